Source: an optimization exercise on an open RTL-to-GDS flow (aim: small area and a short achievable clock period). Production flows keep margins and buffers that such runs may drop.
In this exercise RTL edits were held to simulation tests only and were not proved equivalent to the original.
Order is by start time. A run may have started before the one above it ended, and the first run may already hold edits.
The series may have gaps, and a smaller design here may also do less where the tests do not look.
Power figures rest on the tool's default switching activity, not on a simulated workload.

--- flow/run.sh ---
#!/bin/bash
# synth_recipe.tcl (not shown) runs the flow's synth.tcl, then flattens the netlist and writes it again
# the make line also repeats each setting of config.mk as NAME=value (left out here)
make -C /OpenROAD-flow-scripts/flow DESIGN_CONFIG=/design/flow/config.mk WORK_HOME=/design/flow/orfs CLKGATE_MAP_FILE= SYNTH_SCRIPT=/design/flow/synth_recipe.tcl finish
--- flow/constraint.sdc ---
create_clock -name core_clock -period 8.0 [get_ports {PCLK}]
set_input_delay 1.6000 -clock core_clock [delete_from_list [all_inputs] [get_ports {PCLK}]]
set_output_delay 1.6000 -clock core_clock [all_outputs]
set_load 0.01 [all_outputs]
--- flow/config.mk ---
export PLATFORM = sky130hd
export DESIGN_NAME = i3c_slave_regs
export DESIGN_NICKNAME = i3c_slave_regs
export VERILOG_FILES = /design/flow/design.v
export SDC_FILE = /design/flow/constraint.sdc
export NUM_CORES = 4
export LEC_CHECK = 0
export CAP_MARGIN = 20
export CORE_MARGIN = 2
export CORE_UTILIZATION = 40
export SLEW_MARGIN = 20
--- flow/design.v ---
module i3c_regs #(
    parameter ENA_ID48B       = 3'd1,  
    parameter  ID_48B         = 48'h0,   
    parameter ID_AS_REGS      = 12'd0,   
    parameter  ID_BCR         = 8'd0,    
    parameter  ID_DCR         = 8'd0,    
    parameter ENA_SADDR       = 2'd0,  
    parameter  SADDR_P        = 0,       
    parameter ENA_MAPPED      = 5'd0,    
    parameter  MAP_CNT        = 4'd1,    
    parameter  MAP_I2CID      = 24'd0, 
    parameter  MAP_DA_AUTO    = {5'd0,1'b0,1'b0,3'd0,1'b0,1'b0,1'b0},
    parameter  MAP_DA_DAA     = 0,       
    parameter ENA_IBI_MR_HJ   = 0,       
    parameter  CLK_SLOW_BITS  = 6,       
    parameter  CLK_SLOW_MATCH = 6'd47,   
    parameter  CLK_SLOW_HJMUL = 10'd1000, 
    parameter  ERROR_HANDLING = 3'd0,
    parameter ENA_CCC_HANDLING= 6'd0,    
    parameter RSTACT_CONFIG   = 26'd0,   
    parameter MAX_RDLEN       = 0,       
    parameter MAX_WRLEN       = 0,       
    parameter MAX_DS_WR       = 0,       
    parameter MAX_DS_RD       = 0,       
    parameter MAX_DS_RDTURN   = 0,       
    parameter SEL_BUS_IF      = 0,       
    parameter FIFO_TYPE       = 0,       
    parameter  EXT_FIFO       = 3'd0,    
    parameter  ENA_TOBUS_FIFO = 0,       
    parameter  ENA_FROMBUS_FIFO=0,       
    parameter ENA_HDR         = 0,       
    parameter ENA_TIMEC       = 6'b000010,     
    parameter TIMEC_FREQ_ACC  = {8'd24,8'd10}, 
    parameter BLOCK_ID        = 0,       
    parameter ENA_MASTER      = 0,       
    parameter [7:0] PID_CNT   = MAP_DA_AUTO[8+4:8]  
  )
  (
  input               PRESETn,           
  input               PCLK,              
  input               PSEL,              
  input               PENA,              
  input        [11:2] PADDR,             
  input               PWRITE,            
  output       [31:0] PRDATA,            
  input        [31:0] PWDATA,            
  output              PREADY,            
  output              wr_err,            
  input         [1:0] ign_mwrite,        
  output              cf_SlvEna,         
  output              cf_SlvNack,        
  output        [7:0] cf_SlvSA,          
  output        [3:0] cf_IdInst,         
  output              cf_IdRand,         
  output              cf_Offline,        
  output       [31:0] cf_Partno,         
  output        [7:0] cf_IdBcr,          
  output        [7:0] cf_IdDcr,          
  output       [14:0] cf_IdVid,          
  output              cf_DdrOK,          
  output              cf_TspOK,          
  output              cf_TslOK,          
  output       [11:0] cf_MaxRd,          
  output       [11:0] cf_MaxWr,          
  output       [23:0] cf_RstActTim,      
  output        [7:0] cf_BAMatch,        
  output       [15:0] cf_TCclk,          
  output              cf_s0ignore,       
  output              cf_matchss,        
  output              cf_IbiExtData,     
  output        [3:0] cf_IbiMapIdx,      
  output        [2:0] cf_i2c_dev_rev,    
  output        [1:0] cf_HdrCmd,         
  output        [8:0] cf_vgpio,          
  output        [6:0] cf_CccMask,        
  output  [MAP_CNT-1:0] map_daa_use,       
  output[(MAP_CNT*8)-1:0] map_daa_dcr,       
  output[(MAP_CNT*PID_CNT)-1:0] map_daa_pid,  
  output        [7:0] SetDA,             
  output [(MAP_CNT*10)-1:0] SetMappedDASA,  
  output        [2:0] SetSA10b,          
  input               is_slave,          
  input               master_comp,       
  input       [29:28] raw_ActState,      
  input       [27:24] raw_EvState,       
  input         [2:0] raw_TimeC,         
  input         [6:0] raw_Request,       
  input         [7:0] raw_DynAddr,       
  input         [2:0] raw_DynChgCause,   
  input        [12:0] raw_match_idx,     
  output       [19:8] reg_IntEna,        
  output        [5:0] reg_DmaCtrl,       
  input        [19:8] inp_IntStates,     
  output        [2:0] reg_EvPend,        
  output        [7:0] reg_EvIbiByte,     
  input               inp_EvNoCancel,    
  input       [22:20] inp_EvDet,         
  input         [5:0] inp_GenErr,        
  input        [11:8] inp_DataErr,       
  output        [5:0] msk_GenErr,        
  output       [11:8] msk_DataErr,       
  input               inp_err_loc,       
  output       [19:8] reg_clrIntStates,  
  output        [5:0] reg_clrGenErr,     
  output       [11:8] reg_clrDataErr,    
  output              reg_holdOErr,      
  input               inpflg_MaxRd,      
  input               inpflg_MaxWr,      
  input        [11:0] inp_MaxRW,         
  output              reg_TbEnd,         
  output              reg_TbFlush,       
  output              reg_FbFlush,       
  input               inp_dma_last_tb,   
  output        [5:4] reg_TxTrig,        
  output        [7:6] reg_RxTrig,        
  input       [20:16] inp_TxCnt,         
  input       [28:24] inp_RxCnt,         
  input               inp_TxFull,        
  input               inp_RxEmpty,       
  output        [1:0] regflg_wr_cnt,     
  output        [7:0] reg_wdata,         
  output        [1:0] regflg_rd_cnt,     
  input         [7:0] inp_fb_data,       
  output        [8:7] reg_ActMode,       
  output        [3:0] reg_PendInt,       
  output       [15:8] reg_StatusRes,     
  input               hdr_new_cmd,       
  input         [7:0] raw_hdr_cmd,       
  input               map_rstdaa,        
  input               map_setaasa,       
  input               map_daa_ena,       
  input         [3:0] map_sa_idx,        
  input         [7:1] map_daa_da,        
  output       [10:0] ibi_wr_fifo,       
  input               ibi_wr_ack,        
  output              exp_owrite_err,
  output              exp_oread_err
  );
  wire                is_read, is_pre_read, is_write;
  reg          [14:0] pre_reg;           
  wire                ma_config, ma_stat, ma_ctrl, ma_intset, ma_intclr;
  wire                ma_intmasked, ma_errwarn, ma_dmactrl, ma_datactrl;
  wire                ma_wdatab, ma_wdatabe, ma_rdatab, ma_capable, ma_capable2;
  wire                ma_dynaddr, ma_maxlimits, ma_idpartno, ma_idext, ma_idvid;
  wire                ma_wdatah, ma_wdatahe, ma_rdatah;  
  wire                ma_wibidata, ma_wdatab1, ma_tcclk, ma_msgmap, ma_rsttim, ma_id;
  wire                ma_vgpio, ma_hdrcmd, ma_cccmask, ma_errwarnmask;
  wire                ma_mapctrl0, ma_mapctrln;
  wire                ma_merrwarn;       
  wire         [31:0] dmac, maxl, idpart, idext;
  wire         [14:0] idvid;
  reg                 slv_ena;
  reg                 slv_nack;
  wire        [31:25] opt_slv_saddr;     
  reg                 s0ignore_r;
  reg                 matchss_r;
  wire                opt_idrand;
  reg                 slv_offline;
  wire                opt_ddrok, opt_tspok, opt_tslok;
  wire          [2:0] opt_ctrl_ev;
  wire         [15:8] opt_ctrl_ibidata;
  wire        [19:16] opt_pendint;
  wire        [21:20] opt_actmode;
  wire        [31:24] opt_statusres;
  wire          [7:0] opt_bamatch;
  wire         [15:0] opt_tcclk;
  wire          [5:4] opt_txtrig;
  wire          [7:6] opt_rxtrig;
  wire                opt_ibi_wr_empty;
  wire         [23:0] opt_rsttimes;
  wire          [1:0] opt_hdrcmd;
  wire          [1:0] hdr_cmd;
  wire         [15:8] opt_vgpio_match;
  wire                opt_vgpio_ccc;
  wire          [7:0] write_data;        
  wire          [7:0] read_buff;         
  wire          [7:0] read_buff2;
  wire         [19:8] int_ena;
  reg                 tb_end_r;          
  reg                 tb_flush_r;
  reg                 fb_flush_r;
  wire         [31:0] capable;           
  wire         [31:0] capable2;          
  reg                 oread_err;
  reg                 owrite_err;
  wire          [3:0] MapLastIdx;
  wire          [4:0] MapLastDet;        
  wire          [7:0] MapLastDA;
  wire         [31:0] mapctrl_reg;       
  assign is_read     = PSEL & PENA  & ~PWRITE;
  assign is_pre_read = PSEL & ~PENA & ~PWRITE;
  assign is_write    = PSEL & PENA  & PWRITE;
  assign PREADY  = 1;                    
  generate                               
    assign ma_config     = PADDR == (12'h004>>2);
    assign ma_stat       = PADDR == (12'h008>>2);
    assign ma_ctrl       = PADDR == (12'h00C>>2);
    if (SEL_BUS_IF[2]) begin : allow_irq
      assign ma_intset   = PADDR == (12'h010>>2);
      assign ma_intclr   = PADDR == (12'h014>>2);
      assign ma_intmasked= PADDR == (12'h018>>2);
    end else begin
      assign ma_intset   = 1'b0;
      assign ma_intclr   = 1'b0;
      assign ma_intmasked= 1'b0;
    end
    assign ma_errwarn    = PADDR == (12'h01C>>2);
    assign ma_merrwarn   = ENA_MASTER[0]&(PADDR == (12'h09C>>2));
    assign ma_dmactrl    = SEL_BUS_IF[3] &
                           ((PADDR == (12'h020>>2)) | (ENA_MASTER[0]&(PADDR == (12'hA0>>2))));
    assign ma_datactrl   = (PADDR == (12'h02C>>2)) | (ENA_MASTER[0]&(PADDR == (12'hAC>>2)));
    assign ma_wdatab     = (PADDR == (12'h030>>2)) | (ENA_MASTER[0]&(PADDR == (12'hB0>>2)));
    assign ma_wdatab1    = (PADDR == (12'h054>>2)) | (ENA_MASTER[0]&(PADDR == (12'hCC>>2)));
    assign ma_wdatabe    = (PADDR == (12'h034>>2)) | (ENA_MASTER[0]&(PADDR == (12'hB4>>2)));
    assign ma_rdatab     = (PADDR == (12'h040>>2)) | (ENA_MASTER[0]&(PADDR == (12'hC0>>2)));
    assign ma_wdatah     = (SEL_BUS_IF[4] & (PADDR == (12'h038>>2))) | 
                           (ENA_MASTER[0]&(PADDR == (12'hB8>>2))) |
                           (ENA_MASTER[0]&(PADDR == (12'hD0>>2))) |
                           (ENA_MASTER[0]&(PADDR == (12'hD8>>2)));
    assign ma_wdatahe    = (SEL_BUS_IF[4] & (PADDR == (12'h03C>>2)))|
                           (ENA_MASTER[0]&(PADDR == (12'hBC>>2)));
    assign ma_rdatah     = (SEL_BUS_IF[4] & (PADDR == (12'h048>>2))) | 
                           (ENA_MASTER[0]&(PADDR == (12'hC8>>2))) |
                           (ENA_MASTER[0]&(PADDR == (12'hD4>>2))) |
                           (ENA_MASTER[0]&(PADDR == (12'hDC>>2)));
    assign ma_wibidata   = (ENA_IBI_MR_HJ[5]&(PADDR == (12'h050>>2)));
    assign ma_capable    = PADDR == (12'h060>>2);
    assign ma_capable2   = PADDR == (12'h05C>>2);
    assign ma_dynaddr    = PADDR == (12'h064>>2);
    assign ma_maxlimits  = ENA_CCC_HANDLING[1] & (PADDR == (12'h068>>2));
    assign ma_idpartno   = ((ENA_ID48B == 3'd3) |
                            (ENA_ID48B == 3'd4)) &
                           (PADDR == (12'h06C>>2));
    assign ma_idext      = (ID_AS_REGS[3] | ID_AS_REGS[2] |
                            (ENA_ID48B == 3'd2) | (|MAP_I2CID)) &
                           (PADDR == (12'h070>>2));
    assign ma_rsttim     = RSTACT_CONFIG[1] & (PADDR == (12'h100>>2));
    assign ma_idvid      = ID_AS_REGS[4] & (PADDR == (12'h074>>2));
    assign ma_tcclk      = ENA_TIMEC[5] & (PADDR == (12'h078>>2));
    assign ma_msgmap     = ENA_MAPPED[0] & (PADDR == (12'h07C>>2));
    assign ma_vgpio      = ID_AS_REGS[8] & (PADDR == (12'h104>>2));
    assign ma_hdrcmd     = ID_AS_REGS[7] & (PADDR == (12'h108>>2));
    assign ma_cccmask    = ID_AS_REGS[9] & (PADDR == (12'h10C>>2));
    assign ma_errwarnmask= ID_AS_REGS[10] & (PADDR == (12'h110>>2));
    localparam MPMX = 12'h11C+(MAP_CNT*4);
    assign ma_mapctrln   = ENA_MAPPED[0] & 
                             ((PADDR >= (12'h120>>2)) & (PADDR <= (MPMX>>2)));
    assign ma_mapctrl0   = ENA_MAPPED[0] & (PADDR == (12'h11C>>2));
    assign ma_id         = PADDR == (12'hFFC>>2);
  endgenerate
  assign wr_err = is_write & 
                  (ma_intmasked | ma_rdatab | ma_rdatah | ma_capable | ma_capable2 |
                   ma_msgmap | ma_id);
  assign PRDATA = {32{is_read}} & (
    ({32{ma_config}}   & {cf_SlvSA[7:1],1'b0,cf_BAMatch,4'd0,hdr_cmd,cf_Offline,
                          cf_IdRand,1'b0,cf_TslOK,cf_TspOK,cf_DdrOK,cf_s0ignore,
                          cf_matchss,cf_SlvNack,cf_SlvEna}) |
    ({32{ma_stat}}     & {pre_reg[14:7],2'd0,inp_EvDet[21:20],inp_IntStates[19:8],
                          1'b0,pre_reg[6:0]}) |
    ({32{ma_ctrl}}     & {opt_statusres,2'b00,opt_actmode, opt_pendint,
                          opt_ctrl_ibidata[15:8],cf_IbiMapIdx,cf_IbiExtData,1'b0,
                          opt_ctrl_ev[1:0]}) |
    ({32{ma_intset}}   & {12'd0,int_ena,8'd0}) |
    ({32{ma_intclr}}   & {12'd0,int_ena,8'd0}) |
    ({32{ma_intmasked}}& {12'd0,int_ena[19:8]&inp_IntStates[19:8],8'd0}) |
    ({32{ma_errwarn}}  & {14'd0,owrite_err,oread_err,4'd0,inp_DataErr,2'd0,inp_GenErr}) |
    ({32{ma_datactrl}} & {inp_RxEmpty,inp_TxFull,1'b0,inp_RxCnt,3'd0,inp_TxCnt, 
                          8'd0,opt_rxtrig,opt_txtrig, 2'b00,2'b00}) |
    ({32{ma_rdatab}}   & {24'd0,read_buff}) |
    ({32{ma_rdatah}}   & {16'd0,read_buff,read_buff2}) |
    ({32{ma_wibidata}} & {31'd0, opt_ibi_wr_empty}) |
    ({32{ma_capable}}  & {capable}) |
    ({32{ma_capable2}} & {capable2}) |
    ({32{ma_dynaddr}}  & (|MapLastIdx ?
                          {15'd0,MapLastDet,MapLastIdx,MapLastDA} :
                          {15'd0,SetDA[0],5'd0, 
                           SetDA[0]?{3'd0,SetDA[7:0]} :
                                    {pre_reg[10:8],{8{pre_reg[0]}} & pre_reg[7:0]}})) |
    ({32{ma_dmactrl}}  & {dmac}) |
    ({32{ma_maxlimits}}& {maxl}) |
    ({32{ma_idpartno}} & {idpart}) |
    ({32{ma_idext}}    & {idext}) |
    ({32{ma_idvid}}    & {17'd0,idvid}) |
    ({32{ma_tcclk}}    & {16'd0,opt_tcclk}) |
    ({32{ma_msgmap}}   & {12'd0,pre_reg[11:8],4'd0,pre_reg[7:4],3'd0,pre_reg[12],pre_reg[3:0]}) |
    ({32{ma_rsttim}}   & {8'd0,opt_rsttimes[23:0]}) |
    ({32{ma_vgpio}}    & {16'd0,opt_vgpio_match[15:8],7'd0,opt_vgpio_ccc}) |
    ({32{ma_hdrcmd}}   & {opt_hdrcmd[1:0],22'd0,raw_hdr_cmd[7:0]}) |  
    ({32{ma_cccmask}}  & {25'd0,cf_CccMask[6:0]}) |
    ({32{ma_errwarnmask}}&{14'd0,6'd0,msk_DataErr,2'd0,msk_GenErr}) |
    ({32{ma_mapctrl0}} & {15'd0,SetDA[0],5'd0, 
                           SetDA[0]?{3'd0,SetDA[7:0]} :
                                    {pre_reg[10:8],{8{pre_reg[0]}} & pre_reg[7:0]}}) |
    ({32{ma_mapctrln}} & mapctrl_reg) |
    ({32{ma_id}}       & {BLOCK_ID})     
    );
  wire [1:0] timec = raw_TimeC[0] ? (|raw_TimeC[2:1] ? 2'd3 : 2'd1) : 
                     |raw_TimeC[2:1] ? 2'd2 : 2'd0;
  always @ (posedge PCLK or negedge PRESETn)
    if (!PRESETn) 
      pre_reg   <= 15'd0;                
    else if (is_pre_read)
      if (ma_stat)                       
        pre_reg[14:0] <= {timec,raw_ActState[29:28],
                          ~raw_EvState[27:24] & 4'b1011,  
                          raw_Request[6:0]};
      else if (ma_dynaddr | ma_mapctrl0)
        pre_reg[10:0]  <= {raw_DynChgCause,raw_DynAddr};
      else if (ma_msgmap)
        pre_reg[12:0] <= raw_match_idx;
  assign cf_SlvEna    = slv_ena;
  assign cf_SlvNack   = slv_nack;
  assign cf_SlvSA[7:1]= opt_slv_saddr;   
  assign cf_SlvSA[0]  = |opt_slv_saddr;  
  assign cf_IdInst    = idext[3:0];
  assign cf_i2c_dev_rev= idext[6:4];
  assign cf_IdRand    = opt_idrand;
  assign cf_Offline   = slv_offline;
  assign cf_Partno    = idpart;
  assign cf_IdBcr     = idext[23:16];
  assign cf_IdDcr     = idext[15:8];
  assign cf_IdVid     = idvid;
  assign cf_DdrOK     = opt_ddrok;
  assign cf_TspOK     = opt_tspok;
  assign cf_TslOK     = opt_tslok;
  assign cf_MaxRd     = maxl[11:0];
  assign cf_MaxWr     = maxl[27:16];
  assign cf_RstActTim = opt_rsttimes;
  assign cf_BAMatch   = opt_bamatch;
  assign cf_TCclk     = opt_tcclk;
  assign cf_s0ignore  = s0ignore_r;
  assign cf_matchss   = matchss_r;
  assign cf_vgpio     = {opt_vgpio_ccc,opt_vgpio_match[15:8]};
  assign reg_IntEna   = int_ena;
  assign reg_DmaCtrl  = dmac[5:0];
  assign reg_TbEnd    = tb_end_r;        
  assign reg_TbFlush  = tb_flush_r;      
  assign reg_FbFlush  = fb_flush_r;      
  assign reg_TxTrig   = opt_txtrig;
  assign reg_RxTrig   = opt_rxtrig;
  assign reg_wdata    = write_data;      
  assign reg_clrGenErr  = (is_write & ma_errwarn) ? PWDATA[5:0]  : 6'd0;
  assign reg_clrDataErr = (is_write & ma_errwarn) ? PWDATA[11:8] : 4'd0;
  assign reg_holdOErr = oread_err | owrite_err;
  assign reg_EvPend   = slv_ena ? opt_ctrl_ev : 3'd0;
  assign reg_EvIbiByte= opt_ctrl_ibidata;
  assign reg_PendInt  = opt_pendint;
  assign reg_ActMode  = opt_actmode;
  assign reg_StatusRes= opt_statusres;
  generate 
    if (ENA_SADDR == 2'd3) begin : saddr_reg
      reg       [7:1] saddr_r;
      assign opt_slv_saddr = saddr_r;
      always @ (posedge PCLK or negedge PRESETn)
        if (!PRESETn)                  saddr_r <= 7'd0;
        else if (0)             saddr_r <= 7'd0;
        else if (is_write & ma_config) saddr_r <= PWDATA[31:25];
    end else begin
      assign opt_slv_saddr = 7'd0;
    end
    if (ENA_IBI_MR_HJ[4]) begin : bamatch_reg
      reg [CLK_SLOW_BITS-1:0] bamatch_r;
      assign opt_bamatch = bamatch_r;  
      always @ (posedge PCLK or negedge PRESETn)
        if (!PRESETn)                  bamatch_r <= CLK_SLOW_MATCH[CLK_SLOW_BITS-1:0]; 
        else if (0)             bamatch_r <= CLK_SLOW_MATCH[CLK_SLOW_BITS-1:0]; 
        else if (is_write & ma_config) bamatch_r <= PWDATA[(16+CLK_SLOW_BITS-1):16];
    end else begin
      assign opt_bamatch = 0;
    end
    if (ENA_TIMEC[5]) begin : tcclk_reg
      reg [15:0] tcclk_r;
      assign opt_tcclk = tcclk_r;
      always @ (posedge PCLK or negedge PRESETn)
        if (!PRESETn)                 tcclk_r <= TIMEC_FREQ_ACC[15:0]; 
        else if (0)            tcclk_r <= TIMEC_FREQ_ACC[15:0]; 
        else if (is_write & ma_tcclk) tcclk_r <= PWDATA[15:0];
    end else begin
      assign opt_tcclk = 16'd0;
    end
    if (ID_AS_REGS[1]) begin : rand_reg
      reg             idrand_r;
      assign opt_idrand = idrand_r;
      always @ (posedge PCLK or negedge PRESETn)
        if (!PRESETn)                  idrand_r <= 1'b0; 
        else if (0)             idrand_r <= 1'b0; 
        else if (is_write & ma_config) idrand_r <= PWDATA[8];
    end else begin
      assign opt_idrand = 1'b0;
    end
    if (ENA_HDR[0]) begin : ddr_reg
      reg               ddr_ok_r;
      assign opt_ddrok = ddr_ok_r;
      always @ (posedge PCLK or negedge PRESETn)
        if (!PRESETn)                  ddr_ok_r <= 1'b0; 
        else if (0)             ddr_ok_r <= 1'b0; 
        else if (is_write & ma_config) ddr_ok_r <= PWDATA[4];
    end else begin
      assign opt_ddrok = 1'b0;
    end
    if (0  ) begin : tsp_reg
      reg               tsp_ok_r;
      assign opt_tspok = tsp_ok_r;
      always @ (posedge PCLK or negedge PRESETn)
        if (!PRESETn)                  tsp_ok_r <= 1'b0; 
        else if (0)             tsp_ok_r <= 1'b0; 
        else if (is_write & ma_config) tsp_ok_r <= PWDATA[5];
    end else begin
      assign opt_tspok = 1'b0;
    end
    if (0  ) begin : tsl_reg
      reg               tsl_ok_r;
      assign opt_tslok = tsl_ok_r;
      always @ (posedge PCLK or negedge PRESETn)
        if (!PRESETn)                  tsl_ok_r <= 1'b0; 
        else if (0)             tsl_ok_r <= 1'b0; 
        else if (is_write & ma_config) tsl_ok_r <= PWDATA[6];
    end else begin
      assign opt_tslok = 1'b0;
    end
    if (ENA_IBI_MR_HJ != 0) begin : ctrl_reg
      reg         [3:0] ctrl_ev_r;  
      reg               is_da;
      wire ev_chg_ok = ~|PWDATA[1:0] |
                       (~|ctrl_ev_r[1:0] &
                          (((PWDATA[1:0]==2'd1)&ENA_IBI_MR_HJ[0]) |
                           ((PWDATA[1:0]==2'd2)&ENA_IBI_MR_HJ[2])  |
                           ((PWDATA[1:0]==2'd3)&ENA_IBI_MR_HJ[3])));
      wire ev_allowed = ~|PWDATA[1:0] | (&PWDATA[1:0] & ~is_da) | (^PWDATA[1:0] & is_da);
      always @ (posedge PCLK or negedge PRESETn)
        if (!PRESETn)
          ctrl_ev_r        <= 4'd0;  
        else if (0)
          ctrl_ev_r        <= 4'd0;  
        else if (inp_EvDet[22:20] == 3'd3)  
          ctrl_ev_r        <= 4'd0;         
        else if (is_write & ma_ctrl) begin  
          if (ev_chg_ok & ~inp_EvNoCancel & ev_allowed)
            ctrl_ev_r[3:0] <= {2'b10,PWDATA[1:0]};  
        end else if (ctrl_ev_r[3])
          ctrl_ev_r[3:2]   <= 2'b01;     
      assign opt_ctrl_ev      = ctrl_ev_r[2:0];
      always @ (posedge PCLK or negedge PRESETn)
        if (!PRESETn)
          is_da <= 1'b0;  
        else if (0)
          is_da <= 1'b0;  
        else if (PSEL & ~PENA & PWRITE)
          is_da <= raw_DynAddr[0];
      if (ENA_MAPPED[0]) begin : ibi_map_idx
        reg       [7:0] midx_r;  
        wire [((MAP_CNT+1)*8)-1:0] addrs = {SetMappedDASA[(MAP_CNT*10)-1:(MAP_CNT*2)],raw_DynAddr};
        wire      [3:0] idx = (PWDATA[7:4]>MAP_CNT) ? 4'd0 : PWDATA[7:4];
        wire      [3:0] vidx = addrs[idx<<3] ? idx : 4'd0;
        always @ (posedge PCLK or negedge PRESETn)
          if (!PRESETn)
            midx_r <= 4'd0;  
          else if (0)
            midx_r <= 4'd0;  
          else if (is_write & ma_ctrl) 
            midx_r <= vidx;
        assign cf_IbiMapIdx = midx_r;
      end else begin
        assign cf_IbiMapIdx = 4'd0;
      end
    end else begin
      assign opt_ctrl_ev   = 3'd0;
      assign cf_IbiMapIdx  = 4'd0;
    end
    if (ENA_IBI_MR_HJ[1]) begin : ibidata_reg
      reg        [15:8] ctrl_ibidata_r;
      reg               ctrl_extd_r;
      assign opt_ctrl_ibidata = ctrl_ibidata_r;
      assign cf_IbiExtData    = ctrl_extd_r;
      always @ (posedge PCLK or negedge PRESETn)
        if (!PRESETn) begin
          ctrl_ibidata_r   <= 8'd0;
          ctrl_extd_r      <= 1'b0;
        end else if (0) begin
          ctrl_ibidata_r   <= 8'd0;
          ctrl_extd_r      <= 1'b0;
        end else if (is_write & ma_ctrl) begin
          if (~inp_EvNoCancel)
            ctrl_ibidata_r <= PWDATA[15:8];
          ctrl_extd_r      <= PWDATA[3];
        end
    end else begin
      assign opt_ctrl_ibidata = 8'd0;
      assign cf_IbiExtData    = 1'b0;
    end
    if (ENA_CCC_HANDLING[2]) begin : status_fields
      reg       [19:16] ctrl_pendint_r;
      reg       [21:20] ctrl_actmode_r;
      assign opt_pendint = ctrl_pendint_r;
      assign opt_actmode = ctrl_actmode_r;
      always @ (posedge PCLK or negedge PRESETn)
        if (!PRESETn) begin
          ctrl_pendint_r <= 4'd0;
          ctrl_actmode_r <= 2'd0;
        end else if (0) begin
          ctrl_pendint_r <= 4'd0;
          ctrl_actmode_r <= 2'd0;
        end else if (is_write & ma_ctrl) begin
          ctrl_pendint_r <= PWDATA[19:16];
          ctrl_actmode_r <= PWDATA[21:20];
        end
    end else begin
      assign opt_pendint = 4'd0;
      assign opt_actmode = 2'd0;
    end
    if (ENA_CCC_HANDLING[3]) begin : status_vend
      reg       [31:24] ctrl_statusres_r;
      assign opt_statusres = ctrl_statusres_r;
      always @ (posedge PCLK or negedge PRESETn)
        if (!PRESETn) 
          ctrl_statusres_r <= 8'd0;
        else if (0) 
          ctrl_statusres_r <= 8'd0;
        else if (is_write & ma_ctrl) 
          ctrl_statusres_r <= PWDATA[31:24];
    end else begin
      assign opt_statusres = 8'd0;
    end
    if (SEL_BUS_IF[3]) begin : dma_reg
      reg         [5:0] dma_r;
      wire              is_slv_done = is_slave & inp_IntStates[9] & 
                                      (inp_IntStates[10] | inp_IntStates[8]);
      wire              is_mst_done = ~is_slave & master_comp;
      assign dmac = {26'd0, dma_r};
      always @ (posedge PCLK or negedge PRESETn)
        if (!PRESETn)
          dma_r        <= 6'h10;
        else if (0)
          dma_r        <= 6'h10;
        else if (is_write & ma_dmactrl) begin
          dma_r[3:0]   <= PWDATA[3:0];   
          if (SEL_BUS_IF[4])
            dma_r[5:4] <= &PWDATA[5:4] ? 2'd0 : PWDATA[5:4];
        end else if (is_slv_done | is_mst_done | inp_err_loc) begin
          dma_r[3:2] <= (dma_r[3:2]==2'd1) ? 2'd0 : dma_r[3:2];
          dma_r[1:0] <= (dma_r[1:0]==2'd1) ? 2'd0 : dma_r[1:0];
        end
    end else begin
      assign dmac = 32'd0;                 
    end
    if (ENA_CCC_HANDLING[1]) begin : ccc_max
      reg        [11:0] maxrd_r, maxwr_r;
      assign maxl = {4'd0,maxwr_r,4'd0,maxrd_r};
      always @ (posedge PCLK or negedge PRESETn)
        if (!PRESETn) begin
          maxrd_r <= MAX_RDLEN;
          maxwr_r <= MAX_WRLEN;
        end else if (0) begin
          maxrd_r <= MAX_RDLEN;
          maxwr_r <= MAX_WRLEN;
        end else if (inpflg_MaxRd)       
          maxrd_r <= inp_MaxRW;
        else if (inpflg_MaxWr)           
          maxwr_r <= inp_MaxRW;
        else if (is_write & ma_maxlimits) begin
          maxrd_r <= PWDATA[11:0];
          maxwr_r <= PWDATA[27:16];
        end
    end else begin
      assign maxl = 32'd0;
    end
    wire [7:0] custim = RSTACT_CONFIG[2] ? 
                        RSTACT_CONFIG[11:4] :  
                        8'd0;
    if (RSTACT_CONFIG[1]) begin : rstact_tim
      reg   [23:0] rsttimes_r;
      assign opt_rsttimes = rsttimes_r;
      always @ (posedge PCLK or negedge PRESETn)
        if (!PRESETn)                    
          rsttimes_r <= {custim, 
                         RSTACT_CONFIG[19:12], 
                         RSTACT_CONFIG[11:4]};
        else if (0)             
          rsttimes_r <= {custim, 
                         RSTACT_CONFIG[19:12], 
                         RSTACT_CONFIG[11:4]};
        else if (is_write & ma_rsttim) 
          rsttimes_r <= PWDATA[23:0];
    end else begin
      assign opt_rsttimes = {custim, 
                             RSTACT_CONFIG[19:12], 
                             RSTACT_CONFIG[11:4]};
    end
    if (ID_AS_REGS[8] & ENA_MAPPED[4]) begin : vpgio_reg
      reg [7:0] vgpio_match_r;           
      reg       vgpio_ccc_r;             
      assign opt_vgpio_match = vgpio_match_r;
      assign opt_vgpio_ccc   = vgpio_ccc_r;
      always @ (posedge PCLK or negedge PRESETn)
        if (!PRESETn) begin
          vgpio_match_r <= 8'd0;
          vgpio_ccc_r   <= 1'b0;
        end else if (0) begin
          vgpio_match_r <= 8'd0;
          vgpio_ccc_r   <= 1'b0;
        end else if (is_write & ma_vgpio) begin
          vgpio_match_r <= PWDATA[15:8];
          vgpio_ccc_r   <= PWDATA[0];
        end
    end else begin
      assign opt_vgpio_match[15:8] = 8'd0;
      assign opt_vgpio_ccc         = 1'b0;  
    end
    if (ID_AS_REGS[7]) begin : hdrcmd_reg
      reg  [1:0] hdr_cmd_r;
      reg   hdr_new_r, hdr_oflow_r;
      assign hdr_cmd   = hdr_cmd_r;
      assign cf_HdrCmd = ~^hdr_cmd_r  ? 2'b00 :  
                         hdr_cmd_r[0] ? 2'b11 :  
                                        2'b10;   
      assign opt_hdrcmd = {hdr_new_r, hdr_oflow_r};
      always @ (posedge PCLK or negedge PRESETn)
        if (!PRESETn) begin
          hdr_new_r     <= 1'b0;
          hdr_oflow_r   <= 1'b0;
        end else if (0) begin
          hdr_new_r     <= 1'b0;
          hdr_oflow_r   <= 1'b0;
        end else if (hdr_new_cmd) begin
          hdr_new_r     <= 1'b1;
          if (hdr_new_r)
            hdr_oflow_r <= 1'b1;
        end else if (is_read & ma_hdrcmd) begin
          hdr_new_r     <= 1'b0;
          hdr_oflow_r   <= 1'b0;
        end
      always @ (posedge PCLK or negedge PRESETn)
        if (!PRESETn)
          hdr_cmd_r <= 2'b00;
        else if (0)
          hdr_cmd_r <= 2'b00;
        else if (is_write & ma_config) 
          hdr_cmd_r <= ~&PWDATA[11:10] ? PWDATA[11:10] : 2'b00;
    end else begin
      assign cf_HdrCmd  = 1'b0;          
      assign opt_hdrcmd = 2'd0;
      assign hdr_cmd    = 2'd0;
    end
    if (ID_AS_REGS[9]) begin : cccmask_reg
      reg [6:0] ccc_mask_r;
      assign cf_CccMask = ccc_mask_r;
      always @ (posedge PCLK or negedge PRESETn)
        if (!PRESETn) 
          ccc_mask_r <= 7'h7F;           
        else if (0) 
          ccc_mask_r <= 7'h7F;
        else if (is_write & ma_cccmask) 
          ccc_mask_r <= PWDATA[6:0];
    end else begin
      assign cf_CccMask = 7'h7F;         
    end
    if (ID_AS_REGS[10]) begin : ewmask_reg
      reg [5:0]  msk_gen_r;
      reg [11:8] msk_data_r;
      assign msk_GenErr  = msk_gen_r;
      assign msk_DataErr = msk_data_r;
      always @ (posedge PCLK or negedge PRESETn)
        if (!PRESETn) begin
          msk_gen_r  <= 6'h3F;           
          msk_data_r <= 4'hF;            
        end else if (0) begin
          msk_gen_r  <= 6'h3F;
          msk_data_r <= 4'hF;
        end else if (is_write & ma_errwarnmask) begin
          msk_gen_r  <= PWDATA[5:0];
          msk_data_r <= PWDATA[11:8];
        end
    end else begin
      assign msk_GenErr  = 6'h3F;
      assign msk_DataErr = 4'hF;
    end
    if ((ENA_ID48B == 3'd3) |
        (ENA_ID48B == 3'd4)) begin : partno_reg
      reg        [31:0] partno_r;
      assign idpart = partno_r;
      always @ (posedge PCLK or negedge PRESETn)
        if (!PRESETn)                    partno_r   <= 32'd0;
        else if (0)               partno_r   <= 32'd0;
        else if (is_write & ma_idpartno) partno_r <= PWDATA;
    end else begin
      assign idpart = 32'd0;
    end
    assign idext[31:24] = 8'd0;
    if (ID_AS_REGS[3]) begin : bcr_reg
      reg         [7:0] bcr_r;
      assign idext[23:16] = bcr_r;
      always @ (posedge PCLK or negedge PRESETn)
        if (!PRESETn)                  bcr_r <= 8'd0;
        else if (0)             bcr_r <= 8'd0;
        else if (is_write & ma_idext)  bcr_r <= PWDATA[23:16];
    end else begin
      assign idext[23:16] = 8'h0;
    end
    if (ID_AS_REGS[2]) begin : dcr_reg
      reg         [7:0] dcr_r;
      assign idext[15:8] = dcr_r;
      always @ (posedge PCLK or negedge PRESETn)
        if (!PRESETn)                  dcr_r <= 8'd0;
        else if (0)             dcr_r <= 8'd0;
        else if (is_write & ma_idext)  dcr_r <= PWDATA[15:8];
    end else begin
      assign idext[15:8] = 8'h0;
    end
    if (ENA_ID48B == 3'd2) begin : inst_reg
      reg         [3:0] inst_r;
      assign idext[3:0] = inst_r;
      always @ (posedge PCLK or negedge PRESETn)
        if (!PRESETn)                  inst_r <= 8'd0;
        else if (0)             inst_r <= 8'd0;
        else if (is_write & ma_idext)  inst_r <= PWDATA[3:0];
    end else begin
      assign idext[3:0] = 4'd0;
    end
    if (|MAP_I2CID) begin : i2c_revision
      reg [2:0] i2c_rev_r;
      assign idext[7:4] = {1'b0,i2c_rev_r};
      always @ (posedge PCLK or negedge PRESETn)
        if (!PRESETn)                  i2c_rev_r <= 3'd0;
        else if (0)             i2c_rev_r <= 3'd0;
        else if (is_write & ma_idext)  i2c_rev_r <= PWDATA[6:4];
    end else begin
      assign idext[7:4] = 4'd0;
    end
    if (ID_AS_REGS[4]) begin : vid_reg
      reg          [14:0] vid_r;
      assign idvid [14:0] = vid_r;
      always @ (posedge PCLK or negedge PRESETn)
        if (!PRESETn)                  vid_r <= ID_48B[47:33];  
        else if (0)             vid_r <= ID_48B[47:33];  
        else if (is_write & ma_idvid)  vid_r <= PWDATA[14:0];
    end else begin
      assign idvid = 15'd0;
    end
    if (ID_AS_REGS[5]) begin : wrda_reg
      reg [7:1] wr_da;
      reg       hold_wr_da;              
      reg       force_rst;
      assign SetDA = force_rst ? 8'hFF : {wr_da, hold_wr_da};
      always @ (posedge PCLK or negedge PRESETn)
        if (!PRESETn) begin
          wr_da      <= 7'd0;
          hold_wr_da <= 1'b0;
          force_rst  <= 1'b0;
        end else if (0) begin
          wr_da      <= 7'd0;
          hold_wr_da <= 1'b0;
          force_rst  <= 1'b0;
        end else if (is_write & ma_dynaddr & ~|PWDATA[11:8] & 
                     (~slv_ena | ENA_MAPPED[0]) & 
                     PWDATA[0] & (PWDATA[31:16]==16'hA4D9)) begin
          wr_da      <= PWDATA[7:1];
          hold_wr_da <= 1'b1;
        end else if (is_write & ma_dynaddr & ENA_MAPPED[0] & 
                     ~|PWDATA[15:0] & (PWDATA[31:16]==16'hCB19))
          force_rst  <= 1'b1;
        else if (inp_IntStates[13])
          hold_wr_da <= 1'b0;
        else if (force_rst)
          force_rst  <= 1'b0;
    end else begin
      assign SetDA = 8'd0;
    end
    if (ENA_MAPPED[0]) begin : wrda_map
      reg [(MAP_CNT*8)-1:0] map_regs_ad;
      reg [(MAP_CNT*2)-1:0] map_regs_det;
      reg             [3:0] map_last_idx;  
      assign SetMappedDASA = {map_regs_ad,map_regs_det};
      genvar i;
      for (i = 1; i <= MAP_CNT; i = i + 1) begin : map_writes
        always @ (posedge PCLK or negedge PRESETn)
          if (!PRESETn) begin
            map_regs_ad[((i*8)-1) -: 8]  <= 0;
            map_regs_det[((i*2)-1) -: 2] <= 0;
          end else if (0) begin
            map_regs_ad[((i*8)-1) -: 8]  <= 0;
            map_regs_det[((i*2)-1) -: 2] <= 0;
          end else if (map_rstdaa) begin  
            if (~map_regs_det[((i*2)-2)])
              map_regs_ad[((i*8)-8)]<= 1'b0;  
          end else if (map_setaasa) begin  
            map_regs_det[((i*2)-2)] <= 1'b0;  
          end else if (map_daa_ena & (map_sa_idx==i)) begin  
            map_regs_det[((i*2)-2)] <= 1'b0;  
            map_regs_ad[((i*8)-1) -: 8]  <= {map_daa_da,1'b1};
          end else if (is_write & ma_dynaddr & (PWDATA[11:8]==i) &
                     (PWDATA[31:16]==16'hA4D9)) begin
            map_regs_ad[((i*8)-1) -: 8]  <= PWDATA[7:0];
            map_regs_det[((i*2)-1) -: 2] <= {1'b0,PWDATA[12]};
          end else if (is_write & ma_dynaddr & (PWDATA[11:8]==i) &
                      (PWDATA[31:16]==16'hA731)) begin
            map_regs_det[((i*2)-1) -: 1] <= ~PWDATA[0];  
          end else if (is_write & ma_mapctrln & (PADDR[4:2]==(i-1))) begin
            map_regs_ad[((i*8)-1) -: 8]  <= PWDATA[7:0];
            map_regs_det[((i*2)-1) -: 2] <= {PWDATA[12],PWDATA[8]};
          end
      end
      if (ENA_MAPPED[1]) begin : static_10b
      end else begin
        assign SetSA10b = 3'd0;
      end
      always @ (posedge PCLK or negedge PRESETn)
        if (!PRESETn) 
          map_last_idx <= 4'd0;
        else if (0) 
          map_last_idx <= 4'd0;
        else if (is_write & ma_dynaddr)  
          map_last_idx <= {4{|PWDATA[11:8] & ~|PWDATA[31:16]}} & PWDATA[11:8];
      wire [1:0] last_ns= map_regs_det[(map_last_idx<<1)-1 -: 2];
      assign MapLastIdx = map_last_idx;
      assign MapLastDet = {last_ns[1],{3{map_last_idx==4'd1}}&SetSA10b,last_ns[0]};
      assign MapLastDA  = map_regs_ad[(map_last_idx<<3)-1 -: 8];
      wire [5:0] mapr   = PADDR[4:2];  
      wire [7:0] mapp   = (mapr * PID_CNT);
      wire [1:0] mapns  = map_regs_det[(mapr<<1) +: 2];
      wire [7:0] maddr  =  map_regs_ad[(mapr<<3) +: 8];
      wire [31:14] mpid;
      wire [31:24] mdcr;
      wire       mdause;
      if (MAP_DA_AUTO[6]) begin : daa_mrr_rd
      end else begin
        assign mpid     = 0; 
        assign mdcr     = 0;
        assign mdause   = 1'b0;
      end
      assign mapctrl_reg= {mdcr,mpid[23:14],mdause,mapns[1],
                           {3{mapr==4'd0}}&SetSA10b,mapns[0],maddr};
      if (MAP_DA_AUTO[6]) begin : map_daa_mmr
      end else begin
        assign map_daa_use = 0;
        assign map_daa_dcr = 0;
        assign map_daa_pid = 0;
      end
    end else begin
      assign SetMappedDASA = 0;
      assign SetSA10b      = 0;
      assign MapLastIdx    = 0;
      assign MapLastDet    = 0;
      assign MapLastDA     = 0;
      assign mapctrl_reg   = 0;
      assign map_daa_use   = 0;
      assign map_daa_dcr   = 0;
      assign map_daa_pid   = 0;
    end
    if (SEL_BUS_IF[2]) begin : int_reg
      reg        [19:8] int_ena_r;
      assign int_ena          = int_ena_r;
      always @ (posedge PCLK or negedge PRESETn)
        if (!PRESETn) begin
          int_ena_r[18:8]   <= 11'd0;
          int_ena_r[19]     <= RSTACT_CONFIG[0];  
        end else if (0) begin
          int_ena_r[18:8]   <= 11'd0;
          int_ena_r[19]     <= RSTACT_CONFIG[0];  
        end else if (is_write)
          if (ma_intset) begin
            int_ena_r[18:8] <= int_ena_r[18:8] | PWDATA[18:8];
            int_ena_r[19]   <= int_ena_r[19] | (PWDATA[19]&RSTACT_CONFIG[0]);
          end else if (ma_intclr) 
            int_ena_r       <= int_ena_r & ~PWDATA[19:8];
    end else begin
      assign int_ena          = 12'd0;
    end
    assign reg_clrIntStates = (is_write & ma_stat) ? PWDATA[19:8] : 12'd0;
    reg       [5:4] txtrig_r;
    assign opt_txtrig = txtrig_r;
    always @ (posedge PCLK or negedge PRESETn)
      if (!PRESETn)
        txtrig_r <= 2'd3;              
      else if (0)
        txtrig_r <= 2'd3;
      else if (is_write & ma_datactrl & PWDATA[3])  
        txtrig_r <= PWDATA[5:4];
    reg       [7:6] rxtrig_r;
    assign opt_rxtrig = rxtrig_r;
    always @ (posedge PCLK or negedge PRESETn)
      if (!PRESETn) 
        rxtrig_r <= 2'd0;
      else if (0) 
        rxtrig_r <= 2'd0;
      else if (is_write & ma_datactrl & PWDATA[3])  
        rxtrig_r <= PWDATA[7:6];
  endgenerate
  always @ (posedge PCLK or negedge PRESETn)
    if (!PRESETn) begin
      slv_ena    <= ID_AS_REGS[6];  
      slv_nack   <= 1'b0;
      s0ignore_r <= 1'b0;
      matchss_r  <= 1'b0;
      slv_offline<= 1'b0;
    end else if (0) begin
      slv_ena    <= ID_AS_REGS[6]; 
      slv_nack   <= 1'b0;
      s0ignore_r <= 1'b0;
      matchss_r  <= 1'b0;
      slv_offline<= 1'b0;
    end else if (is_write & ma_config) begin
      slv_ena    <= PWDATA[0];
      slv_nack   <= PWDATA[1];
      matchss_r  <= PWDATA[2];
      s0ignore_r <= PWDATA[3];
      slv_offline<= PWDATA[9];
    end 
  reg           [7:0] write_data_r;
  reg           [7:0] write_data2_r;
  reg           [1:0] rd_cnt;
  reg           [1:0] wr_cnt;
  reg           [1:0] wr_again;
  assign write_data = wr_again[0] ? write_data2_r : write_data_r;
  always @ (posedge PCLK or negedge PRESETn)
    if (!PRESETn) begin
      write_data_r   <= 0;
      write_data2_r  <= 0;
      wr_again       <= 2'b00;
      wr_cnt         <= 2'b00;
      owrite_err     <= 1'b0;
    end else if (0) begin
      write_data_r   <= 0;
      write_data2_r  <= 0;
      wr_again       <= 2'b00;
      wr_cnt         <= 2'b00;
      owrite_err     <= 1'b0;
    end else if (is_write & (ma_wdatab | ma_wdatabe | ma_wdatab1 | &ign_mwrite)) begin
      if (inp_TxFull)
        owrite_err   <= 1'b1;
      else begin 
        write_data_r <= PWDATA[7:0];
        wr_cnt       <= 2'b01;
      end
    end else if (is_write & ~ign_mwrite[0] & (ma_wdatah | ma_wdatahe)) begin
      if (inp_TxFull)
        owrite_err   <= 1'b1;
      else begin
        write_data2_r<= PWDATA[7:0];
        write_data_r <= PWDATA[15:8];
        wr_cnt       <= 2'b01;
        wr_again     <= {ma_wdatahe|PWDATA[16]|inp_dma_last_tb,1'b1};
      end
    end else if (is_write & (ma_errwarn|ma_merrwarn) & PWDATA[17])
      owrite_err     <= 1'b0;            
    else if (wr_again[0]) begin
      if (inp_TxFull)                    
        owrite_err   <= 1'b1;
      wr_again[0]    <= 1'b0;
    end else begin
      wr_cnt         <= 2'b00;           
      if (is_pre_read & ma_rdatah & ~inp_RxEmpty)
        write_data2_r<= read_buff;       
    end
  assign regflg_wr_cnt = wr_cnt;
  assign regflg_rd_cnt = (((is_read | is_pre_read) & ma_rdatah & ~inp_RxEmpty) |
                          (is_read & ma_rdatab & ~inp_RxEmpty)) ? 2'd1 : 2'd0;
  assign read_buff     = inp_RxEmpty ? 8'd0 : inp_fb_data[7:0];
  assign read_buff2    = write_data2_r;    
  assign exp_owrite_err= owrite_err;
  assign exp_oread_err = oread_err;
  always @ (posedge PCLK or negedge PRESETn)
    if (!PRESETn) begin
      rd_cnt      <= 2'b00;
      oread_err   <= 1'b0;
    end else if (0) begin
      rd_cnt      <= 2'b00;
      oread_err   <= 1'b0;
    end else if (is_read & ma_rdatab) begin
      if (inp_RxEmpty)
        oread_err <= 1'b1;
      else
        rd_cnt    <= 2'b01;
    end else if ((is_read | is_pre_read) & ma_rdatah) begin
      if (inp_RxEmpty)
        oread_err <= 1'b1;
      else
        rd_cnt    <= 2'b01;
    end else if (is_write & (ma_errwarn|ma_merrwarn) & PWDATA[16])
      oread_err   <= 1'b0;               
    else
      rd_cnt      <= 2'b00;
  always @ (posedge PCLK or negedge PRESETn)
    if (!PRESETn) 
      tb_end_r     <= 1'b0;
    else if (0) 
      tb_end_r     <= 1'b0;
    else if (is_write) begin
      if (ma_wdatabe)                    
        tb_end_r   <= 1'b1;
      else if (ma_wdatab & (PWDATA[8] | PWDATA[16] | inp_dma_last_tb))
        tb_end_r   <= 1'b1;              
      else if (ma_wdatab1 & inp_dma_last_tb)
        tb_end_r   <= 1'b1;              
      else
        tb_end_r   <= 1'b0;
    end else if (wr_again == 2'b11)      
      tb_end_r     <= 1'b1;              
    else
      tb_end_r     <= 1'b0; 
  always @ (posedge PCLK or negedge PRESETn)
    if (!PRESETn) 
      tb_flush_r <= 1'b0;
    else if (0) 
      tb_flush_r <= 1'b0;
    else if (is_write & ma_datactrl & PWDATA[0])
      tb_flush_r <= 1'b1;
    else if (tb_flush_r)
      tb_flush_r <= 1'b0;
  always @ (posedge PCLK or negedge PRESETn)
    if (!PRESETn) 
      fb_flush_r <= 1'b0;
    else if (0) 
      fb_flush_r <= 1'b0;
    else if (is_write & ma_datactrl & PWDATA[1])
      fb_flush_r <= 1'b1;
    else if (fb_flush_r)
      fb_flush_r <= 1'b0;
  generate if (ENA_IBI_MR_HJ[5]) begin : ibi_fifo_mux
    reg       rdy_r, valid_r, end_r, flush_r;
    reg [7:0] data_r;
    assign ibi_wr_fifo      = {flush_r, end_r, valid_r, data_r};
    assign opt_ibi_wr_empty = ~rdy_r;
    always @ (posedge PCLK or negedge PRESETn)
      if (!PRESETn)  begin
        rdy_r     <= 1'b0;               
        end_r     <= 1'b0;
        flush_r   <= 1'b0;
        data_r    <= 8'd0;
      end else if (0)  begin
        rdy_r     <= 1'b0;
        end_r     <= 1'b0;
        flush_r   <= 1'b0;
        data_r    <= 8'd0;
      end else if (is_write & ma_wibidata) begin
        if (PWDATA[31])
          flush_r <= 1'b1;
        else begin
          rdy_r   <= 1'b1;
          end_r   <= PWDATA[8] | PWDATA[16];
          data_r  <= PWDATA[7:0];
          flush_r <= 1'b0;
        end
      end else if (rdy_r & ibi_wr_ack)   
        rdy_r     <= 1'b0;
      else if (flush_r)
        flush_r   <= 1'b0;
    always @ (posedge PCLK or negedge PRESETn)
      if (!PRESETn)
        valid_r   <= 1'b0;               
      else if (0)
        valid_r   <= 1'b0;
      else if (is_write & ma_wibidata) 
        valid_r   <= 1'b1;
      else
        valid_r   <= 1'b0;
  end else begin
    assign ibi_wr_fifo      = 11'd0;
    assign opt_ibi_wr_empty = 1'b0;
  end endgenerate
  assign capable[1:0]   = ENA_ID48B[1:0];  
  assign capable[5:2]   = ID_AS_REGS[3:0];
  assign capable[8:6]   = ENA_HDR[2:0];  
  assign capable[9]     = ENA_MASTER[0];
  assign capable[11:10] = ENA_SADDR[1:0];
  assign capable[15:12] = ENA_CCC_HANDLING[3:0];
  assign capable[20:16] = ENA_IBI_MR_HJ[4:0];
  assign capable[21]    = |ENA_TIMEC;
  assign capable[22]    = 1'b0;
  assign capable[25:23] = EXT_FIFO[2:0];
  wire [2:0] tmptb, tmpfb;
  assign tmptb          = ENA_TOBUS_FIFO[2:0]-2'd1;
  assign capable[27:26] = |ENA_TOBUS_FIFO[2:0] ? tmptb[1:0] : 2'd0;
  assign tmpfb          = ENA_FROMBUS_FIFO[2:0]-2'd1;
  assign capable[29:28] = |ENA_FROMBUS_FIFO[2:0] ? tmpfb[1:0] : 2'd0;
  assign capable[30]    = SEL_BUS_IF[2];
  assign capable[31]    = SEL_BUS_IF[3];
  assign capable2[3:0]  = ENA_MAPPED ? MAP_CNT[3:0] : 4'd0;
  assign capable2[4]    = ENA_MAPPED[1];
  assign capable2[5]    = ENA_MAPPED[2];
  assign capable2[6]    = |MAP_I2CID; 
  assign capable2[7]    = 1'b0;
  assign capable2[8]    = 1'b1;  
  assign capable2[9]    = ENA_IBI_MR_HJ[5];
  assign capable2[15:10]= 0;
  assign capable2[16]   = ENA_CCC_HANDLING[5];
  assign capable2[17]   = RSTACT_CONFIG[0];
  assign capable2[19:18]= 2'd0;  
  assign capable2[20]   = 1'b0; 
  assign capable2[21]   = ENA_CCC_HANDLING[4];
  assign capable2[22]   = 1'b0;
  assign capable2[23]   = 1'b0;
  assign capable2[31:24]= 0;
endmodule
module i3c_slave_regs (
  input               PRESETn,
  input               PCLK,
  input               PSEL,
  input               PENA,
  input        [11:2] PADDR,
  input               PWRITE,
  output       [31:0] PRDATA,
  input        [31:0] PWDATA,
  output              wr_err,
  output              cf_SlvEna,
  output              cf_SlvNack,
  output        [7:0] cf_SlvSA,
  output              cf_IdRand,
  output              cf_Offline,
  output       [31:0] cf_Partno,
  output        [7:0] cf_IdBcr,
  output        [7:0] cf_IdDcr,
  output       [14:0] cf_IdVid,
  output              cf_DdrOK,
  output       [11:0] cf_MaxRd,
  output       [11:0] cf_MaxWr,
  output       [23:0] cf_RstActTim,
  output        [7:0] cf_BAMatch,
  output       [15:0] cf_TCclk,
  output              cf_s0ignore,
  output              cf_matchss,
  output              cf_IbiExtData,
  output        [1:0] cf_HdrCmd,
  output        [6:0] cf_CccMask,
  output        [7:0] SetDA,
  input       [29:28] raw_ActState,
  input       [27:24] raw_EvState,
  input         [2:0] raw_TimeC,
  input         [6:0] raw_Request,
  input         [7:0] raw_DynAddr,
  input         [2:0] raw_DynChgCause,
  input        [12:0] raw_match_idx,
  output       [19:8] reg_IntEna,
  output        [5:0] reg_DmaCtrl,
  input        [19:8] inp_IntStates,
  output        [2:0] reg_EvPend,
  output        [7:0] reg_EvIbiByte,
  input               inp_EvNoCancel,
  input       [22:20] inp_EvDet,
  input         [5:0] inp_GenErr,
  input        [11:8] inp_DataErr,
  output        [5:0] msk_GenErr,
  output       [11:8] msk_DataErr,
  output       [19:8] reg_clrIntStates,
  output        [5:0] reg_clrGenErr,
  output       [11:8] reg_clrDataErr,
  output              reg_holdOErr,
  input               inpflg_MaxRd,
  input               inpflg_MaxWr,
  input        [11:0] inp_MaxRW,
  output              reg_TbEnd,
  output              reg_TbFlush,
  output              reg_FbFlush,
  input               inp_dma_last_tb,
  output        [5:4] reg_TxTrig,
  output        [7:6] reg_RxTrig,
  input       [20:16] inp_TxCnt,
  input       [28:24] inp_RxCnt,
  input               inp_TxFull,
  input               inp_RxEmpty,
  output        [1:0] regflg_wr_cnt,
  output        [7:0] reg_wdata,
  output        [1:0] regflg_rd_cnt,
  input         [7:0] inp_fb_data,
  output        [8:7] reg_ActMode,
  output        [3:0] reg_PendInt,
  output       [15:8] reg_StatusRes,
  input               hdr_new_cmd,
  input         [7:0] raw_hdr_cmd,
  output       [10:0] ibi_wr_fifo,
  input               ibi_wr_ack
  );
  wire        unused_PREADY, unused_TspOK, unused_TslOK;
  wire  [3:0] unused_IdInst, unused_IbiMapIdx;
  wire  [2:0] unused_dev_rev;
  wire  [8:0] unused_vgpio;
  wire        unused_daa_use;
  wire  [7:0] unused_daa_dcr;
  wire  [1:0] unused_daa_pid;
  wire  [9:0] unused_MappedDASA;
  wire  [2:0] unused_SA10b;
  wire        unused_owrite_err, unused_oread_err;
  i3c_regs #(
    .ENA_ID48B        (3'd3),
    .ID_48B           ({15'h011B, 1'b0, 32'h0}),
    .ID_AS_REGS       (12'h6BE),
    .ID_BCR           (8'h66),
    .ID_DCR           (8'h44),
    .ENA_SADDR        (2'd3),
    .ENA_MAPPED       (5'd0),
    .ENA_IBI_MR_HJ    (6'h3F),
    .CLK_SLOW_BITS    (6),
    .CLK_SLOW_MATCH   (6'd47),
    .ERROR_HANDLING   (3'd3),
    .ENA_CCC_HANDLING (6'h3F),
    .RSTACT_CONFIG    (26'h0020103),
    .MAX_RDLEN        (12'd256),
    .MAX_WRLEN        (12'd256),
    .SEL_BUS_IF       (5'h1F),
    .FIFO_TYPE        (4'b0001),
    .ENA_TOBUS_FIFO   (3),
    .ENA_FROMBUS_FIFO (3),
    .ENA_HDR          (1),
    .ENA_TIMEC        (6'b100010),
    .TIMEC_FREQ_ACC   ({8'd24,8'd10}),
    .BLOCK_ID         (32'h4933_0101)
  ) regs (
    .PRESETn          (PRESETn),
    .PCLK             (PCLK),
    .PSEL             (PSEL),
    .PENA             (PENA),
    .PADDR            (PADDR),
    .PWRITE           (PWRITE),
    .PRDATA           (PRDATA),
    .PWDATA           (PWDATA),
    .PREADY           (unused_PREADY),
    .wr_err           (wr_err),
    .ign_mwrite       (2'b00),
    .cf_SlvEna        (cf_SlvEna),
    .cf_SlvNack       (cf_SlvNack),
    .cf_SlvSA         (cf_SlvSA),
    .cf_IdInst        (unused_IdInst),
    .cf_IdRand        (cf_IdRand),
    .cf_Offline       (cf_Offline),
    .cf_Partno        (cf_Partno),
    .cf_IdBcr         (cf_IdBcr),
    .cf_IdDcr         (cf_IdDcr),
    .cf_IdVid         (cf_IdVid),
    .cf_DdrOK         (cf_DdrOK),
    .cf_TspOK         (unused_TspOK),
    .cf_TslOK         (unused_TslOK),
    .cf_MaxRd         (cf_MaxRd),
    .cf_MaxWr         (cf_MaxWr),
    .cf_RstActTim     (cf_RstActTim),
    .cf_BAMatch       (cf_BAMatch),
    .cf_TCclk         (cf_TCclk),
    .cf_s0ignore      (cf_s0ignore),
    .cf_matchss       (cf_matchss),
    .cf_IbiExtData    (cf_IbiExtData),
    .cf_IbiMapIdx     (unused_IbiMapIdx),
    .cf_i2c_dev_rev   (unused_dev_rev),
    .cf_HdrCmd        (cf_HdrCmd),
    .cf_vgpio         (unused_vgpio),
    .cf_CccMask       (cf_CccMask),
    .map_daa_use      (unused_daa_use),
    .map_daa_dcr      (unused_daa_dcr),
    .map_daa_pid      (unused_daa_pid),
    .SetDA            (SetDA),
    .SetMappedDASA    (unused_MappedDASA),
    .SetSA10b         (unused_SA10b),
    .is_slave         (1'b1),
    .master_comp      (1'b0),
    .raw_ActState     (raw_ActState),
    .raw_EvState      (raw_EvState),
    .raw_TimeC        (raw_TimeC),
    .raw_Request      (raw_Request),
    .raw_DynAddr      (raw_DynAddr),
    .raw_DynChgCause  (raw_DynChgCause),
    .raw_match_idx    (raw_match_idx),
    .reg_IntEna       (reg_IntEna),
    .reg_DmaCtrl      (reg_DmaCtrl),
    .inp_IntStates    (inp_IntStates),
    .reg_EvPend       (reg_EvPend),
    .reg_EvIbiByte    (reg_EvIbiByte),
    .inp_EvNoCancel   (inp_EvNoCancel),
    .inp_EvDet        (inp_EvDet),
    .inp_GenErr       (inp_GenErr),
    .inp_DataErr      (inp_DataErr),
    .msk_GenErr       (msk_GenErr),
    .msk_DataErr      (msk_DataErr),
    .inp_err_loc      (inp_IntStates[15]),
    .reg_clrIntStates (reg_clrIntStates),
    .reg_clrGenErr    (reg_clrGenErr),
    .reg_clrDataErr   (reg_clrDataErr),
    .reg_holdOErr     (reg_holdOErr),
    .inpflg_MaxRd     (inpflg_MaxRd),
    .inpflg_MaxWr     (inpflg_MaxWr),
    .inp_MaxRW        (inp_MaxRW),
    .reg_TbEnd        (reg_TbEnd),
    .reg_TbFlush      (reg_TbFlush),
    .reg_FbFlush      (reg_FbFlush),
    .inp_dma_last_tb  (inp_dma_last_tb),
    .reg_TxTrig       (reg_TxTrig),
    .reg_RxTrig       (reg_RxTrig),
    .inp_TxCnt        (inp_TxCnt),
    .inp_RxCnt        (inp_RxCnt),
    .inp_TxFull       (inp_TxFull),
    .inp_RxEmpty      (inp_RxEmpty),
    .regflg_wr_cnt    (regflg_wr_cnt),
    .reg_wdata        (reg_wdata),
    .regflg_rd_cnt    (regflg_rd_cnt),
    .inp_fb_data      (inp_fb_data),
    .reg_ActMode      (reg_ActMode),
    .reg_PendInt      (reg_PendInt),
    .reg_StatusRes    (reg_StatusRes),
    .hdr_new_cmd      (hdr_new_cmd),
    .raw_hdr_cmd      (raw_hdr_cmd),
    .map_rstdaa       (1'b0),
    .map_setaasa      (1'b0),
    .map_daa_ena      (1'b0),
    .map_sa_idx       (4'd0),
    .map_daa_da       (7'd0),
    .ibi_wr_fifo      (ibi_wr_fifo),
    .ibi_wr_ack       (ibi_wr_ack),
    .exp_owrite_err   (unused_owrite_err),
    .exp_oread_err    (unused_oread_err)
  );
endmodule
==> impl_metrics.tcl, run 1 <==
set metrics [dict create \
    status "timing/DRC/antenna clean" \
    top_regs "regs.partno_reg.partno_r: 32 flops, regs.rstact_tim.rsttimes_r: 24 flops, regs.tcclk_reg.tcclk_r: 16 flops" \
    top_layer_used "met5" \
    gp_congestion 0.963 \
    vdd_drop_max_v 0.000130 \
    synth-edff-count 0 \
    muxShareOfSynthArea_pct 20.0 \
    grt_usage_pct 36.9 \
    crit_fanout 40 \
    drv_slew 0 \
    wl_met1_mm 29.9 \
    crit_path_start_kind "primary input" \
    maxSlewHeadroom_pct 26.4 \
    max-cap-violations 0 \
    grt_max_degree 144 \
    routed-wl-met2_mm 33.2 \
    drive_gt1_share_pct 20.4 \
    clkTransAtPathRegs_ns 0.06 \
    internal_power_mw 2.50 \
    dp_hpwl_mm 53.8 \
    synth-compound-area-share_pct 13.9 \
    avgViaCountPerCell 6.16 \
    coreArea_um2 36700 \
    seqPwrFrac_pct 43.1 \
    synth_area_um2 14900 \
    fin_ws_ns 1.13 \
    rows 70 \
    ys_ff_latch 278 \
    ys.flop_type "dfrtp_1" \
    crit_arrival_ns 5.27 \
    p_sw_mw 0.876 \
    fp.dieH_um 197 \
    layout.nets 1998 \
    finalCritPeriodShare_pct 85.9 \
    cts_sinks 278 \
    worst_skew_pair.late_latency_ns 0.51 \
    reg2regPathDepth 4 \
    io_pins 465 \
    drt_first_iter_violations 1638 \
    period_minus_slack_ns 6.87 \
    dr.pass1.iters 6 \
    hold_class "reg2reg" \
    start_util_pct 40.6 \
    synth_fa_ha_area_share_pct 0.336 \
    dp.cells 2268 \
    hold_violations 0 \
    swShare_pct 25.9 \
    synth_top_family_by_area "multiplexers" \
    grt_pass1_vias 14000 \
    cts_hold_buf 0 \
    cp_slowest_cell "nor2b_1" \
    final_cells 2334 \
    synth-seq-area-share_pct 47.0 \
    largest_register "regs.partno_reg.partno_r" \
    cts_setup_buffers 0 \
    cts_tree "yes" \
    layout_commonest_cell "clkdlybuf4s50_1" \
    cts_resized 0 \
    crit_type "in2out" \
    syn_to_final_growth_pct 40.9 \
    power.leakage_nw 8.97 \
    grt_pass1_wl_mm 103 \
    wl_met3_mm 7.74 \
    synth_area_per_cell_um2 10.5 \
    h-tree-depth 2 \
    async_reset_ff_share_pct 100 \
    synth-xor-area-share_pct 0 \
    clock.fmax_mhz 146 \
    cellPowerDensity_nw_per_um2 161 \
    grt_remaining_overflow 0 \
    yosys_warnings 1 \
    antenna_found_initial 17 \
    synth_cell_type_count 77 \
    fin_skew_ns 0.00429 \
    rsz0062_at_grt "false" \
    routed_wirelength_mm 73.4 \
    p_clk_share_pct 45.5 \
    setup_viol 0 \
    cpPeakStageDelay_ns 0.78 \
    largest_reg_flops 32 \
    place_ws_ns 1.44 \
    tns_ns 0 \
    drc 0 \
    worst_pin_slew_ns 1.10 \
    synth-simple-area-share_pct 14.5 \
    critical_path_required_ns 6.40 \
    ant_nets 0 \
    dieArea_um2 38800 \
    r2r_slack_ns 5.67 \
    routedWlPerCell_um 31.4 \
    power_frac_comb_pct 11.4 \
    cts_made_buffers 34 \
    clockBufferDepth 3 \
    final_cell_mix "clkdlybuf4s50_1 (442), dfrtp_1 (239), mux2_2 (194)" \
    holdPathStages 2 \
    port_buffers 447 \
    worst_setup_path_end_kind "output port" \
    post-route-util_pct 57.3 \
    syn_inst 1416 \
    vias 14400 \
    root_buffer "clkbuf_16" \
    crit_chain "buf_2 > nor2b_1 > nand2_1 > nor4b_1 > a2111oi_0 > a31oi_1 > clkdlybuf4s50_1" \
    die_x_um 197 \
]
## metrics by stage
stage	total power [mW]	instance area (um2)	hold WS [ns]
final	3.38	21000	0.477
after global routing	3.46	21000	0.522
after CTS	3.38	21000	0.478
after detailed placement	1.86	19900	0.470
after global placement	1.85	19900	0.471
after floorplan	1.60	14900	0.450
## cell families after synthesis
family          after synthesis
simple gates                405
compound gates              309
flops                       278
mux                         272
buf+inv                     147
fa+ha+maj                     4
other cells                   1
## power groups by stage
| stage | combinational [mW] | sequential (mW) | clock [mW] |
|---|---|---|---|
| after floorplan | 0.123 | 1.48 | 0 |
| after global placement | 0.377 | 1.48 | 0 |
| after detailed placement | 0.378 | 1.48 | 0 |
| after CTS | 0.380 | 1.45 | 1.55 |
| after global routing | 0.402 | 1.46 | 1.60 |
| final | 0.386 | 1.46 | 1.54 |
## worst paths after layout
kind | startpoint | to
setup / recovery | PADDR[3] | PRDATA[4]
hold reg to reg | regs.dma_reg.dma_r[4] | regs.dma_reg.dma_r[4]
hold / removal | regs.dma_reg.dma_r[4] | regs.dma_reg.dma_r[4]
min in group asynchronous | PRESETn | regs.bcr_reg.bcr_r[6]
setup reg to reg | regs.slv_ena | regs.wrda_reg.wr_da[7]
max in group asynchronous | PRESETn | regs.ibi_fifo_mux.data_r[1]
## routing by layer
| layer | GRT usage, % | up-vias |
|---|---|---|
| met5 | 0 | - |
| met4 | 12.7 | 4 |
| met3 | 9.83 | 141 |
| met2 | 57.5 | 890 |
| met1 | 49.9 | 7256 |
| li1 | - | 6090 |
## cell usage after synthesis (18+ instances only)
library cell / number / share of area [%]
nand3_1: 26 / 0.87
and2_1: 18 / 0.76
o21ai_0: 48 / 1.6
nor2b_1: 26 / 1.1
nor3_1: 40 / 1.3
buf_2: 34 / 1.1
mux2i_1: 68 / 4.6
a22oi_1: 40 / 2.0
a21oi_1: 79 / 2.7
clkbuf_1: 69 / 1.7
dfstp_2: 39 / 6.9
nor2_1: 88 / 2.2
and3_1: 27 / 1.1
a31oi_1: 26 / 1.1
nand2_1: 97 / 2.4
inv_1: 24 / 0.60
mux2_2: 194 / 15
dfrtp_1: 239 / 40
## cell type report
class	instances	area (um2)
fillers	3224	15700
multi-input cells	993	7310
flip-flops and latches	278	7010
repair buffers	504	4900
clock buffers	56	1070
well taps	468	586
inverters	25	93.8
clock inverters	4	30.0
diodes	6	15.0
## critical path, delay by kind of cell
| family | cells | cell delay (ns) |
|---|---|---|
| AOI/OAI and AO/OA | 2 | 0.55 |
| buffers and inverters | 2 | 1.33 |
| and+or+nand+nor | 3 | 1.77 |
==> inputs of run 2 (changes only) <==
==> flow/flow/run.sh (new file) <==
#!/bin/bash
set -euo pipefail
export BUFFER_PORTS_ARGS="-buffer_cell sky130_fd_sc_hd__buf_1"
bash standard.sh finish > flow_standard.log 2>&1
==> flow/standard.sh (new file) <==
#!/bin/bash
# synth_recipe.tcl (not shown) runs the flow's synth.tcl, then flattens the netlist and writes it again
# the make line also repeats each setting of config.mk as NAME=value (left out here)
make -C /OpenROAD-flow-scripts/flow DESIGN_CONFIG=/design/flow/config.mk WORK_HOME=/design/flow/orfs CLKGATE_MAP_FILE= SYNTH_SCRIPT=/design/flow/synth_recipe.tcl "${@:-finish}"
removed: flow/run.sh
==> run 2 against run 1 <==
  * Combinational power decreased by 18%
  * Area after synthesis unchanged
  * Clock skew increased by 0.014 ns
  * Die area unchanged
  * Critical path type unchanged
  * Global-route usage decreased by 0.64 points
  * Power decreased by 4.4%
  * Via count increased by 0.99%
  * Count of clock-buffer cells in the layout decreased by 10
  * First-iteration DRC count increased by 8.1%
  * Register-to-register slack got worse by 0.03 ns
  * Utilization decreased by 7.8 points
  * Routed wire length decreased by 1.4%
==> impl_metrics.tcl, run 2 <==
set metrics [dict create \
    finalCritPeriodShare_pct 81.1 \
    fin_skew_ns 0.0180 \
    yosysTopAreaCell "dfrtp_1" \
    gp_congestion 0.957 \
    dr.pass1.iters 8 \
    cellPowerDensity_nw_per_um2 178 \
    drc 0 \
    antenna_found_initial 10 \
    largest_register "regs.partno_reg.partno_r" \
    grt_remaining_overflow 0 \
    h-tree-depth 1 \
    yosys-top-cells-area "dfrtp_1 (40%), mux2_2 (15%), dfstp_2 (6.9%), mux2i_1 (4.6%), a21oi_1 (2.7%)" \
    grt_pass1_wl_mm 101 \
    synth-edff-count 0 \
    worst_setup_path_end_kind "output port" \
    synth_area_um2 14900 \
    largest_reg_flops 32 \
    drv_slew 0 \
    post-route-util_pct 49.4 \
    gr-max-usage-layer "met2" \
    die_x_um 197 \
    ys.flop_type "dfrtp_1" \
    syn_to_final_growth_pct 21.6 \
    top_regs "regs.partno_reg.partno_r: 32 flops, regs.rstact_tim.rsttimes_r: 24 flops, regs.tcclk_reg.tcclk_r: 16 flops" \
    ys_ff_latch 278 \
    rsz0062_at_grt "false" \
    cts_resized 0 \
    crit_path_start "PADDR[3]" \
    power.leakage_nw 7.84 \
    async_reset_ff_share_pct 100 \
    hold_violations 0 \
    yosys_warnings 1 \
    ant_nets 0 \
    final_cell_mix "buf_1 (441), dfrtp_1 (239), mux2_2 (194)" \
    drive_gt1_share_pct 20.3 \
    max-cap-violations 0 \
    critical_path_required_ns 6.40 \
    r2r-end "regs.wrda_reg.wr_da[6]" \
    layout_commonest_cell "buf_1" \
    use_met1_pct 49.7 \
    cts_setup_buffers 0 \
    r2r_slack_ns 5.64 \
    synth_area_per_cell_um2 10.5 \
    grt_max_degree 153 \
    crit_fanout 34 \
    maxSlewHeadroom_pct 22.8 \
    dp_hpwl_mm 52.8 \
    cts_hold_buf 0 \
    reg2regPathDepth 4 \
    clkTransAtPathRegs_ns 0.07 \
    use_met3_pct 8.31 \
    synth_cell_type_count 77 \
    hold_class "reg2reg" \
    crit_path_start_kind "primary input" \
    vdd_drop_max_v 0.000153 \
    rows 70 \
    crit_type "in2out" \
    routedWlPerCell_um 31.1 \
    synth_top_cell_area_share_pct 40.1 \
    worstReg2RegStart "regs.slv_ena" \
    start_util_pct 40.6 \
    vias 14500 \
    io_pins 465 \
    yosysMostFrequentCell "dfrtp_1" \
    cts_tree "yes" \
    clock.fmax_mhz 154 \
    grt_usage_pct 36.3 \
    layout.nets 1993 \
    crit_arrival_ns 4.89 \
    drt_first_iter_violations 1771 \
    grt_pass1_vias 13900 \
    worst_skew_pair.late_latency_ns 0.59 \
    cts_made_buffers 31 \
    dieArea_um2 38800 \
    status "timing/DRC/antenna clean" \
    avgViaCountPerCell 6.24 \
    coreArea_um2 36700 \
    grt_use_met2_pct 55.2 \
    worst_pin_slew_ns 1.15 \
    syn_inst 1416 \
    crit_path_end "PRDATA[4]" \
    port_buffers 447 \
    synth_commonest_cells "dfrtp_1 (239), mux2_2 (194), nand2_1 (97), nor2_1 (88), a21oi_1 (79)" \
    setup_viol 0 \
    clockBufferDepth 3 \
    routed_wirelength_mm 72.4 \
    synth-seq-area-share_pct 47.0 \
    cts_sinks 278 \
    root_buffer "clkbuf_16" \
    fp.dieH_um 197 \
    period_minus_slack_ns 6.49 \
    tns_ns 0 \
]
==> run 2: report_power, final <==
part / switching [mW] / internal (mW)
clock: 0.626 / 0.833
sequential: 0.0247 / 1.43
combinational: 0.229 / 0.0869
total: 0.880 / 2.35
==> run 2: kinds of logic (layout without fill, tap and decap cells) <==
kind of cell             Yosys count  in the layout  share of synthesized area (%)
AO/OA/AOI/OAI                    309            309                           13.9
adder cells (fa/ha/maj)            4              4                          0.336
buffers and inverters            147            585                           4.31
flip-flops                       278            278                           47.0
multiplexers                     272            272                           20.0
other                              1              8                         0.0251
AND/OR/NAND/NOR                  405            405                           14.5
==> run 2: layout make-up <==
class                   count  area, um2
flip-flops and latches    278       7010
clock buffers              46        892
clock inverters            12        119
fillers                  3524      18600
multi-input cells         993       7320
inverters                  25       93.8
well taps                 468        586
diodes                      5       12.5
repair buffers            502       2110
==> run 2: worst min-delay path by stage <==
| stage | start | end | slack, ns | depth (start not counted) |
|---|---|---|---|---|
| floorplan | regs.pre_reg[3] | regs.pre_reg[3] | 0.45 | 2 |
| finish | register | register | 0.48 | 2 |
| detailed placement | register | register | 0.47 | 2 |
| global route | regs.dma_reg.dma_r[4] | regs.dma_reg.dma_r[4] | 0.51 | 2 |
| CTS | register | register | 0.48 | 2 |
| global placement | register | register | 0.47 | 2 |
==> run 2: layer usage <==
layer,share of wire (%),wire length (um)
met1,41,29400
met2,44,32000
met3,11,7640
met5,0.014,10
met4,4.6,3350
==> run 2: stage by stage <==
step	power, mW	worst slack, ns	instance area (um2)	instances	hold WS, ns
global placement	1.78	1.77	17100	2266	0.471
CTS	3.22	1.73	18100	2324	0.484
global route	3.31	1.53	18100	2328	0.512
finish	3.23	1.51	18100	2329	0.485
floorplan	1.60	3.11	14900	1418	0.450
detailed placement	1.79	1.75	17100	2266	0.474
==> run 2: critical path: stages <==
cell	delay, ns
clkbuf_2	0.59
buf_4	0.52
nor2b_1	0.42
buf_4	0.33
nand2_1	0.12
nor4b_1	0.65
a2111oi_0	0.16
a31oi_1	0.23
buf_1	0.23

[static timing again, ports no longer ideal]
No port has a modelled driver above. Below, the same layouts with a new extraction and two added sets of constraints.
Step 1, drivers: a clkbuf_16 drives PCLK and a buf_2 each remaining input, both assumed.
Step 2 times the ports against the registers' clock, not the clock port: input delays grow and output delays shrink by t, the midpoint of the rising clock arrivals with the driver on.
Slacks: ideal ports / drivers / drivers and shift; pairs: ideal ports / drivers.
run | shift t [ns] | setup slack, ns | worst setup path after step 2 | slew at the worst register clock pin (ns)
run 1 | 0.573 | 1.129 / 1.060 / 1.060 | input to output | 0.06 / 0.06
run 2 | 0.627 | 1.510 / 1.458 / 1.458 | input to output | 0.07 / 0.07
After both steps setup and hold are still met in every run listed. The setup slack of run 1, which loses most, moves by -0.069 ns with the drivers and by -0.069 ns with both steps.
